Context: an optimization exercise on an open-source flow, tuned for small area. The choices shown serve that exercise and are no tape-out recipe.
Only simulation tests tie the RTL to the original design; equivalence was not proved.
Order is by start time. A run may have started before the one above it ended, and the first run may already hold edits.
Not every run is shown, and edits may drop behaviour that the tests do not exercise.
The clock cells of runs 3 to 6 come from the design's own scripts or RTL, not from TritonCTS.
No driver is modelled on the clock port, so clock power and skew are understated where the tree is cut down; a real chip needs a root buffer or a tree.
Power and IR drop assume default switching activity.

[flow/run.sh]
#!/bin/bash
# synth_recipe.tcl (not shown) runs the flow's synth.tcl, then flattens the netlist and writes it again
# the make line also repeats each setting of config.mk as NAME=value (left out here)
make -C /OpenROAD-flow-scripts/flow DESIGN_CONFIG=/design/flow/config.mk WORK_HOME=/design/flow/orfs CLKGATE_MAP_FILE= SYNTH_SCRIPT=/design/flow/synth_recipe.tcl finish
[flow/config.mk]
export PLATFORM = sky130hd
export DESIGN_NAME = sparse_buffer
export DESIGN_NICKNAME = sparse_buffer
export VERILOG_FILES = /design/flow/design.v
export SDC_FILE = /design/flow/constraint.sdc
export NUM_CORES = 4
export LEC_CHECK = 0
export CAP_MARGIN = 20
export CORE_MARGIN = 2
export CORE_UTILIZATION = 40
export SLEW_MARGIN = 20
[flow/constraint.sdc]
create_clock -name core_clock -period 6.0 [get_ports {clk_i}]
set_input_delay 1.2000 -clock core_clock [delete_from_list [all_inputs] [get_ports {clk_i}]]
set_output_delay 1.2000 -clock core_clock [all_outputs]
set_load 0.01 [all_outputs]
[flow/design.v]
module fid_bottom_ptr_impl(
  input  logic [7:0] entry_valid_i,
  input  logic [2:0] bottom_ptr_current,
  output logic [2:0] bottom_ptr_next
);
  logic [7:0] entry_valid_shift;
  assign entry_valid_shift = entry_valid_i >> bottom_ptr_current
                           | entry_valid_i << ('d8 - bottom_ptr_current);
  assign bottom_ptr_next[2:0] = entry_valid_shift[0] ? bottom_ptr_current[2:0]
                              : entry_valid_shift[1] ? bottom_ptr_current[2:0] + 3'd1
                              : entry_valid_shift[2] ? bottom_ptr_current[2:0] + 3'd2
                              : entry_valid_shift[3] ? bottom_ptr_current[2:0] + 3'd3
                              : entry_valid_shift[4] ? bottom_ptr_current[2:0] + 3'd4
                              : entry_valid_shift[5] ? bottom_ptr_current[2:0] + 3'd5
                              : entry_valid_shift[6] ? bottom_ptr_current[2:0] + 3'd6
                              : entry_valid_shift[7] ? bottom_ptr_current[2:0] + 3'd7
                              :                        3'd7;  
endmodule
module sparse_buffer #(
  parameter DW   = 8,
  parameter AW   = 3,
  parameter SIZE = 8
)(
  input  logic            clk_i,
  input  logic            rstn_i,
  input  logic            write_valid_i,
  output logic            write_allowIn_o,
  input  logic [DW-1:0]   write_data_i,
  input  logic            read_valid_i,
  output logic            read_allowIn_o,
  input  logic [AW-1:0]   read_ptr_i,
  output logic            read_rtn_valid_o,
  input  logic            read_rtn_allowIn_i,
  output logic [DW-1:0]   read_rtn_data_o,
  output logic [SIZE-1:0] sparse_buffer_valid_o,
  output logic [AW-1:0]   sparse_buffer_bottom_ptr_o
);
  logic [DW-1:0]   sparse_array_In [SIZE-1:0];
  logic [DW-1:0]   sparse_array_Q  [SIZE-1:0];
  logic [SIZE-1:0] sparse_array_valid_In;
  logic [SIZE-1:0] sparse_array_valid_Q;
  logic            write_kickoff;
  logic [AW-1:0]   write_ptr_In;
  logic [AW-1:0]   write_ptr_Q;
  logic            read_kickoff;
  logic [AW-1:0]   bottom_ptr_In;
  logic [AW-1:0]   bottom_ptr_Q;
  assign write_allowIn_o = (write_ptr_Q != bottom_ptr_Q) | ~|sparse_array_valid_Q;
  assign write_ptr_In = write_ptr_Q + 'd1;
  assign write_kickoff = write_valid_i & write_allowIn_o;
  always_ff @(posedge clk_i or negedge rstn_i) begin
    if (~rstn_i) begin
      write_ptr_Q <= '0;
    end
    else if (write_kickoff) begin
      write_ptr_Q <= write_ptr_In;
    end
  end
  always_comb begin
    for (int i = 0; i < SIZE; i++) begin
      sparse_array_In[i] = sparse_array_Q[i];
    end
    if (write_kickoff) begin
      sparse_array_In[write_ptr_Q] = write_data_i; 
    end
  end
  always_ff @(posedge clk_i or negedge rstn_i) begin
    if (~rstn_i) begin
      for (int i = 0; i < SIZE; i++) begin
        sparse_array_Q[i] <= '0;
      end
    end
    else begin
      for (int i = 0; i < SIZE; i++) begin
        sparse_array_Q[i] <= sparse_array_In[i];
      end
    end
  end
  always_comb begin
    sparse_array_valid_In = sparse_array_valid_Q;
    if (write_kickoff) begin
      sparse_array_valid_In[write_ptr_Q] = 1'b1;
    end
    if (read_kickoff) begin
      sparse_array_valid_In[read_ptr_i] = 1'b0;
    end
  end
  always_ff @(posedge clk_i or negedge rstn_i) begin
    if (~rstn_i) begin
      sparse_array_valid_Q <= '0;
    end
    else begin
      sparse_array_valid_Q <= sparse_array_valid_In;
    end
  end
  assign sparse_buffer_valid_o = sparse_array_valid_Q;
  assign sparse_buffer_bottom_ptr_o = bottom_ptr_Q;
  assign read_kickoff = read_valid_i & read_allowIn_o;
  assign read_allowIn_o = read_rtn_allowIn_i;
  assign read_rtn_valid_o = read_valid_i
                          ? sparse_array_valid_Q[read_ptr_i]
                          : 1'b0;
  assign read_rtn_data_o = read_valid_i
                         ? sparse_array_Q[read_ptr_i]
                         : 'd0;
  fid_bottom_ptr_impl u_fid_bottom_ptr_impl(  
    .entry_valid_i      ( sparse_array_valid_Q[7:0] ),
    .bottom_ptr_current ( bottom_ptr_Q[2:0]         ),
    .bottom_ptr_next    ( bottom_ptr_In[2:0]        )
  );
  always_ff @(posedge clk_i or negedge rstn_i) begin
    if (~rstn_i) begin
      bottom_ptr_Q <= 'd7;
    end
    else begin
      bottom_ptr_Q <= bottom_ptr_In;
    end
  end
endmodule
==> run summary, run 1 <==
* DR iter-0 viols at 317
* Hold_buf cts at 0
* Setup WS post-layout at 0.652 ns
* DP Worst Slack at 0.721 ns
* Min Tclk post-route at 5.35 ns
* Required @ worst endpoint at 4.80 ns
* Hold slack at 0.490 ns
* Synth warn at 3
* Slew Viols, Final at 0
* Slew @ Worst Pin at 0.720 ns
* Achievable Freq at 187 MHz
* Final ANT Viol Nets at 0
* Rows at 39
* Clock network power share at 16.0%
* Die ar. at 12,800 um^2
* Most common cell after layout, fill and taps aside: mux2_2
* Status: no timing/DRC/antenna violations
* Post-CTS setup buffers at 0
* Layout cells sized above 1 at 24.8%
* Switching power at 1.48 mW
* Crit path DAT at 4.15 ns
* CP startpoint kind: input pin
* Grt ovf at 0
* I/O Pins at 38
* Layout area overhead at 16.7%
* Sequential share of power at 31.1%
* Post-DP Area at 5190 um^2
* Post-Layout Inst Area at 5540 um^2
* Setup_tns at 0 ns
* CTS tree: built
* Clk Latency, worst-skew pair at 0.33 ns
* Power Internal at 2.16 mW
* TritonRoute pass-1 iters at 16
* WL/cell at 19.6 um
* Crit path kind: input pin to output pin
* Die Width at 113 um
* Syn_nets at 461
* Mapped Cells at 426
* Final Instance Count excl. Fillers at 599
* CTS Sinks at 78
* HPWL Detailed at 7.69 mm
* Period utilization at 89.1%
* Avg Cell Area, Syn at 11.1 um^2
* Largest net degree at the start of global routing at 79
* Residual DRC at 0
* Mapped Area at 4750 um^2
* Core Util, Final at 48.1%
* Clock buffer depth at 2
* Final-report setup violation count at 0
* GR Util All Layers at 19.0%
* H-tree levels at 3
* Core area at 11,500 um^2
* Gpl congestion at 0.886
* Vias in the first global route at 3,532
* Max-Cap Viols at 0
* Net Sw Frac at 40.6%
* # nets final at 486
* Synth Register Bits at 78
* Clk_skew at 0.00381 ns
* Critical-path maximum fanout at 10
* Commonest cells after routing, fill and taps aside: mux2_2, dfrtp_1, clkdlybuf4s50_1
* Die Y at 113 um
* Clk root buf: clkbuf_16
* Drt via density at 6.05
* Drt total wl at 11.7 mm
* Initial core utilization at 41.2%
* Final Power at 3.64 mW
* Peak supply drop at 259 uV
* Final Hold Vio Count at 0
* Leak pwr at 2.26 nW
* Hold/Removal Path Class: register to register
* Diode count at 0
* Relative slew slack at 52.0%
* RSZ-0062 raised after global routing: no
* Number of fillers in the final layout at 1,040
* Global-route wire length before repair at 19.1 mm
* Power per Cell Area at 657 nW/um^2
* Yosys cell types at 65
* CTS resizes at 0
* Ys async rst share at 100%
* Setup crit end kind: output pin
* Clk slew on worst S/H paths at 0.06 ns
* Cells after DPL at 582
* Antenna violations before repair at 0
* Power share of the combinational group at 52.9%
* Buffers on Ports at 37
* Number of synthesized flops with an enable pin at 0
* Ys flop type: dfrtp_1
* Num CTS Buffers at 9
* Post-synthesis sequential area ratio at 41.2%
* Routed vias at 3,625
-- metal layers --
layer	GRT usage, %	vias up	share of wire [%]
met5	0	-	0
li1	-	1665	-
met2	28.9	121	45
met1	27.5	1828	48
met4	4.63	0	1.1
met3	4.50	11	5.8
-- critical path, cell delays in order --
cell and delay (ns):
clkdlybuf4s50_1 0.68, inv_1 0.14, ha_1 0.22, ha_1 0.34, nor4_1 0.34, buf_4 0.22, a221oi_1 0.09, a21boi_0 0.31
clkdlybuf4s50_1 0.60
-- power groups by stage --
stage                     sequential [mW]  combinational (mW)  clock [mW]
final                                1.13                1.93       0.583
after global routing                 1.17                2.12       0.619
after CTS                            1.13                1.92       0.594
after detailed placement             1.14                1.91           0
after global placement               1.12                1.89           0
after floorplan                     0.960                1.56           0
-- synth_stat cells (all sizes together), types with 8 or more instances --
cell | count | area (um^2)
mux2i | 16 | 160
clkbuf | 15 | 57.6
buf | 11 | 62.6
mux2 | 84 | 946
ha | 19 | 238
a221oi | 10 | 87.6
o21ai | 10 | 50.1
nand2 | 14 | 52.6
a21oi | 35 | 186
dfrtp | 75 | 1880
inv | 9 | 33.8
nor2 | 19 | 73.8
a22oi | 8 | 60.1
-- cells by family after synthesis --
| kind of cell | share of synthesized area [%] |
|---|---|
| adders and majority gates | 5.01 |
| xor gates and xnor gates | 1.84 |
| DFF | 41.2 |
| muxes | 24.7 |
| buffers and inverters | 3.40 |
| AOI/OAI and AO/OA | 15.6 |
| and+or+nand+nor | 8.25 |
-- final timing paths --
path	start	endpoint	slack [ns]	cells after the start
worst min-delay path	sparse_array_Q[0][3]$_DFFE_PN0P_	sparse_array_Q[0][3]$_DFFE_PN0P_	0.49	1
worst max register to register	bottom_ptr_Q[0]$_DFFE_PN1P_	bottom_ptr_Q[0]$_DFFE_PN1P_	2.36	9
max in group asynchronous	rstn_i	bottom_ptr_Q[0]$_DFFE_PN1P_	4.60	2
min in group asynchronous	rstn_i	sparse_array_Q[7][6]$_DFFE_PN0P_	0.78	1
worst max-delay path	read_ptr_i[0]	read_rtn_data_o[2]	0.65	9
worst min register to register	sparse_array_Q[0][3]$_DFFE_PN0P_	sparse_array_Q[0][3]$_DFFE_PN0P_	0.49	1
-- state kept, by name, indices dropped and copies added, names as in the netlist --
name	cells
sparse_array_Q	64
bottom_ptr_Q	3
sparse_array_valid_Q	8
write_ptr_Q	3
-- layout make-up --
type                            count  area [um^2]  share of cell area, %
Multi-Input combinational cell    311         2630                   47.5
Sequential cell                    78         1960                   35.3
Timing Repair Buffer               40          410                   7.41
Clock buffer                       10          239                   4.31
Tap cell                          143          179                   3.23
Clock inverter                      6         85.1                   1.54
Inverter                           11         41.3                  0.745
==> run 2: changes to the inputs <==
==> flow/design.v (replaced) <==
module fid_bottom_ptr_impl(
  input  logic [7:0] entry_valid_i,
  input  logic [2:0] bottom_ptr_current,
  output logic [2:0] bottom_ptr_next
);
  logic [2:0] b;
  logic [7:0] ge;      
  logic [7:0] upper;   
  logic [6:0] sel;
  assign b = bottom_ptr_current;
  assign ge[0] = ~b[2] & ~b[1] & ~b[0];
  assign ge[1] = ~b[2] & ~b[1];
  assign ge[2] = ~b[2] & (~b[1] | ~b[0]);
  assign ge[3] = ~b[2];
  assign ge[4] = ~b[2] | (~b[1] & ~b[0]);
  assign ge[5] = ~b[2] | ~b[1];
  assign ge[6] = ~b[2] | ~b[1] | ~b[0];
  assign ge[7] = 1'b1;
  assign upper = entry_valid_i & ge;
  assign sel   = (|upper) ? upper[6:0] : entry_valid_i[6:0];
  assign bottom_ptr_next[0] = ~sel[0] & (sel[1] | ~sel[2] & (sel[3] | ~sel[4] & (sel[5] | ~sel[6])));
  assign bottom_ptr_next[1] = ~(sel[0] | sel[1]) & (sel[2] | sel[3] | ~(sel[4] | sel[5]));
  assign bottom_ptr_next[2] = ~(sel[0] | sel[1] | sel[2] | sel[3]);
endmodule
module sparse_buffer #(
  parameter DW   = 8,
  parameter AW   = 3,
  parameter SIZE = 8
)(
  input  logic            clk_i,
  input  logic            rstn_i,
  input  logic            write_valid_i,
  output logic            write_allowIn_o,
  input  logic [DW-1:0]   write_data_i,
  input  logic            read_valid_i,
  output logic            read_allowIn_o,
  input  logic [AW-1:0]   read_ptr_i,
  output logic            read_rtn_valid_o,
  input  logic            read_rtn_allowIn_i,
  output logic [DW-1:0]   read_rtn_data_o,
  output logic [SIZE-1:0] sparse_buffer_valid_o,
  output logic [AW-1:0]   sparse_buffer_bottom_ptr_o
);
  logic [DW-1:0]   sparse_array_Q  [SIZE-1:0];
  logic [SIZE-1:0] sparse_array_valid_In;
  logic [SIZE-1:0] sparse_array_valid_Q;
  logic            write_kickoff;
  logic [AW-1:0]   write_ptr_Q;
  logic            read_kickoff;
  logic [AW-1:0]   bottom_ptr_In;
  logic [AW-1:0]   bottom_ptr_Q;
  logic [SIZE-1:0] write_sel;    
  logic [SIZE-1:0] read_sel;     
  logic [SIZE-1:0] entry_we;
  always_comb begin
    for (int i = 0; i < SIZE; i++) begin
      write_sel[i] = (write_ptr_Q == AW'(i));
      read_sel[i]  = (read_ptr_i  == AW'(i));
    end
  end
  assign write_allowIn_o = (write_ptr_Q != bottom_ptr_Q) | ~|sparse_array_valid_Q;
  assign write_kickoff = write_valid_i & write_allowIn_o;
  always_ff @(posedge clk_i or negedge rstn_i) begin
    if (~rstn_i) begin
      write_ptr_Q <= '0;
    end
    else if (write_kickoff) begin
      write_ptr_Q <= {write_ptr_Q[2] ^ (write_ptr_Q[1] & write_ptr_Q[0]),
                      write_ptr_Q[1] ^ write_ptr_Q[0],
                      ~write_ptr_Q[0]};
    end
  end
  assign entry_we = write_sel & {SIZE{write_kickoff}};
  always_ff @(posedge clk_i) begin
    for (int i = 0; i < SIZE; i++) begin
      if (entry_we[i]) begin
        sparse_array_Q[i] <= write_data_i;
      end
    end
  end
  assign sparse_array_valid_In = (sparse_array_valid_Q | entry_we)
                               & ~(read_sel & {SIZE{read_kickoff}});
  always_ff @(posedge clk_i or negedge rstn_i) begin
    if (~rstn_i) begin
      sparse_array_valid_Q <= '0;
    end
    else begin
      sparse_array_valid_Q <= sparse_array_valid_In;
    end
  end
  assign sparse_buffer_valid_o = sparse_array_valid_Q;
  assign sparse_buffer_bottom_ptr_o = bottom_ptr_Q;
  assign read_kickoff = read_valid_i & read_allowIn_o;
  assign read_allowIn_o = read_rtn_allowIn_i;
  assign read_rtn_valid_o = read_valid_i & |(sparse_array_valid_Q & read_sel);
  always_comb begin
    read_rtn_data_o = '0;
    for (int i = 0; i < SIZE; i++) begin
      read_rtn_data_o = read_rtn_data_o | (sparse_array_Q[i] & {DW{read_sel[i]}});
    end
  end
  fid_bottom_ptr_impl u_fid_bottom_ptr_impl(
    .entry_valid_i      ( sparse_array_valid_Q[7:0] ),
    .bottom_ptr_current ( bottom_ptr_Q[2:0]         ),
    .bottom_ptr_next    ( bottom_ptr_In[2:0]        )
  );
  always_ff @(posedge clk_i or negedge rstn_i) begin
    if (~rstn_i) begin
      bottom_ptr_Q <= 'd7;
    end
    else begin
      bottom_ptr_Q <= bottom_ptr_In;
    end
  end
endmodule
--- a/flow/config.mk
+++ b/flow/config.mk
@@ -5,6 +5,7 @@
 export SDC_FILE = /design/flow/constraint.sdc
 export NUM_CORES = 4
 export LEC_CHECK = 0
+export ABC_AREA = 1
 export CAP_MARGIN = 20
 export CORE_MARGIN = 2
 export CORE_UTILIZATION = 40
==> run 2 against run 1 <==
  * Via count decreased by 38%
  * Utilization increased by 1.2 points
  * Sequential share of layout area increased by 21 points
  * Clock skew increased by 0.0078 ns
  * Non-clock buffer count decreased by 3
  * Synthesized area decreased by 29%
  * Worst setup slack improved by 0.46 ns
  * Combinational power decreased by 75%
  * Global-route usage decreased by 0.93 points
  * Register-to-register slack improved by 1.5 ns
  * Worst hold slack improved by 0.12 ns
  * First-iteration DRC count decreased by 62%
  * Critical path type unchanged
==> run summary, run 2 <==
* # nets final at 352 (-28%)
* Max-Cap Viols at 0 (unchanged)
* Rows at 33 (-15%)
* Required @ worst endpoint at 4.80 ns (about the same)
* Clk root buf: clkbuf_8
* Relative slew slack at 33.6% (-18 points)
* Setup crit end kind: output pin
* Top cells by count, synth: edfxtp_1, nand2_1, inv_1
* Hold slack at 0.609 ns (+0.119 ns)
* Routed vias at 2,259 (-38%)
* Diode count at 0 (unchanged)
* Drt total wl at 7.60 mm (-35%)
* Setup_tns at 0 ns (unchanged)
* H-tree levels at 3 (unchanged)
* Mapped Cells at 286 (-33%)
* Ys flop type: edfxtp_1
* Drt via density at 5.13 (-15%)
* Commonest cells after routing, fill and taps aside: edfxtp_1, nand2_1, inv_1
* Synth top area share at 57.1% (+18 points)
* Reg2Reg Setup Slack at 3.86 ns (+1.50 ns)
* Core area at 8180 um^2 (-29%)
* Initial core utilization at 41.2% (-0.078 points)
* Status: no timing/DRC/antenna violations
* Gpl congestion at 0.817 (-7.8%)
* Core Util, Final at 49.3% (+1.2 points)
* Clk_skew at 0.0116 ns (+0.00777 ns)
* Period utilization at 81.4% (-7.7 points)
* Buffers on Ports at 37 (unchanged)
* Die Y at 95.7 um (-15%)
* Grt ovf at 0 (unchanged)
* TritonRoute pass-1 iters at 4 (-12)
* Syn_nets at 308 (-33%)
* CP startpoint kind: input pin
* Num CTS Buffers at 9 (unchanged)
* Global-route wire length before repair at 11.8 mm (-38%)
* Post-synthesis sequential area ratio at 67.6% (+26 points)
* Synth Register Bits at 78 (unchanged)
* CTS resizes at 0 (unchanged)
* CTS Sinks at 78 (unchanged)
* Number of flip-flops in the largest register at 64 (unchanged)
* CTS tree: built
* Achievable Freq at 205 MHz (+9.4%)
* Ys async rst share at 17.9% (-82 points)
* Final Hold Vio Count at 0 (unchanged)
* Slew @ Worst Pin at 0.991 ns (+0.271 ns)
* Biggest regs: sparse_array_Q x64, sparse_array_valid_Q x8
* Layout area overhead at 19.9%
* Antenna violations before repair at 0 (unchanged)
* Residual DRC at 0 (unchanged)
* Clk slew on worst S/H paths at 0.08 ns (+0.02 ns)
* Most common cell after layout, fill and taps aside: edfxtp_1
* RSZ-0062 raised after global routing: no
* Leak pwr at 1.59 nW (-30%)
* Hold/Removal Path Class: register to register
* Number of synthesized flops with an enable pin at 64 (+64)
* Peak supply drop at 174 uV (-33%)
* Final Instance Count excl. Fillers at 440 (-27%)
* Synth warn at 2 (-1)
* Power per Cell Area at 402 nW/um^2 (-39%)
* Final-report setup violation count at 0 (unchanged)
* Clk Latency, worst-skew pair at 0.35 ns (+0.02 ns)
* Clock buffer depth at 2 (unchanged)
* Avg Cell Area, Syn at 11.8 um^2 (+5.5%)
* GR Util All Layers at 18.1% (-0.93 points)
* Top cells by area, synth: edfxtp_1, dfrtp_1, nand2_1
* Slew Viols, Final at 0 (unchanged)
* Min Tclk post-route at 4.89 ns (-0.462 ns)
* Hold_buf cts at 0 (unchanged)
* Mapped Area at 3360 um^2 (-29%)
* Crit path DAT at 3.69 ns (-0.46 ns)
* Critical-path maximum fanout at 10 (unchanged)
* Number of fillers in the final layout at 754 (-28%)
* Cells after DPL at 424 (-27%)
* Post-CTS setup buffers at 0 (unchanged)
* Crit path kind: input pin to output pin
* I/O Pins at 38 (unchanged)
* DR iter-0 viols at 120 (-62%)
* Largest net degree at the start of global routing at 15 (-81%)
* Final ANT Viol Nets at 0 (unchanged)
* Area leader, netlist: edfxtp_1
* Largest Register: sparse_array_Q
* HPWL Detailed at 4.93 mm (-36%)
* Die ar. at 9160 um^2 (-28%)
* Most common cell in the netlist: edfxtp_1
* WL/cell at 17.3 um (-12%)
* Vias in the first global route at 2,255 (-36%)
* Layout cells sized above 1 at 9.55% (-15 points)
* Die Width at 95.7 um (-15%)
* Yosys cell types at 33 (-49%)
==> run 2: final cells by class <==
cell class	count	area, um^2	share of cell area, %
clock buffer	10	128	3.16
tap	105	131	3.26
inverter	49	184	4.56
clock inverter	6	62.6	1.55
sequential	78	2280	56.4
timing repair buffer	37	370	9.18
multi-input combinational	155	882	21.9
==> run 2: through the flow <==
step	area (um^2)	power, mW	setup WS (ns)
2_1_floorplan	3360	1.05	2.60
3_3_place_gp	3840	1.25	1.22
3_5_place_dp	3840	1.26	1.18
4_1_cts	4030	1.64	1.15
5_1_grt	4030	1.72	0.954
6_report	4030	1.62	1.11
==> run 2: path summary, 6_finish.rpt <==
path,start,endpoint,depth (start not counted)
worst max-delay path,read_ptr_i[1],read_rtn_data_o[4],6
worst min-delay path,sparse_array_valid_Q[6]$_DFF_PN0_,sparse_array_valid_Q[6]$_DFF_PN0_,2
worst max register to register,bottom_ptr_Q[1]$_DFF_PN1_,sparse_array_Q[6][1]$_DFFE_PP_,8
worst min register to register,sparse_array_valid_Q[6]$_DFF_PN0_,sparse_array_valid_Q[6]$_DFF_PN0_,2
max in group asynchronous,rstn_i,sparse_array_valid_Q[2]$_DFF_PN0_,1
min in group asynchronous,rstn_i,write_ptr_Q[1]$_DFFE_PN0P_,1
==> run 2: worst max-delay path: stages <==
cell	delay, ns
clkdlybuf4s50_1	0.62
inv_1	0.13
nor3_2	0.76
a22oi_1	0.22
o2111ai_1	0.16
clkdlybuf4s50_1	0.59
==> run 2: routing by layer <==
layer	part of all wire (%)	vias up	track usage [%]
met4	3.0	0	10.1
li1	-	1091	-
met2	45	61	26.6
met5	0	-	0
met3	4.8	18	3.52
met1	47	1089	25.1
==> run 2: power by group <==
| part | internal, mW | switching (mW) | total, mW |
|---|---|---|---|
| sequential | 0.706 | 0.0670 | 0.773 |
| clock | 0.191 | 0.185 | 0.375 |
| combinational | 0.200 | 0.273 | 0.473 |
| total | 1.10 | 0.525 | 1.62 |
==> run 2: cell families (layout without fill, tap and decap cells) <==
| group | Yosys count | count (layout) | synth area share [%] |
|---|---|---|---|
| buffers and inverters | 53 | 102 | 6.14 |
| and+or+nand+nor | 95 | 95 | 13.2 |
| adders and majority gates | 6 | 6 | 2.23 |
| AOI/OAI and AO/OA | 52 | 52 | 10.3 |
| xor gates and xnor gates | 2 | 2 | 0.521 |
| DFF | 78 | 78 | 67.6 |
==> run 3: changes to the inputs <==
==> flow/flow/run.sh (new file) <==
#!/bin/bash
# Own layout flow: the standard ORFS flow with
#  - an area-oriented abc script in synthesis (registers unchanged),
#  - port buffers of the smallest buffer cell,
#  - a one-level clock tree of four clock buffers in place of TritonCTS.
set -euo pipefail
WORK=$(pwd)
export FLOW_WORK=$WORK
export FLOW_ABC_SCRIPT=$WORK/flow/abc_area.script

bash standard.sh ABC_AREA=1 SYNTH_SCRIPT=$WORK/flow/synth.tcl synth > $WORK/synth.log 2>&1

bash standard.sh \
  "BUFFER_PORTS_ARGS=-buffer_cell sky130_fd_sc_hd__buf_1" \
  "PRE_CTS_TCL=$WORK/flow/clkbuf.tcl" \
  finish > $WORK/layout.log 2>&1
==> flow/flow/abc_area.script (new file) <==
strash; dc2; dc2; &get -n; &dch -f; &nf -R 1000 -a; &put; topo; dnsize -c
==> flow/flow/clkbuf.tcl (new file) <==
# Drive the clock sinks through buffers of cell bufcell, each fed by the
# clock port; the sinks are split into nx columns by x, then each column
# into ny groups by y, with one buffer per group at its centre.
proc insert_clock_buffers { nx ny bufcell } {
  set block [ord::get_db_block]
  set clknet [$block findNet clk_i]
  set master [[ord::get_db] findMaster $bufcell]
  set sinks {}
  foreach it [$clknet getITerms] {
    set loc [[$it getInst] getLocation]
    lappend sinks [list [lindex $loc 0] [lindex $loc 1] $it]
  }
  set sinks [lsort -integer -index 0 $sinks]
  set total [llength $sinks]
  set k 0
  for { set i 0 } { $i < $nx } { incr i } {
    set col [lrange $sinks [expr { $i * $total / $nx }] [expr { ($i + 1) * $total / $nx - 1 }]]
    set col [lsort -integer -index 1 $col]
    set ctot [llength $col]
    for { set j 0 } { $j < $ny } { incr j } {
      set group [lrange $col [expr { $j * $ctot / $ny }] [expr { ($j + 1) * $ctot / $ny - 1 }]]
      set net [odb::dbNet_create $block "clknet_buf_$k"]
      $net setSigType CLOCK
      set buf [odb::dbInst_create $block $master "clkbuf_root_$k"]
      set sx 0
      set sy 0
      foreach s $group {
        set it [lindex $s 2]
        $it disconnect
        $it connect $net
        incr sx [lindex $s 0]
        incr sy [lindex $s 1]
      }
      set cnt [llength $group]
      $buf setLocation [expr { $sx / $cnt }] [expr { $sy / $cnt }]
      $buf setPlacementStatus PLACED
      [$buf findITerm A] connect $clknet
      [$buf findITerm X] connect $net
      incr k
    }
  }
}

# Replaces the clock tree synthesis of ORFS's cts step (sourced as
# PRE_CTS_TCL): the clock port feeds four clock buffers, each driving the
# flip-flops of one quarter of the placement. The rest of the cts step
# (legalisation, timing repair) runs as usual.
proc clock_tree_synthesis { args } {
  insert_clock_buffers 2 2 sky130_fd_sc_hd__clkbuf_8
  set_propagated_clock [all_clocks]
}
==> flow/flow/synth.tcl (new file) <==
# The standard synthesis (synth_recipe.tcl) with one change: abc maps the
# combinational logic with an area-oriented script. Flip-flops are mapped
# by dfflibmap before abc runs, so the registers are the standard ones.
proc abc {args} {
  set i [lsearch -exact $args -script]
  if { $i >= 0 } {
    lset args [expr { $i + 1 }] $::env(FLOW_ABC_SCRIPT)
  }
  yosys abc {*}$args
}
source $::env(FLOW_WORK)/synth_recipe.tcl
==> flow/standard.sh (new file) <==
#!/bin/bash
# synth_recipe.tcl (not shown) runs the flow's synth.tcl, then flattens the netlist and writes it again
# the make line also repeats each setting of config.mk as NAME=value (left out here)
make -C /OpenROAD-flow-scripts/flow DESIGN_CONFIG=/design/flow/config.mk WORK_HOME=/design/flow/orfs CLKGATE_MAP_FILE= SYNTH_SCRIPT=/design/flow/synth_recipe.tcl "${@:-finish}"
--- a/flow/config.mk
+++ b/flow/config.mk
@@ -8,5 +8,5 @@
 export ABC_AREA = 1
 export CAP_MARGIN = 20
 export CORE_MARGIN = 2
-export CORE_UTILIZATION = 40
+export CORE_UTILIZATION = 60
 export SLEW_MARGIN = 20
removed: flow/run.sh
==> run 3 against run 2 <==
  * Global-route usage rose by 5.6 points
  * Cell count fell by 28%
  * Via count fell by 10%
  * Sequential share of layout area rose by 10 points
  * Register-to-register slack got worse by 0.29 ns
  * Maximum frequency rose by 24%
  * Clock skew rose by 0.0023 ns
  * Critical path type unchanged
  * Largest cell class unchanged
==> run summary, run 3 <==
* Grt ovf at 0 (unchanged)
* Biggest regs: sparse_array_Q x64, sparse_array_valid_Q x8
* Core area at 5040 um^2 (-38%)
* Clk Latency, worst-skew pair at 0.17 ns (-0.18 ns)
* HPWL Detailed at 4.43 mm (-10%)
* Drt total wl at 6.80 mm (-11%)
* Peak supply drop at 278 uV (+60%)
* Setup WS post-layout at 2.05 ns (+0.931 ns)
* Period utilization at 65.9% (-16 points)
* Crit path DAT at 2.75 ns (-0.94 ns)
* Slew @ Worst Pin at 0.872 ns (-0.119 ns)
* Top cells by count, synth: edfxtp_1, a222oi_1, nand2_1
* Most common cell after layout, fill and taps aside: edfxtp_1
* Leak pwr at 1.14 nW (-28%)
* Buffers on Ports at 37 (unchanged)
* WL/cell at 21.6 um (+25%)
* Relative slew slack at 41.6% (+8.1 points)
* I/O Pins at 38 (unchanged)
* Crit path kind: input pin to output pin
* DR iter-0 viols at 232 (+93%)
* RSZ-0062 raised after global routing: no
* Post-Layout Inst Area at 3410 um^2 (-15%)
* Max-Cap Viols at 0 (unchanged)
* Area leader, netlist: edfxtp_1
* Mapped Cells at 202 (-29%)
* Synth top area share at 61.8% (+4.7 points)
* Clk_skew at 0.0139 ns (+0.00230 ns)
* Hold slack at 0.629 ns (+0.0203 ns)
* GR Util All Layers at 23.6% (+5.6 points)
* Power per Cell Area at 402 nW/um^2 (about the same)
* Mapped Area at 3110 um^2 (-7.6%)
* # nets final at 269 (-24%)
* Post-CTS setup buffers at 0 (unchanged)
* Post-DP Area at 3360 um^2 (-13%)
* Diode count at 0 (unchanged)
* Min Tclk post-route at 3.95 ns (-0.931 ns)
* Number of flip-flops in the largest register at 64 (unchanged)
* Die ar. at 5770 um^2 (-37%)
* Top cells by area, synth: edfxtp_1, dfrtp_1, a222oi_1
* Gpl congestion at 0.845 (+3.5%)
* Setup crit end kind: output pin
* Layout area overhead at 9.70%
* Setup_tns at 0 ns (unchanged)
* Commonest cells after routing, fill and taps aside: edfxtp_1, buf_1, nand2_1, a222oi_1, a22oi_1
* Routed vias at 2,029 (-10%)
* Achievable Freq at 253 MHz (+24%)
* Number of fillers in the final layout at 377 (-50%)
* Required @ worst endpoint at 4.80 ns (about the same)
* Synth warn at 2 (unchanged)
* Final Hold Vio Count at 0 (unchanged)
* Post-synthesis sequential area ratio at 73.2% (+5.6 points)
* Slew Viols, Final at 0 (unchanged)
* DP Worst Slack at 2.07 ns (+0.889 ns)
* Critical-path maximum fanout at 10 (unchanged)
* Final-report setup violation count at 0 (unchanged)
* Global-route wire length before repair at 10.8 mm (-8.9%)
* Ys async rst share at 17.9% (unchanged)
* Largest Register: sparse_array_Q
* Largest net degree at the start of global routing at 21 (+6)
* Avg Cell Area, Syn at 15.4 um^2 (+31%)
* Hold_buf cts at 0 (unchanged)
* Most common cell in the netlist: edfxtp_1
* CP startpoint kind: input pin
* CTS resizes at 0 (unchanged)
* Number of synthesized flops with an enable pin at 64 (unchanged)
* Antenna violations before repair at 0 (unchanged)
* Final ANT Viol Nets at 0 (unchanged)
* Synth Register Bits at 78 (unchanged)
* Hold/Removal Path Class: register to register
* Vias in the first global route at 2,011 (-11%)
* Ys flop type: edfxtp_1
* Layout cells sized above 1 at 4.49% (-5.1 points)
* Status: no timing/DRC/antenna violations
* Die Width at 76.0 um (-21%)
* Die Y at 76.0 um (-21%)
* Yosys cell types at 29 (-12%)
* Core Util, Final at 67.6% (+18 points)
* Clk slew on worst S/H paths at 0.11 ns (+0.03 ns)
* Rows at 26 (-21%)
* Drt via density at 6.44 (+25%)
* Residual DRC at 0 (unchanged)
* Initial core utilization at 61.7% (+21 points)
* TritonRoute pass-1 iters at 5 (+1)
* Syn_nets at 224 (-27%)
## run 3: cell count changes in the layout (fill, tap and decap cells not counted), moves of 5 or more
| cell | previous run | this run |
|---|---|---|
| clkbuf_8 | 9 | 4 |
| inv_1 | 45 | 0 |
| o21ai_0 | 12 | 3 |
| buf_1 | 0 | 37 |
| and3_1 | 0 | 9 |
| nand3_1 | 13 | 8 |
| a222oi_1 | 0 | 14 |
| a22oi_1 | 8 | 13 |
| clkdlybuf4s50_1 | 37 | 0 |
| nor2_1 | 15 | 8 |
| a221oi_1 | 9 | 0 |
| a2bb2oi_1 | 0 | 5 |
| nand2_1 | 48 | 14 |
## run 3: cells by family (layout without fill, tap and decap cells)
group                    Yosys count  after routing  synth area share [%]
XOR/XNOR                           4              4                  1.13
adder cells (fa/ha/maj)            6              6                  2.41
AND/OR/NAND/NOR                   59             59                  10.2
flip-flops                        78             78                  73.2
buffers and inverters              6             49                 0.845
AO/OA/AOI/OAI                     49             49                  12.2
## run 3: layout make-up
cell class / instances / area, um^2 / area share, %
Tap cell: 70 / 87.6 / 2.57
Multi-Input combinational cell: 118 / 812 / 23.8
Inverter: 5 / 18.8 / 0.550
Buffer: 4 / 55.1 / 1.61
Sequential cell: 78 / 2280 / 66.7
Timing Repair Buffer: 40 / 161 / 4.73
## run 3: final timing paths
path | start | end | slack (ns) | cells past startpoint
max | read_ptr_i[1] | read_rtn_data_o[2] | 2.05 | 6
min | sparse_array_valid_Q[7]$_DFF_PN0_ | sparse_array_valid_Q[7]$_DFF_PN0_ | 0.63 | 1
max reg2reg | bottom_ptr_Q[2]$_DFF_PN1_ | bottom_ptr_Q[0]$_DFF_PN1_ | 3.57 | 10
min reg2reg | sparse_array_valid_Q[7]$_DFF_PN0_ | sparse_array_valid_Q[7]$_DFF_PN0_ | 0.63 | 1
max in group asynchronous | rstn_i | sparse_array_valid_Q[3]$_DFF_PN0_ | 4.46 | 1
min in group asynchronous | rstn_i | sparse_array_valid_Q[6]$_DFF_PN0_ | 1.06 | 1
## run 3: layer usage
layer	global-route usage (%)	wire, um	share of wire, %
met1	33.8	2870	42
met2	41.6	3470	51
met3	2.13	376	5.5
met4	2.73	78	1.1
met5	0	0	0
## run 3: per-stage QoR
stage / cells / power (mW)
CTS: 315 / 1.38
detailed placement: 311 / 1.20
global route: 315 / 1.46
global placement: 311 / 1.17
finish: 315 / 1.37
floorplan: 202 / 1.05
## run 3: worst max-delay path: stages
cell	delay, ns
buf_1	0.24
nand2_1	0.09
nor2_1	0.67
a222oi_1	0.25
nand3_1	0.14
buf_1	0.16
## run 3: where the power goes
part / switching [mW] / internal (mW) / leakage, nW / total (mW)
Clock: 0.121 / 0.0623 / 0.0288 / 0.184
Combinational: 0.234 / 0.140 / 0.378 / 0.374
Sequential: 0.0993 / 0.716 / 0.737 / 0.815
Total: 0.455 / 0.918 / 1.14 / 1.37
==> run 4: changes to the inputs <==
==> flow/design.v (replaced) <==
module fid_bottom_ptr_impl(
  input  logic [7:0] entry_valid_i,
  input  logic [2:0] bottom_ptr_current,
  output logic [2:0] bottom_ptr_next
);
  logic [2:0] b;
  logic [7:0] ge;      
  logic [7:0] upper;   
  logic [6:0] sel;
  assign b = bottom_ptr_current;
  assign ge[0] = ~b[2] & ~b[1] & ~b[0];
  assign ge[1] = ~b[2] & ~b[1];
  assign ge[2] = ~b[2] & (~b[1] | ~b[0]);
  assign ge[3] = ~b[2];
  assign ge[4] = ~b[2] | (~b[1] & ~b[0]);
  assign ge[5] = ~b[2] | ~b[1];
  assign ge[6] = ~b[2] | ~b[1] | ~b[0];
  assign ge[7] = 1'b1;
  assign upper = entry_valid_i & ge;
  assign sel   = (|upper) ? upper[6:0] : entry_valid_i[6:0];
  assign bottom_ptr_next[0] = ~sel[0] & (sel[1] | ~sel[2] & (sel[3] | ~sel[4] & (sel[5] | ~sel[6])));
  assign bottom_ptr_next[1] = ~(sel[0] | sel[1]) & (sel[2] | sel[3] | ~(sel[4] | sel[5]));
  assign bottom_ptr_next[2] = ~(sel[0] | sel[1] | sel[2] | sel[3]);
endmodule
module sb_hold_mux (
  input  logic en,
  input  logic en_n,
  input  logic d,
  input  logic q,
  output logic y
);
  assign y = (en & d) | (en_n & q);
endmodule
module sb_o22ai (
  input  logic a1,
  input  logic a2,
  input  logic b1,
  input  logic b2,
  output logic y
);
  assign y = ~((a1 | a2) & (b1 | b2));
endmodule
module sb_o22a (
  input  logic a1,
  input  logic a2,
  input  logic b1,
  input  logic b2,
  output logic y
);
  assign y = (a1 | a2) & (b1 | b2);
endmodule
module sb_nor4 (
  input  logic a,
  input  logic b,
  input  logic c,
  input  logic d,
  output logic y
);
  assign y = ~(a | b | c | d);
endmodule
module sb_nand4 (
  input  logic a,
  input  logic b,
  input  logic c,
  input  logic d,
  output logic y
);
  assign y = ~(a & b & c & d);
endmodule
module sb_inv (
  input  logic a,
  output logic y
);
  assign y = ~a;
endmodule
module sb_sel8 (
  input  logic [7:0] d,
  input  logic [7:0] sel_n,
  output logic       y
);
  logic [3:0] z;
  for (genvar k = 0; k < 4; k++) begin : g_pair
    sb_o22ai u_o22ai (.a1(d[2*k]), .a2(sel_n[2*k]), .b1(d[2*k+1]), .b2(sel_n[2*k+1]), .y(z[k]));
  end
  sb_nor4 u_nor4 (.a(z[0]), .b(z[1]), .c(z[2]), .d(z[3]), .y(y));
endmodule
module sb_sel8v (
  input  logic [7:0] d,
  input  logic [7:0] sel_n,
  input  logic       read_valid,
  output logic       y
);
  logic [3:0] z;
  for (genvar k = 0; k < 4; k++) begin : g_pair
    sb_o22ai u_o22ai (.a1(d[2*k]), .a2(sel_n[2*k]), .b1(d[2*k+1]), .b2(sel_n[2*k+1]), .y(z[k]));
  end
  assign y = read_valid & ~(z[0] | z[1] | z[2] | z[3]);
endmodule
module sb_ctrl (
  input  logic [7:0] valid,
  input  logic [2:0] wptr,
  input  logic [2:0] bptr,
  input  logic       write_valid,
  output logic       write_allow,
  output logic       write_kickoff,
  output logic [2:0] wptr_next,
  output logic [2:0] bptr_next
);
  assign write_allow   = (wptr != bptr) | ~|valid;
  assign write_kickoff = write_valid & write_allow;
  assign wptr_next     = {wptr[2] ^ (write_kickoff & wptr[1] & wptr[0]),
                          wptr[1] ^ (write_kickoff & wptr[0]),
                          wptr[0] ^ write_kickoff};
  fid_bottom_ptr_impl u_fid_bottom_ptr_impl (
    .entry_valid_i      ( valid     ),
    .bottom_ptr_current ( bptr      ),
    .bottom_ptr_next    ( bptr_next )
  );
endmodule
module sparse_buffer #(
  parameter DW   = 8,
  parameter AW   = 3,
  parameter SIZE = 8
)(
  input  logic            clk_i,
  input  logic            rstn_i,
  input  logic            write_valid_i,
  output logic            write_allowIn_o,
  input  logic [DW-1:0]   write_data_i,
  input  logic            read_valid_i,
  output logic            read_allowIn_o,
  input  logic [AW-1:0]   read_ptr_i,
  output logic            read_rtn_valid_o,
  input  logic            read_rtn_allowIn_i,
  output logic [DW-1:0]   read_rtn_data_o,
  output logic [SIZE-1:0] sparse_buffer_valid_o,
  output logic [AW-1:0]   sparse_buffer_bottom_ptr_o
);
  logic [DW-1:0]   sparse_array_Q  [SIZE-1:0];
  logic [DW-1:0]   sparse_array_In [SIZE-1:0];
  logic [SIZE-1:0] sparse_array_valid_In;
  logic [SIZE-1:0] sparse_array_valid_Q;
  logic            write_kickoff;
  logic [AW-1:0]   write_ptr_In;
  logic [AW-1:0]   write_ptr_Q;
  logic [AW-1:0]   write_ptr_n;
  logic [AW-1:0]   bottom_ptr_In;
  logic [AW-1:0]   bottom_ptr_Q;
  logic [AW-1:0]   read_ptr_n;
  logic            read_allow_n;
  logic [SIZE-1:0] entry_we;       
  logic [SIZE-1:0] entry_we_n;
  logic [SIZE-1:0] read_sel_n;     
  logic [DW-1:0]   entry_col [SIZE-1:0];   
  sb_ctrl u_ctrl (
    .valid         ( sparse_array_valid_Q ),
    .wptr          ( write_ptr_Q          ),
    .bptr          ( bottom_ptr_Q         ),
    .write_valid   ( write_valid_i        ),
    .write_allow   ( write_allowIn_o      ),
    .write_kickoff ( write_kickoff        ),
    .wptr_next     ( write_ptr_In         ),
    .bptr_next     ( bottom_ptr_In        )
  );
  always_ff @(posedge clk_i or negedge rstn_i) begin
    if (~rstn_i) begin
      write_ptr_Q  <= '0;
      bottom_ptr_Q <= 'd7;
    end
    else begin
      write_ptr_Q  <= write_ptr_In;
      bottom_ptr_Q <= bottom_ptr_In;
    end
  end
  for (genvar b = 0; b < AW; b++) begin : g_inv
    sb_inv u_winv (.a(write_ptr_Q[b]), .y(write_ptr_n[b]));
    sb_inv u_rinv (.a(read_ptr_i[b]),  .y(read_ptr_n[b]));
  end
  sb_inv u_ainv (.a(read_rtn_allowIn_i), .y(read_allow_n));
  for (genvar i = 0; i < SIZE; i++) begin : g_dec
    sb_nand4 u_wdec (
      .a ( write_kickoff ),
      .b ( i[2] ? write_ptr_Q[2] : write_ptr_n[2] ),
      .c ( i[1] ? write_ptr_Q[1] : write_ptr_n[1] ),
      .d ( i[0] ? write_ptr_Q[0] : write_ptr_n[0] ),
      .y ( entry_we_n[i] )
    );
    sb_inv u_weinv (.a(entry_we_n[i]), .y(entry_we[i]));
    sb_nand4 u_rdec (
      .a ( read_valid_i ),
      .b ( i[2] ? read_ptr_i[2] : read_ptr_n[2] ),
      .c ( i[1] ? read_ptr_i[1] : read_ptr_n[1] ),
      .d ( i[0] ? read_ptr_i[0] : read_ptr_n[0] ),
      .y ( read_sel_n[i] )
    );
  end
  for (genvar i = 0; i < SIZE; i++) begin : g_entry
    for (genvar b = 0; b < DW; b++) begin : g_bit
      sb_hold_mux u_hold (
        .en   ( entry_we[i]          ),
        .en_n ( entry_we_n[i]        ),
        .d    ( write_data_i[b]      ),
        .q    ( sparse_array_Q[i][b] ),
        .y    ( sparse_array_In[i][b] )
      );
      assign entry_col[b][i] = sparse_array_Q[i][b];
    end
  end
  always_ff @(posedge clk_i) begin
    for (int i = 0; i < SIZE; i++) begin
      sparse_array_Q[i] <= sparse_array_In[i];
    end
  end
  for (genvar i = 0; i < SIZE; i++) begin : g_valid
    sb_o22a u_vnext (
      .a1 ( sparse_array_valid_Q[i] ),
      .a2 ( entry_we[i]             ),
      .b1 ( read_sel_n[i]           ),
      .b2 ( read_allow_n            ),
      .y  ( sparse_array_valid_In[i] )
    );
  end
  always_ff @(posedge clk_i or negedge rstn_i) begin
    if (~rstn_i) begin
      sparse_array_valid_Q <= '0;
    end
    else begin
      sparse_array_valid_Q <= sparse_array_valid_In;
    end
  end
  assign sparse_buffer_valid_o = sparse_array_valid_Q;
  assign sparse_buffer_bottom_ptr_o = bottom_ptr_Q;
  assign read_allowIn_o = read_rtn_allowIn_i;
  sb_sel8v u_rvalid (.d(sparse_array_valid_Q), .sel_n(read_sel_n), .read_valid(read_valid_i), .y(read_rtn_valid_o));
  for (genvar b = 0; b < DW; b++) begin : g_rdata
    sb_sel8 u_rdata (.d(entry_col[b]), .sel_n(read_sel_n), .y(read_rtn_data_o[b]));
  end
endmodule
--- a/flow/config.mk
+++ b/flow/config.mk
@@ -10,3 +10,5 @@
 export CORE_MARGIN = 2
 export CORE_UTILIZATION = 60
 export SLEW_MARGIN = 20
+export SYNTH_HIERARCHICAL = 1
+export SYNTH_MINIMUM_KEEP_SIZE = 0
==> run 4 against run 3 <==
  * First-iteration DRC count rose by 21%
  * Critical endpoint is now read_rtn_data_o[3]
  * Cell area down 5.3%
  * Critical path depth stayed put
  * Register-to-register slack got worse by 0.10 ns
  * Highest routed layer unchanged
  * Utilization is 0.30 points higher
  * Via count increased by 24%
==> run summary, run 4 <==
* CP startpoint kind: input pin
* DR iter-0 viols at 281 (+21%)
* Largest Register: sparse_array_Q
* WL/cell at 19.8 um (-8.1%)
* GR Util All Layers at 27.2% (+3.6 points)
* Power per Cell Area at 547 nW/um^2 (+36%)
* Most numerous cell on the critical path: buf_1
* Status: no timing/DRC/antenna violations
* Yosys cell types at 29 (unchanged)
* Slew @ Worst Pin at 0.758 ns (-0.114 ns)
* Rows at 25 (-3.8%)
* Biggest regs: sparse_array_Q x64, sparse_array_valid_Q x8
* DP Worst Slack at 2.12 ns (+0.0522 ns)
* Die Y at 74.2 um (-2.3%)
* Ys async rst share at 17.9% (unchanged)
* Post-CTS setup buffers at 0 (unchanged)
* Multi-input gate area at 1260 um^2 (+55%)
* Cells after DPL at 370 (+19%)
* Antenna violations before repair at 0 (unchanged)
* Hold_buf cts at 0 (unchanged)
* Mapped Cells at 267 (+32%)
* Final ANT Viol Nets at 0 (unchanged)
* Residual DRC at 0 (unchanged)
* Setup crit end kind: output pin
* Post-synthesis sequential area ratio at 55.2% (-18 points)
* Layout area overhead at 9.13%
* Clk Latency, worst-skew pair at 0.17 ns (about the same)
* HPWL Detailed at 5.47 mm (+24%)
* Leak pwr at 1.31 nW (+14%)
* Seq. cell area at 1640 um^2 (-28%)
* Drt via density at 6.71 (+4.1%)
* Clk_skew at 0.00858 ns (-0.00529 ns)
* Initial core utilization at 62.3% (+0.60 points)
* Number of fillers in the final layout at 387 (+2.7%)
* Final-report setup violation count at 0 (unchanged)
* Max incr delay on CP at 0.39 ns (-0.28 ns)
* Crit path kind: input pin to output pin
* Grt ovf at 0 (unchanged)
* Mapped Area at 2960 um^2 (-4.8%)
* Crit path DAT at 2.70 ns (-0.05 ns)
* Die ar. at 5510 um^2 (-4.5%)
* Final Power at 1.77 mW (+29%)
* Largest net degree at the start of global routing at 21 (unchanged)
* Min Tclk post-route at 3.90 ns (-0.0590 ns)
* Post-Layout Inst Area at 3230 um^2 (-5.3%)
* Achievable Freq at 257 MHz (+1.5%)
* # nets final at 326 (+21%)
* Required @ worst endpoint at 4.80 ns (about the same)
* Vias in the first global route at 2,278 (+13%)
* Peak supply drop at 367 uV (+32%)
* Top cells by count, synth: a22o_1, dfxtp_1, o22ai_1
* Max-Cap Viols at 0 (unchanged)
* Final Instance Count excl. Fillers at 374 (+19%)
* Commonest cells after routing, fill and taps aside: a22o_1, dfxtp_1, buf_1
* Post-DP Area at 3180 um^2 (-5.4%)
* Synth warn at 12 (+10)
* Avg Cell Area, Syn at 11.1 um^2 (-28%)
* Synth top area share at 43.3% (-19 points)
* Final Hold Vio Count at 0 (unchanged)
* Hold slack at 0.486 ns (-0.143 ns)
* Period utilization at 64.9% (-0.98 points)
* Clk slew on worst S/H paths at 0.11 ns (about the same)
* Core Util, Final at 67.9% (+0.30 points)
* Syn_nets at 284 (+27%)
* Global-route wire length before repair at 11.9 mm (+11%)
* Gpl congestion at 0.933 (+10%)
* TritonRoute pass-1 iters at 5 (unchanged)
* Area leader, netlist: dfxtp_1
* Hold/Removal Path Class: register to register
* Max stage delay cell, worst path: nand4_1
* Diode count at 0 (unchanged)
* Core area at 4750 um^2 (-5.7%)
* Number of synthesized flops with an enable pin at 0 (-100%)
* Critical-path maximum fanout at 10 (unchanged)
* Number of flip-flops in the largest register at 64 (unchanged)
* Die Width at 74.2 um (-2.3%)
* Synth Register Bits at 78 (unchanged)
* Layout cells sized above 1 at 2.28% (-2.2 points)
* Routed vias at 2,508 (+24%)
* Top cells by area, synth: dfxtp_1, a22o_1, dfrtp_1
* I/O Pins at 38 (unchanged)
* Setup_tns at 0 ns (unchanged)
* Ys flop type: dfxtp_1
* Setup WS post-layout at 2.10 ns (+0.0590 ns)
* RSZ-0062 raised after global routing: no
* Drt total wl at 7.42 mm (+9.1%)
* CTS resizes at 0 (unchanged)
* Critical-path cell list: buf_1 -> clkinv_1 -> nand4_1 -> o22ai_1 -> nor4_1 -> buf_1
* Relative slew slack at 49.5% (+7.8 points)
* Slew Viols, Final at 0 (unchanged)
* Buffers on Ports at 37 (unchanged)
==> run 4: cell count changes after synthesis, moves of 8 or more <==
cell and delta:
nor4_1 +9, o22a_1 +8, a22oi_1 -13, dfxtp_1 +64
nand2_1 -8, clkinv_1 +10, and3_1 -8, a22o_1 +64
nand4_1 +12, o22ai_1 +36, a222oi_1 -14, edfxtp_1 -64
==> run 4: logic make-up after synthesis <==
| group | share of synthesized area [%] |
|---|---|
| XOR/XNOR | 1.48 |
| buffers and inverters | 2.16 |
| AND/OR/NAND/NOR | 9.05 |
| AO/OA/AOI/OAI | 31.7 |
| flip-flops | 55.2 |
| adder cells (fa/ha/maj) | 0.423 |
==> run 4: layout make-up <==
| type | instances | share of cell area (%) |
|---|---|---|
| multi-input cells | 173 | 39.0 |
| inverters | 15 | 1.74 |
| flip-flops and latches | 78 | 50.6 |
| repair buffers | 37 | 4.30 |
| plain buffers | 4 | 1.70 |
| well taps | 67 | 2.59 |
==> run 4: per-layer routing <==
metal	global-route usage [%]	wire, um	vias to the layer above
met1	44.8	3690	1228
met3	2.57	494	8
met4	4.17	58	0
met5	0	0	-
met2	39.5	3180	96
li1	-	-	1176
==> run 4: Yosys stat by module, one instance, submodules excluded, a selection <==
module               times used  cell area, um^2  flip-flops and latches  cells inside
sparse_buffer                 1             1640                      78            79
fid_bottom_ptr_impl           1              153                       0            27
sb_ctrl                       1             90.1                       0            12
sb_sel8v                      1             12.5                       0             2
sb_o22a                       8             8.76                       0             1
sb_hold_mux                  64             8.76                       0             1
sb_nor4                       8             6.26                       0             1
sb_nand4                     16             6.26                       0             1
sb_inv                       15             3.75                       0             1
==> run 4: where the power goes <==
group	leakage, nW	internal (mW)	total [mW]	switching, mW
sequential	0.693	0.780	0.998	0.218
combinational	0.586	0.295	0.583	0.288
clock	0.0288	0.0623	0.186	0.124
==> run 4: worst max-delay path, delay by kind of cell <==
kind                   cells  cell delay, ns
AND/OR/NAND/NOR            2            0.74
buffers and inverters      3            0.56
AO/OA/AOI/OAI              1            0.20
==> run 4: worst paths after layout <==
path / slack [ns] / cells past startpoint / endpoint / startpoint
worst max-delay path: 2.10 / 6 / read_rtn_data_o[3] / read_ptr_i[0]
worst min-delay path: 0.49 / 1 / sparse_array_Q[4][2]$_DFF_P_ / sparse_array_Q[4][2]$_DFF_P_
worst max register to register: 3.47 / 6 / sparse_array_Q[2][5]$_DFF_P_ / bottom_ptr_Q[1]$_DFF_PN1_
worst min register to register: 0.49 / 1 / sparse_array_Q[4][2]$_DFF_P_ / sparse_array_Q[4][2]$_DFF_P_
max in group asynchronous: 4.46 / 1 / sparse_array_valid_Q[6]$_DFF_PN0_ / rstn_i
min in group asynchronous: 1.07 / 1 / sparse_array_valid_Q[4]$_DFF_PN0_ / rstn_i
==> run 5: changes to the inputs <==
--- a/flow/design.v
+++ b/flow/design.v
@@ -17,7 +17,7 @@
   assign ge[6] = ~b[2] | ~b[1] | ~b[0];
   assign ge[7] = 1'b1;
   assign upper = entry_valid_i & ge;
-  assign sel   = (|upper) ? upper[6:0] : entry_valid_i[6:0];
+  assign sel   = entry_valid_i[6:0] & (ge[6:0] | {7{~|upper}});
   assign bottom_ptr_next[0] = ~sel[0] & (sel[1] | ~sel[2] & (sel[3] | ~sel[4] & (sel[5] | ~sel[6])));
   assign bottom_ptr_next[1] = ~(sel[0] | sel[1]) & (sel[2] | sel[3] | ~(sel[4] | sel[5]));
   assign bottom_ptr_next[2] = ~(sel[0] | sel[1] | sel[2] | sel[3]);
@@ -40,6 +40,16 @@
 );
   assign y = ~((a1 | a2) & (b1 | b2));
 endmodule
+module sb_o221ai (
+  input  logic a1,
+  input  logic a2,
+  input  logic b1,
+  input  logic b2,
+  input  logic c1,
+  output logic y
+);
+  assign y = ~((a1 | a2) & (b1 | b2) & c1);
+endmodule
 module sb_o22a (
   input  logic a1,
   input  logic a2,
@@ -91,10 +101,11 @@
   output logic       y
 );
   logic [3:0] z;
-  for (genvar k = 0; k < 4; k++) begin : g_pair
+  for (genvar k = 0; k < 3; k++) begin : g_pair
     sb_o22ai u_o22ai (.a1(d[2*k]), .a2(sel_n[2*k]), .b1(d[2*k+1]), .b2(sel_n[2*k+1]), .y(z[k]));
   end
-  assign y = read_valid & ~(z[0] | z[1] | z[2] | z[3]);
+  sb_o221ai u_o221ai (.a1(d[6]), .a2(sel_n[6]), .b1(d[7]), .b2(sel_n[7]), .c1(read_valid), .y(z[3]));
+  sb_nor4 u_nor4 (.a(z[0]), .b(z[1]), .c(z[2]), .d(z[3]), .y(y));
 endmodule
 module sb_ctrl (
   input  logic [7:0] valid,
==> flow/flow/abc_area.script (replaced) <==
strash; &get -n; &st; &dch -f; &nf -R 1000 -a -E 10; &put; topo; dnsize -c
==> run 5 against run 4 <==
  * Register-to-register slack got worse by 0.09 ns
  * Maximum frequency down 0.67%
  * Critical path depth stayed put
  * Via count decreased by 2.2%
  * First-iteration DRC count fell by 33%
  * Clock skew is 0.0049 ns lower
  * Cell count decreased by 0.80%
  * Critical path type unchanged
==> run summary, run 5 <==
* GR Util All Layers at 26.2% (-1.0 points)
* Gpl congestion at 0.915 (-2.0%)
* Slew Viols, Final at 0 (unchanged)
* Ys flop type: dfxtp_1
* Area leader, netlist: dfxtp_1
* Yosys cell types at 29 (unchanged)
* Antenna violations before repair at 0 (unchanged)
* Max incr delay on CP at 0.43 ns (+0.04 ns)
* Max stage delay cell, worst path: nor4_1
* Synth warn at 12 (unchanged)
* Core area at 4720 um^2 (-0.66%)
* Clk slew on worst S/H paths at 0.11 ns (about the same)
* CP startpoint kind: input pin
* Setup crit end kind: output pin
* Met2 wire len at 3.02 mm (-4.8%)
* Leak pwr at 1.29 nW (-1.6%)
* Buffers on Ports at 37 (unchanged)
* Required @ worst endpoint at 4.80 ns (about the same)
* Core Util, Final at 68.2% (+0.24 points)
* Biggest regs: sparse_array_Q x64, sparse_array_valid_Q x8
* Mapped Area at 2950 um^2 (-0.34%)
* Final Hold Vio Count at 0 (unchanged)
* Max-Cap Viols at 0 (unchanged)
* Hold/Removal Path Class: register to register
* Global-route wire length before repair at 11.5 mm (-3.7%)
* Number of cells on the worst hold path at 1 (unchanged)
* Die Y at 74.1 um (-0.16%)
* Min Tclk post-route at 3.92 ns (+0.0261 ns)
* Layout cells sized above 1 at 2.30% (+0.023 points)
* TritonRoute pass-1 iters at 4 (-1)
* WL/cell at 19.3 um (-2.6%)
* Period utilization at 65.4% (+0.44 points)
* I/O Pins at 38 (unchanged)
* Slew @ Worst Pin at 0.774 ns (+0.0153 ns)
* Final Instance Count excl. Fillers at 371 (-0.80%)
* Post-synthesis sequential area ratio at 55.4% (+0.19 points)
* Number of synthesized flops with an enable pin at 0 (unchanged)
* Post-CTS setup buffers at 0 (unchanged)
* Cells after DPL at 367 (-0.81%)
* Hold_sp: sparse_array_Q[3][4]$_DFF_P_
* Residual DRC at 0 (unchanged)
* Critical-path maximum fanout at 10 (unchanged)
* HPWL Detailed at 5.25 mm (-4.0%)
* CTS resizes at 0 (unchanged)
* # nets final at 323 (-0.92%)
* Top cells by count, synth: a22o_1, dfxtp_1, o22ai_1
* Relative slew slack at 48.4% (-1.0 points)
* Met1 wire length at 3.69 mm (+0.16%)
* Die Width at 74.1 um (-0.16%)
* Grt ovf at 0 (unchanged)
* R2r endpoint: sparse_array_valid_Q[0]$_DFF_PN0_
* Top cells by area, synth: dfxtp_1, a22o_1, dfrtp_1
* Diode count at 0 (unchanged)
* Power per Cell Area at 543 nW/um^2 (-0.67%)
* Most numerous cell on the critical path: buf_1
* WHS Endpoint: sparse_array_Q[3][4]$_DFF_P_
* Wire length on met3 at 386 um (-22%)
* Synth Register Bits at 78 (unchanged)
* Vias in the first global route at 2,226 (-2.3%)
* Reg2Reg Setup Slack at 3.38 ns (-0.09 ns)
* Commonest cells after routing, fill and taps aside: a22o_1, dfxtp_1, buf_1
* Multi-input gate area at 1250 um^2 (-0.79%)
* Crit path kind: input pin to output pin
* Largest net degree at the start of global routing at 21 (unchanged)
* Peak supply drop at 376 uV (+2.5%)
* Synth top area share at 43.4% (+0.15 points)
* Seq. cell area at 1640 um^2 (unchanged)
* Critical-path cell list: buf_1 -> clkinv_1 -> nand4_1 -> o22ai_1 -> nor4_1 -> buf_1
* Ys async rst share at 17.9% (unchanged)
* Clk Latency, worst-skew pair at 0.17 ns (about the same)
* Rows at 25 (unchanged)
* RSZ-0062 raised after global routing: no
* DR iter-0 viols at 188 (-33%)
* Achievable Freq at 255 MHz (-0.67%)
* Setup_tns at 0 ns (unchanged)
* Clk_skew at 0.00372 ns (-0.00487 ns)
* Setup WS post-layout at 2.08 ns (-0.0261 ns)
* Hold slack at 0.485 ns (-0.00112 ns)
* Initial core utilization at 62.5% (+0.20 points)
* Layout area overhead at 9.16% (about the same)
* Number of flip-flops in the largest register at 64 (unchanged)
* DP Worst Slack at 2.10 ns (-0.0154 ns)
* Number of fillers in the final layout at 374 (-3.4%)
* DR top layer: met4
* Hold_buf cts at 0 (unchanged)
* Avg Cell Area, Syn at 11.2 um^2 (+0.79%)
* Reg-to-reg startpoint: sparse_array_valid_Q[1]$_DFF_PN0_
* Largest Register: sparse_array_Q
* Drt via density at 6.61 (-1.4%)
* Crit path DAT at 2.72 ns (+0.02 ns)
* Routed vias at 2,452 (-2.2%)
* Final ANT Viol Nets at 0 (unchanged)
* Final-report setup violation count at 0 (unchanged)
* Status: no timing/DRC/antenna violations
* Syn_nets at 281 (-1.1%)
* Mapped Cells at 264 (-1.1%)
* Die ar. at 5490 um^2 (-0.32%)
* R2R cell count at 7 (+1)
* Drt total wl at 7.17 mm (-3.4%)
[run 5: critical path, delay by kind of cell]
kind / cells / cell delay [ns]
AO/OA/AOI/OAI: 1 / 0.18
AND/OR/NAND/NOR: 2 / 0.80
buffers and inverters: 3 / 0.53
[run 5: logic make-up (layout without fill, tap and decap cells)]
kind of cell | Yosys count | after routing | share of synthesized area, %
adders and majority gates | 1 | 1 | 0.424
xor gates and xnor gates | 5 | 5 | 1.48
and+or+nand+nor | 41 | 41 | 8.10
buffers and inverters | 16 | 56 | 2.16
AOI/OAI and AO/OA | 123 | 123 | 32.4
DFF | 78 | 78 | 55.4
[run 5: worst max path at each step]
stage                   from            endpoint  slack [ns]  cells past startpoint
2_1_floorplan  read_ptr_i[0]  read_rtn_data_o[0]        2.66                      4
3_3_place_gp   read_ptr_i[0]  read_rtn_data_o[7]        2.14                      6
3_5_place_dp   read_ptr_i[0]  read_rtn_data_o[7]        2.10                      6
4_1_cts        read_ptr_i[0]  read_rtn_data_o[7]        2.10                      6
5_1_grt        read_ptr_i[0]  read_rtn_data_o[7]        1.90                      6
6_report       read_ptr_i[0]  read_rtn_data_o[7]        2.08                      6
[run 5: cell type report]
type,count,area share [%]
inverters,15,1.75
flip-flops and latches,78,50.8
multi-input cells,170,38.9
well taps,67,2.60
plain buffers,4,1.71
repair buffers,37,4.31
[run 5: through the flow]
stage               instance area, um^2  total power [mW]
floorplan                          2950              1.38
global placement                   3170              1.55
detailed placement                 3170              1.56
CTS                                3220              1.75
global route                       3220              1.86
finish                             3220              1.75
[run 5: layer usage]
metal  track usage [%]  vias up
li1                  -     1175
met1              43.7     1189
met2              39.4       82
met3              1.08        6
met4              1.82        0
met5                 0        -
[run 5: power by group]
part	switching, mW	internal [mW]	leakage [nW]
Sequential	0.208	0.780	0.693
Clock	0.123	0.0623	0.0288
Combinational	0.282	0.295	0.564
Total	0.613	1.14	1.29
[run 5: Yosys stat by module (local to each module, per instance), a selection]
module | copies in the design | flip-flops and latches | cell area, um^2 | cells inside
sparse_buffer | 1 | 78 | 1640 | 79
fid_bottom_ptr_impl | 1 | 0 | 146 | 25
sb_ctrl | 1 | 0 | 90.1 | 12
sb_hold_mux | 64 | 0 | 8.76 | 1
sb_o221ai | 1 | 0 | 8.76 | 1
sb_o22a | 8 | 0 | 8.76 | 1
sb_nand4 | 16 | 0 | 6.26 | 1
sb_nor4 | 9 | 0 | 6.26 | 1
sb_o22ai | 35 | 0 | 6.26 | 1
sb_inv | 15 | 0 | 3.75 | 1
==> run 6: changes to the inputs <==
--- a/flow/design.v
+++ b/flow/design.v
@@ -77,6 +77,21 @@
 );
   assign y = ~(a & b & c & d);
 endmodule
+module sb_nand3 (
+  input  logic a,
+  input  logic b,
+  input  logic c,
+  output logic y
+);
+  assign y = ~(a & b & c);
+endmodule
+module sb_nand2 (
+  input  logic a,
+  input  logic b,
+  output logic y
+);
+  assign y = ~(a & b);
+endmodule
 module sb_inv (
   input  logic a,
   output logic y
@@ -158,7 +173,7 @@
   logic [AW-1:0]   bottom_ptr_In;
   logic [AW-1:0]   bottom_ptr_Q;
   logic [AW-1:0]   read_ptr_n;
-  logic            read_allow_n;
+  logic            read_kickoff_n;
   logic [SIZE-1:0] entry_we;       
   logic [SIZE-1:0] entry_we_n;
   logic [SIZE-1:0] read_sel_n;     
@@ -187,7 +202,7 @@
     sb_inv u_winv (.a(write_ptr_Q[b]), .y(write_ptr_n[b]));
     sb_inv u_rinv (.a(read_ptr_i[b]),  .y(read_ptr_n[b]));
   end
-  sb_inv u_ainv (.a(read_rtn_allowIn_i), .y(read_allow_n));
+  sb_nand2 u_rk (.a(read_valid_i), .b(read_rtn_allowIn_i), .y(read_kickoff_n));
   for (genvar i = 0; i < SIZE; i++) begin : g_dec
     sb_nand4 u_wdec (
       .a ( write_kickoff ),
@@ -197,11 +212,10 @@
       .y ( entry_we_n[i] )
     );
     sb_inv u_weinv (.a(entry_we_n[i]), .y(entry_we[i]));
-    sb_nand4 u_rdec (
-      .a ( read_valid_i ),
-      .b ( i[2] ? read_ptr_i[2] : read_ptr_n[2] ),
-      .c ( i[1] ? read_ptr_i[1] : read_ptr_n[1] ),
-      .d ( i[0] ? read_ptr_i[0] : read_ptr_n[0] ),
+    sb_nand3 u_rdec (
+      .a ( i[2] ? read_ptr_i[2] : read_ptr_n[2] ),
+      .b ( i[1] ? read_ptr_i[1] : read_ptr_n[1] ),
+      .c ( i[0] ? read_ptr_i[0] : read_ptr_n[0] ),
       .y ( read_sel_n[i] )
     );
   end
@@ -227,7 +241,7 @@
       .a1 ( sparse_array_valid_Q[i] ),
       .a2 ( entry_we[i]             ),
       .b1 ( read_sel_n[i]           ),
-      .b2 ( read_allow_n            ),
+      .b2 ( read_kickoff_n          ),
       .y  ( sparse_array_valid_In[i] )
     );
   end
==> run 6 against run 5 <==
  * Still clean on timing, DRC and antenna
  * Cell area down 0.31%
  * Combinational power is 7.1% higher
  * Wire length rose by 13%
  * Global-route usage increased by 3.3 points
  * Cell count stayed put
  * Critical endpoint is now read_rtn_valid_o
==> run summary, run 6 <==
* Status: no timing/DRC/antenna violations
* Core area at 4720 um^2 (unchanged)
* Slew @ Worst Pin at 0.771 ns (-0.00246 ns)
* Avg Cell Area, Syn at 11.1 um^2 (-0.34%)
* Yosys cell types at 29 (unchanged)
* Gpl congestion at 0.872 (-4.7%)
* Post-synthesis sequential area ratio at 55.6% (+0.19 points)
* Grt ovf at 0 (unchanged)
* Max stage delay cell, worst path: nand3_1
* CTS resizes at 0 (unchanged)
* Power per Cell Area at 559 nW/um^2 (+2.9%)
* Synth warn at 12 (unchanged)
* Clk Latency, worst-skew pair at 0.17 ns (about the same)
* Clk slew on worst S/H paths at 0.11 ns (about the same)
* Hold slack at 0.480 ns (-0.00491 ns)
* Die Y at 74.0 um (-0.16%)
* Die ar. at 5480 um^2 (-0.31%)
* Achievable Freq at 252 MHz (-1.1%)
* RSZ-0062 raised after global routing: no
* # nets final at 323 (unchanged)
* Most numerous cell on the critical path: buf_1
* Min Tclk post-route at 3.96 ns (+0.0418 ns)
* Number of synthesized flops with an enable pin at 0 (unchanged)
* Largest net degree at the start of global routing at 21 (unchanged)
* Post-CTS setup buffers at 0 (unchanged)
* TritonRoute pass-1 iters at 8 (+4)
* Setup crit end kind: output pin
* CP startpoint kind: input pin
* Commonest cells after routing, fill and taps aside: a22o_1, dfxtp_1, buf_1
* Final ANT Viol Nets at 0 (unchanged)
* Die Width at 74.0 um (-0.16%)
* Layout area overhead at 9.19% (about the same)
* WL/cell at 21.8 um (+13%)
* Setup_tns at 0 ns (unchanged)
* Rows at 25 (unchanged)
* Drt total wl at 8.09 mm (+13%)
* Mapped Cells at 264 (unchanged)
* HPWL Detailed at 5.39 mm (+2.7%)
* GR Util All Layers at 29.6% (+3.3 points)
* Ys async rst share at 17.9% (unchanged)
* Ys flop type: dfxtp_1
* Critical-path maximum fanout at 10 (unchanged)
* Setup WS post-layout at 2.04 ns (-0.0418 ns)
* Antenna violations before repair at 0 (unchanged)
* Syn_nets at 281 (unchanged)
* Crit path kind: input pin to output pin
* Final Hold Vio Count at 0 (unchanged)
* Hold/Removal Path Class: register to register
* Vias in the first global route at 2,332 (+4.8%)
* Cells after DPL at 367 (unchanged)
* Relative slew slack at 48.6% (+0.16 points)
* Initial core utilization at 62.3% (-0.21 points)
* Period utilization at 66.1% (+0.70 points)
* Buffers on Ports at 37 (unchanged)
* DP Worst Slack at 2.14 ns (+0.0338 ns)
* Top cells by count, synth: a22o_1, dfxtp_1, o22ai_1
* Global-route wire length before repair at 12.4 mm (+8.6%)
* Final-report setup violation count at 0 (unchanged)
* Routed vias at 2,548 (+3.9%)
* Drt via density at 6.87 (+3.9%)
* Final Instance Count excl. Fillers at 371 (unchanged)
* Biggest regs: sparse_array_Q x64, sparse_array_valid_Q x8
* Synth top area share at 43.6% (+0.15 points)
* Largest Register: sparse_array_Q
* Max-Cap Viols at 0 (unchanged)
* Layout cells sized above 1 at 2.30% (unchanged)
* Required @ worst endpoint at 4.80 ns (about the same)
* Diode count at 0 (unchanged)
* Crit path DAT at 2.76 ns (+0.04 ns)
* Residual DRC at 0 (unchanged)
* Number of flip-flops in the largest register at 64 (unchanged)
* Mapped Area at 2940 um^2 (-0.34%)
* Synth Register Bits at 78 (unchanged)
* Hold_buf cts at 0 (unchanged)
* Slew Viols, Final at 0 (unchanged)
* I/O Pins at 38 (unchanged)
* Area leader, netlist: dfxtp_1
* Number of fillers in the final layout at 375 (+0.27%)
* Critical-path cell list: buf_1 -> clkinv_1 -> nand3_1 -> o221ai_1 -> nor4_1 -> buf_1
* Leak pwr at 1.28 nW (-0.14%)
* Peak supply drop at 337 uV (-10%)
* Top cells by area, synth: dfxtp_1, a22o_1, dfrtp_1
* Clk_skew at 0.00729 ns (+0.00357 ns)
* DR iter-0 viols at 287 (+53%)
* Max incr delay on CP at 0.47 ns (+0.04 ns)
[run 6: changes by cell type after synthesis]
cell      change
clkinv_1      -1
nand4_1       -8
nand2_1       +1
nand3_1       +8
[run 6: routing by layer]
metal	up-vias	share of wire (%)	track usage, %
met5	-	0	0
met4	0	2.8	8.28
met3	16	7.8	3.25
met2	132	42	43.5
met1	1230	48	46.2
li1	1170	-	-
[run 6: worst paths after layout]
kind,start,end,slack [ns],cells past startpoint
hold / removal,sparse_array_Q[4][2]$_DFF_P_,sparse_array_Q[4][2]$_DFF_P_,0.48,1
max in group asynchronous,rstn_i,sparse_array_valid_Q[4]$_DFF_PN0_,4.46,1
hold reg to reg,sparse_array_Q[4][2]$_DFF_P_,sparse_array_Q[4][2]$_DFF_P_,0.48,1
setup reg to reg,sparse_array_valid_Q[1]$_DFF_PN0_,sparse_array_valid_Q[6]$_DFF_PN0_,3.03,7
min in group asynchronous,rstn_i,sparse_array_valid_Q[0]$_DFF_PN0_,1.06,1
setup / recovery,read_ptr_i[0],read_rtn_valid_o,2.04,6
[run 6: where the power goes]
part	internal (mW)	leakage, nW	switching (mW)
registers	0.780	0.693	0.205
clock network	0.0626	0.0288	0.131
logic	0.304	0.562	0.314
[run 6: cell families (layout without fill, tap and decap cells)]
logic type | count (synthesis) | in the layout | share of synthesized area, %
AND/OR/NAND/NOR | 42 | 42 | 7.92
AO/OA/AOI/OAI | 123 | 123 | 32.5
XOR/XNOR | 5 | 5 | 1.49
flip-flops | 78 | 78 | 55.6
buffers and inverters | 15 | 55 | 2.04
adder cells (fa/ha/maj) | 1 | 1 | 0.425
[run 6: layout make-up]
type                            count  area, um^2  area share [%]
Buffer                              4        55.1            1.71
Inverter                           14        52.6            1.64
Multi-Input combinational cell    171        1240            38.8
Sequential cell                    78        1640            50.9
Tap cell                           67        83.8            2.61
Timing Repair Buffer               37         139            4.33
[run 6: modules after synthesis (local to each module, per instance), excerpt]
module | flops+latches | cells | times used
sb_inv | 0 | 1 | 14
sb_nand2 | 0 | 1 | 1
sb_nand3 | 0 | 1 | 8
sb_nand4 | 0 | 1 | 8
sb_o221ai | 0 | 1 | 1
sb_o22a | 0 | 1 | 8
sb_o22ai | 0 | 1 | 35
sparse_buffer | 78 | 79 | 1
[run 6: critical path, delay by kind of cell]
family,cells,cell delay [ns]
compound gates,1,0.22
simple gates,2,0.77
buf+inv,3,0.56
[run 6: per-stage QoR]
| stage | power (mW) | cell area, um^2 | utilization (%) |
|---|---|---|---|
| 2_1_floorplan | 1.39 | 2940 | - |
| 3_3_place_gp | 1.58 | 3160 | 66.8 |
| 3_5_place_dp | 1.60 | 3160 | 66.8 |
| 4_1_cts | 1.78 | 3210 | 68.0 |
| 5_1_grt | 1.90 | 3210 | 68.0 |
| 6_report | 1.79 | 3210 | 68.0 |

-- re-timing with driven ports --
The results above use ideal ports. As a check the final layouts listed here were re-extracted and re-timed, cells and wires unchanged.
Step 1, drivers: a clkbuf_16 drives clk_i and a buf_2 each remaining input, both assumed.
Step 2 also shifts input and output timing later by t, the mid clock arrival at the registers, as if the neighbouring blocks saw the same clock.
Three values: ideal, step 1, step 2; two values: the first two.
run	t (ns)	slack for setup (ns)	latest minus earliest clock arrival (ns)
run 1	0.365	0.652 / 0.624 / 0.624	0.004 / 0.004
run 2	0.368	1.114 / 1.090 / 1.090	0.011 / 0.011
run 3	0.217	2.045 / 2.021 / 2.021	0.013 / 0.013
run 4	0.222	2.104 / 2.083 / 2.083	0.009 / 0.008
run 5	0.218	2.078 / 2.054 / 2.054	0.004 / 0.004
run 6	0.225	2.036 / 2.009 / 2.009	0.007 / 0.008
After both steps every run listed still meets setup and hold. The setup slack of run 1, which loses most, moves by -0.028 ns with the drivers and by -0.028 ns with both steps.
